Background: an optimization exercise with open tools, aiming at small area. Do not read the settings as production practice.
Where RTL was checked, it was by simulation tests only, not by an equivalence proof against the original.
Runs are listed by start time; runs that overlapped did not see each other's results, and the first one shown may already differ from the original design.
Not every run is shown, and edits may drop behaviour that the tests do not exercise.
Only the layout flow was run in runs 1 and 12; the RTL was not checked for function there.
The clock port is modelled as an ideal driver; clocking choices that lean on that would not hold on a real chip.
No activity file was given, so power comes from the tool's default toggle rates.

==> design/flow/constraint.sdc <==
create_clock -name core_clock -period 5.0 [get_ports {clk}]
set_input_delay 1.0000 -clock core_clock [delete_from_list [all_inputs] [get_ports {clk}]]
set_output_delay 1.0000 -clock core_clock [all_outputs]
set_load 0.01 [all_outputs]
==> design/flow/design.v <==
`timescale 1ns / 1ps
module axi_stream_insert_header_1 #(
parameter DATA_WD = 32,
parameter DATA_BYTE_WD = DATA_WD / 8,
parameter BYTE_CNT_WD = $clog2(DATA_BYTE_WD)
) (
input clk,
input rst_n,
input valid_in,
input [DATA_WD-1 : 0] data_in,
input [DATA_BYTE_WD-1 : 0] keep_in,
input last_in,
output ready_in,
output valid_out,
output [DATA_WD-1 : 0] data_out,
output [DATA_BYTE_WD-1 : 0] keep_out,
output last_out,
input ready_out,
input valid_insert,
input [DATA_WD-1 : 0] data_insert,
input [DATA_BYTE_WD-1 : 0] keep_insert,
input [BYTE_CNT_WD-1: 0] byte_insert_cnt,
output ready_insert
);
reg last_in_r1;
reg last_in_r2;
wire last_in_pulse_p;
reg [DATA_WD-1 : 0] data_out_r1; 
reg [DATA_WD-1 : 0] data_out_r2;
reg [DATA_BYTE_WD-1 : 0] keep_in_r;
wire axis_ready_in;
wire neg_flag;
always@(posedge clk or negedge rst_n)
if(!rst_n)
begin
    last_in_r1 <= 0;
    last_in_r2 <= 0;
end
else 
begin
    last_in_r1 <= last_in;
    last_in_r2 <= last_in_r1;
end
assign last_in_pulse_p = ~last_in_r1 & last_in_r2;
assign axis_ready_in = last_in_pulse_p? 0 : 1;
assign ready_in = axis_ready_in;
always@(posedge clk or negedge rst_n)
if(!rst_n)
begin
    data_out_r1 <= 0;
end
else if(valid_in && axis_ready_in) 
begin
    keep_in_r <= keep_in;
    data_out_r1 <= data_in;
    data_out_r2 <= data_out_r1;
end
else
begin
    data_out_r1 <= data_out_r1;
    data_out_r2 <= data_out_r2;
end
reg [DATA_WD-1 : 0]header_out_r;
reg insert_flag;
reg [DATA_BYTE_WD-1 : 0] keep_insert_out_r;
always@(posedge clk or negedge rst_n)
if(!rst_n)
begin
    header_out_r <= 0;
    insert_flag <= 0;
end
else if(valid_insert && ready_insert)
begin
    case(keep_insert)
    4'b1111:begin header_out_r<=data_insert;insert_flag<=1; end
    4'b0111:begin header_out_r<={8'b0,data_insert[23:0]};insert_flag<=1;end
    4'b0011:begin header_out_r<={16'b0,data_insert[15:0]};insert_flag<=1;end
    4'b0001:begin header_out_r<={24'b0,data_insert[7:0]};insert_flag<=1;end
    default:begin header_out_r<=header_out_r;insert_flag<=1; end
    endcase
    keep_insert_out_r <= keep_insert;
end
else
begin
	insert_flag<=0;
end
reg [DATA_WD-1 : 0]header_data_out_r;
always@(posedge clk or negedge rst_n)
if(!rst_n)
begin
    header_data_out_r <= 0;
end
else if(insert_flag)
begin
    case(keep_insert)
    4'b1111:begin header_data_out_r<=header_out_r;end
    4'b0111:begin header_data_out_r<={data_insert[23:0],data_out_r1[31:24]};end
    4'b0011:begin header_data_out_r<={data_insert[15:0],data_out_r1[31:16]};end
    4'b0001:begin header_data_out_r<={data_insert[7:0],data_out_r1[31:8]};end
    default:begin header_data_out_r<=header_data_out_r;end
    endcase
end
else 
    begin
        case(keep_insert_out_r)
        4'b1111:begin header_data_out_r<=data_out_r2; end
        4'b0111:begin header_data_out_r<={data_out_r2[23:0],data_out_r1[31:24]};end
        4'b0011:begin header_data_out_r<={data_out_r2[15:0],data_out_r1[31:16]};end
        4'b0001:begin header_data_out_r<={data_out_r2[7:0],data_out_r1[31:8]};end
        default:begin header_data_out_r<=header_data_out_r; end
    endcase
    end
reg s_ready_insert;
assign data_out = ready_out?header_data_out_r:data_out_r2;
always@(posedge clk or negedge rst_n)
begin
    if(!rst_n)
        s_ready_insert<=0;
    else
        s_ready_insert<= insert_flag==1 ? 0:1;
end
assign ready_insert=s_ready_insert;
reg [1:0]insert_flag_r;
always@(posedge clk or negedge rst_n)
begin
    if(!rst_n)
        insert_flag_r<=0;
    else
        insert_flag_r <= {insert_flag_r[0],insert_flag};
end
assign neg_flag = ~insert_flag_r[1]&insert_flag_r[0];
assign valid_out = neg_flag? 0 : 1;
wire last_out_p;
reg [DATA_BYTE_WD-1 : 0] keep_out_r;
always@(posedge clk or negedge rst_n)
begin
    if(!rst_n)
        keep_out_r<=0;
    else if(valid_out)
        keep_out_r <= 4'b1111;
    else if(last_out_p)
    begin
        case(keep_insert)
            4'b1111:begin keep_out_r <= keep_in_r;end
            4'b0111:begin keep_out_r <= keep_in_r<<1;end
            4'b0011:begin keep_out_r <= keep_in_r<<2;end
            4'b0001:begin keep_out_r <= keep_in_r<<3;end
        endcase
    end
    else
        keep_out_r<=0;
end
assign keep_out = keep_out_r;
reg [1:0]last_out_r;
always@(posedge clk or negedge rst_n)
begin
    if(!rst_n)
        last_out_r <= 0;
    else 
    begin
        last_out_r <= {last_out_r[0],last_in_pulse_p};
    end
end
assign last_out_p = ~last_out_r[0]&last_out_r[1];
assign last_out = last_out_p;
endmodule
==> design/flow/config.mk <==
export PLATFORM = sky130hd
export DESIGN_NAME = axi_stream_insert_header_1
export DESIGN_NICKNAME = axi_stream_insert_header_1
export VERILOG_FILES = /design/flow/design.v
export SDC_FILE = /design/flow/constraint.sdc
export NUM_CORES = 4
export LEC_CHECK = 0
export CAP_MARGIN = 20
export CORE_MARGIN = 2
export CORE_UTILIZATION = 40
export SLEW_MARGIN = 20
==> design/flow/run.sh <==
#!/bin/bash
# synth_recipe.tcl (not shown) runs the flow's synth.tcl, then flattens the netlist and writes it again
# the make line also repeats each setting of config.mk as NAME=value (left out here)
make -C /OpenROAD-flow-scripts/flow DESIGN_CONFIG=/design/flow/config.mk WORK_HOME=/design/flow/orfs CLKGATE_MAP_FILE= SYNTH_SCRIPT=/design/flow/synth_recipe.tcl finish
==> reports/results.ini, run 1 <==
[drt]
viasPerCell=5.80
drc_errors=0
dr.pass1.iters=6
wirelength_um=25500
wl_per_cell_um=21.2
vias=6980
drt_iter0_markers=758
ant_nets=0

[cells_and_area]
layout-drive-gt1-share=0.140
num-nets-final=1000
fin_cells=1203
syn2layout_area_growth_pct=23.5
diodes=0
multi_input_comb_area_sq_um=3810
n_fill_cell=1920
seqCellArea_sq_um=3900

[setup_path]
cp_max_fo=40
critPathCaptureType=output port
rr_worst_depth=6
path_cells=clkdlybuf4s50_1 > buf_4 > mux2_2 > clkdlybuf4s50_1
timing.reg2reg.setup_slack_ps=2410
r2r_end=header_data_out_r[24]
timing.rr.start=keep_insert_out_r[3]
critical_path_class=in -> out
critPathMostFrequentCell=clkdlybuf4s50_1
arrival_ps=2840
worstPathRequired_ps=4000
cp_slowest_cell=clkdlybuf4s50_1
start_kind=input pin
cpPeakStageDelay_ps=490

[power]
peakVddDrop_uv=239
clkPwrFrac=0.375
powerDensity_nw_per_um2=354
switching_share=0.278
power.switching_uw=984
p_int_mw=2.56
share_comb_of_total_power=0.184
p_leak_nw=4.03
seq_power_share=0.441

[sta]
setup_ws_ps=1160
worst_pin_slew_ps=982
clock_skew_ps=7.22
finalHoldViolCount=0
finalSetupViolations=0
relSlewSlack=0.345
setup-tns-final_ps=0
fmax_mhz=261
maxSlewViolCount=0
fin_crit_sh=0.768
fin_crit_ps=3840
holdWs_ps=377
rsz0062_at_grt=no

[grt]
grt_pass1_vias=6643
grt_start_max_net_pins=98
grt_pass1_wl_um=39200
antenna_found_initial=0
grt_util_all_layers=0.240
grt_overflow=0

[clocking]
cts-root-buf=clkbuf_16
cts_buffers=17
clockBufferDepth=2
cts_max_level=4
path_clk_slew_ps=60
clk_latency_ps=430
cts_hold_buf=0
postCtsSetupRepairBufs=0
cts_sinks=148
ctsResizeCount=0
tritoncts=yes

[worst_hold_path]
holdPathStages=0
min_to=last_in_r2
hold_class=reg -> reg
hp-start=last_in_r1

[placement]
dp_slack_ps=1170
io_buffers=117
gp_congestion=0.891
place_inst=1171
dp_hpwl_um=16700

[floorplan]
die-area_sq_um=21400
die_y_um=146
die_w_um=146
io_pins=120
start_util=0.405
rows=52
core_sq_um=20000

[outcome]
run_status=no timing/DRC/antenna violations

[synth]
ys_types=59
yosysWarnings=1
synth_area_leaders=dfrtp_1, edfxtp_1, mux2_2, nand2_1, o21ai_0
avgSynthCellArea_sq_um=9.73
syn_nets=914
synthMostInstantiatedCell=nand2_1
synth-seq-cells=148
synth.top_cell.area_share=0.333
synthFlopType=dfrtp_1
synth-edff-count=40
synthCells=834
syn_area_sq_um=8120
async_flop_share=0.730
netlist_top_cells_count=nand2_1, dfrtp_1, o21ai_0, mux2_2, a21oi_1
netlist.top_cell.by_area=dfrtp_1
yosysSeqAreaShare=0.481

[job]
drv_cap=0

## critical path, delay by kind of cell
family,cells,cell delay (ps)
multiplexers,1,450
buffers and inverters,3,1380
## cells in the final DEF (no fill, tap or decap), drive strengths merged, types with 19 or more instances in the layout
cell             n
nand2b          26
clkbuf          22
o21ai           87
clkdlybuf4s50  114
inv             19
nor2            23
edfxtp          40
buf             22
nand2          142
a21oi           54
mux2            73
dfrtp          108
## routing by layer
layer  up-vias  global-route usage  wire length (um)
met4         0               0.107               833
met2       278               0.378             12100
met5         -                   0                 0
li1       3217                   -                 -
met1      3440               0.325             11000
met3        45              0.0422              1590
## cell type report
cell class                      count  area share
Multi-Input combinational cell    598       0.380
Clock buffer                       22      0.0463
Clock inverter                     10      0.0130
Inverter                           19     0.00712
Timing Repair Buffer              136       0.130
Tap cell                          270      0.0337
Sequential cell                   148       0.390
## worst max-delay path by stage
stage	start	to	slack [ps]	cells past startpoint
after floorplan	ready_out	data_out[10]	2280	2
after global placement	ready_out	data_out[15]	1180	4
after detailed placement	ready_out	data_out[15]	1170	4
after CTS	ready_out	data_out[15]	1170	4
after global routing	ready_out	data_out[31]	1080	4
final	ready_out	data_out[15]	1160	4
## power groups by stage
| stage | registers [mW] | clock network (mW) | logic [mW] |
|---|---|---|---|
| after global routing | 1.58 | 1.39 | 0.713 |
| after floorplan | 1.52 | 0 | 0.393 |
| after global placement | 1.58 | 0 | 0.643 |
| after detailed placement | 1.58 | 0 | 0.650 |
| final | 1.56 | 1.33 | 0.650 |
| after CTS | 1.56 | 1.35 | 0.653 |
## metrics by stage
stage	util	instance area [sq um]	power [mW]
2_1_floorplan	-	8120	1.91
3_3_place_gp	0.470	9420	2.22
3_5_place_dp	0.470	9420	2.23
4_1_cts	0.500	10000	3.56
5_1_grt	0.500	10000	3.69
6_report	0.500	10000	3.54
## state kept, by name, indices dropped and copies added (netlist names)
name	flops
s_ready_insert	1
keep_insert_out_r	4
header_data_out_r	32
last_in_r1	1
data_out_r1	32
last_out_r	2
header_out_r	32
data_out_r2	32
insert_flag	1
keep_in_r	4
keep_out_r	4
last_in_r2	1
insert_flag_r	2
## logic make-up after synthesis
logic type             share of synthesized area
multiplexers                               0.122
AO/OA/AOI/OAI                              0.204
flip-flops                                 0.481
AND/OR/NAND/NOR                            0.143
buffers and inverters                     0.0500
==> inputs of run 2 (changes only) <==
==> design/flow/design.v (replaced) <==
`timescale 1ns / 1ps
module axi_stream_insert_header_1 #(
parameter DATA_WD = 32,
parameter DATA_BYTE_WD = DATA_WD / 8,
parameter BYTE_CNT_WD = $clog2(DATA_BYTE_WD)
) (
input clk,
input rst_n,
input valid_in,
input [DATA_WD-1 : 0] data_in,
input [DATA_BYTE_WD-1 : 0] keep_in,
input last_in,
output ready_in,
output valid_out,
output [DATA_WD-1 : 0] data_out,
output [DATA_BYTE_WD-1 : 0] keep_out,
output last_out,
input ready_out,
input valid_insert,
input [DATA_WD-1 : 0] data_insert,
input [DATA_BYTE_WD-1 : 0] keep_insert,
input [BYTE_CNT_WD-1: 0] byte_insert_cnt,
output ready_insert
);
reg l1, l2, lo0, lo1;
wire pulse = ~l1 & l2;
always @(posedge clk or negedge rst_n)
if (!rst_n) begin
    l1 <= 1'b0; l2 <= 1'b0; lo0 <= 1'b0; lo1 <= 1'b0;
end else begin
    l1 <= last_in; l2 <= l1; lo0 <= pulse; lo1 <= lo0;
end
assign ready_in = ~pulse;
assign last_out = lo1;
wire en = valid_in & ~pulse & rst_n;
reg [31:0] r1, r2;
reg [3:0] kin;
reg nz1, nz2;
always @(posedge clk) if (en) begin r1 <= data_in; r2 <= r1; nz2 <= nz1; kin <= keep_in; end
always @(posedge clk or negedge rst_n)
if (!rst_n) nz1 <= 1'b0;
else if (en) nz1 <= 1'b1;
reg s_ready, ins, n1;
wire hs = valid_insert & s_ready;
always @(posedge clk or negedge rst_n)
if (!rst_n) begin
    s_ready <= 1'b0; ins <= 1'b0; n1 <= 1'b0;
end else begin
    ins <= hs; s_ready <= ~ins; n1 <= s_ready;
end
assign ready_insert = s_ready;
assign valid_out = ~n1 | s_ready;
wire k1111 = keep_insert == 4'b1111;
wire k0111 = keep_insert == 4'b0111;
wire k0011 = keep_insert == 4'b0011;
wire k0001 = keep_insert == 4'b0001;
wire kval = k1111 | k0111 | k0011 | k0001;
reg [3:0] ks;
always @(posedge clk) if (hs) ks <= {k0001, k0011, k0111, k1111};
reg [31:0] hdr;
reg [3:0] nzb;
always @(posedge clk) if (hs & kval) hdr <= data_insert;
always @(posedge clk or negedge rst_n)
if (!rst_n) nzb <= 4'b0;
else if (hs & kval) nzb <= {k1111, k1111 | k0111, ~k0001, 1'b1};
wire si0 = ins & k1111, si1 = ins & k0111, si2 = ins & k0011, si3 = ins & k0001;
wire sn0 = ~ins & ks[0], sn1 = ~ins & ks[1], sn2 = ~ins & ks[2], sn3 = ~ins & ks[3];
wire ld = si0 | si1 | si2 | si3 | sn0 | sn1 | sn2 | sn3;
wire a1 = (si1 | sn1) & nz1, a2 = (si2 | sn2) & nz1, a3 = (si3 | sn3) & nz1;
wire b0 = sn0 & nz2, b1 = sn1 & nz2, b2 = sn2 & nz2, b3 = sn3 & nz2;
reg [31:0] hdo;
reg nzh;
wire [7:0] di0 = data_insert[7:0], di1 = data_insert[15:8], di2 = data_insert[23:16];
wire [7:0] q0 = r1[7:0], q1 = r1[15:8], q2 = r1[23:16], q3 = r1[31:24];
wire [7:0] p0 = r2[7:0], p1 = r2[15:8], p2 = r2[23:16], p3 = r2[31:24];
function [7:0] m; input s; input [7:0] v; m = {8{s}} & v; endfunction
wire [7:0] h3 = m(si0 & nzb[3], hdr[31:24]) | m(si1, di2) | m(si2, di1) | m(si3, di0)
              | m(b0, p3) | m(b1, p2) | m(b2, p1) | m(b3, p0) | m(~ld, hdo[31:24]);
wire [7:0] h2 = m(si0 & nzb[2], hdr[23:16]) | m(si1, di1) | m(si2, di0) | m(a3, q3)
              | m(b0, p2) | m(b1, p1) | m(b2, p0) | m(~ld, hdo[23:16]);
wire [7:0] h1 = m(si0 & nzb[1], hdr[15:8]) | m(si1, di0) | m(a2, q3) | m(a3, q2)
              | m(b0, p1) | m(b1, p0) | m(~ld, hdo[15:8]);
wire [7:0] h0 = m(si0 & nzb[0], hdr[7:0]) | m(a1, q3) | m(a2, q2) | m(a3, q1)
              | m(b0, p0) | m(~ld, hdo[7:0]);
always @(posedge clk) hdo <= {h3, h2, h1, h0};
always @(posedge clk or negedge rst_n)
if (!rst_n) nzh <= 1'b0;
else if (ld) nzh <= 1'b1;
wire so = ready_out & nzh, sr = ~ready_out & nz2;
assign data_out = ({32{so}} & hdo) | ({32{sr}} & r2);
reg [3:0] keep_out_r;
wire [3:0] kl = ({4{k1111}} & kin) | ({4{k0111}} & {kin[2:0], 1'b0})
              | ({4{k0011}} & {kin[1:0], 2'b0}) | ({4{k0001}} & {kin[0], 3'b0})
              | {4{~kval}};
always @(posedge clk or negedge rst_n)
if (!rst_n) keep_out_r <= 4'b0;
else keep_out_r <= valid_out ? 4'b1111 : ({4{lo1}} & kl);
assign keep_out = keep_out_r;
endmodule
==> run 2 against run 1 <==
Effect of this change: clock-buffer cell count decreased by 5; first-iteration DRC count decreased by 2.4%; power decreased by 9.8%; non-clock buffer count decreased by 11.
==> reports/results.ini, run 2 <==
[synth]
synth_area_leaders=edfxtp_1, dfxtp_1, dfrtp_1, a22oi_1, a22o_1
syn_nets=594
yosysWarnings=1
synth.top_cell.area_share=0.481
ys_types=48
synthFlopType=edfxtp_1
netlist.top_cell.by_area=edfxtp_1
syn_area_sq_um=6550
synth-edff-count=105
async_flop_share=0.110
avgSynthCellArea_sq_um=12.7
yosysSeqAreaShare=0.644
synthCells=514
synthMostInstantiatedCell=edfxtp_1
synth-seq-cells=154
netlist_top_cells_count=edfxtp_1, nand3_1, a22oi_1, a22o_1, dfxtp_1

[setup_path]
cp_max_fo=32
rr_worst_depth=4
arrival_ps=2830
critPathCaptureType=output port
start_kind=input pin
critical_path_class=in -> out
worstPathRequired_ps=4000

[drt]
drc_errors=0
wl_per_cell_um=22.2
drt_iter0_markers=740
ant_nets=0
wirelength_um=18700
vias=5071
dr.pass1.iters=7
viasPerCell=6.02

[clocking]
clk_latency_ps=440
cts-root-buf=clkbuf_16
cts_sinks=154
cts_buffers=17
cts_hold_buf=0
path_clk_slew_ps=70
cts_max_level=4
ctsResizeCount=0
postCtsSetupRepairBufs=0
clockBufferDepth=2
tritoncts=yes

[cells_and_area]
fin_cells=843
multi_input_comb_area_sq_um=2090
layout_common_cells=clkdlybuf4s50_1, edfxtp_1, nand3_1
final_common_cell=clkdlybuf4s50_1
syn2layout_area_growth_pct=29.0
seqCellArea_sq_um=4220
diodes=0
layout-drive-gt1-share=0.0893
n_fill_cell=1361
num-nets-final=694

[power]
peakVddDrop_uv=254
p_leak_nw=2.92
powerDensity_nw_per_um2=378

[placement]
dp_slack_ps=1180
gp_congestion=0.857
io_buffers=117
place_inst=811
dp_hpwl_um=12500

[floorplan]
io_pins=120
rows=46
die_w_um=132
die-area_sq_um=17400
core_sq_um=15900
die_y_um=132
start_util=0.411

[sta]
setup-tns-final_ps=0
holdWs_ps=351
finalHoldViolCount=0
fmax_mhz=261
worst_pin_slew_ps=1070
rsz0062_at_grt=no
maxSlewViolCount=0
setup_ws_ps=1170
relSlewSlack=0.282
finalSetupViolations=0
fin_crit_ps=3830
clock_skew_ps=10.8
fin_crit_sh=0.767

[grt]
grt_util_all_layers=0.217
grt_start_max_net_pins=59
antenna_found_initial=0
grt_pass1_vias=4796
grt_pass1_wl_um=28600
grt_overflow=0

[job]
drv_cap=0

[worst_hold_path]
holdPathStages=0
hold_class=reg -> reg

[outcome]
run_status=no timing/DRC/antenna violations

-- run 2: changes by cell type after synthesis, sizes merged, moves of 30 or more --
cell    before  now
dfrtp      108   17
mux2        73    0
o21ai       87    9
a22o         3   33
nand3       11   55
a21oi       54   18
edfxtp      40  105
dfxtp        0   32
nand2      142   22
a22oi        2   40
-- run 2: worst max-delay path: stages --
cell and delay, ps:
clkdlybuf4s50_1 490, and2_1 130, buf_4 360, a22o_1 250, clkdlybuf4s50_1 580
-- run 2: through the flow --
stage,utilization,power (mW),cell area [sq um]
floorplan,-,1.71,6550
global placement,0.493,1.91,7860
detailed placement,0.493,1.91,7860
CTS,0.530,3.21,8450
global route,0.530,3.30,8450
finish,0.530,3.20,8450
-- run 2: routing by layer --
metal	global-route usage	routed length [um]	up-vias
li1	-	-	2285
met1	0.323	8510	2494
met2	0.293	8000	274
met3	0.0754	2020	18
met4	0.0688	201	0
met5	0	0	-
-- run 2: cell type report --
cell class                      instances  area share
Inverter                                9     0.00400
Tap cell                              216      0.0320
Clock buffer                           17      0.0503
Sequential cell                       154       0.499
Timing Repair Buffer                  125       0.147
Clock inverter                         15      0.0204
Multi-Input combinational cell        307       0.247
-- run 2: final timing paths --
| check | startpoint | end | slack [ps] |
|---|---|---|---|
| worst max-delay path | ready_out | data_out[10] | 1170 |
| worst min-delay path | lo0 | lo1 | 350 |
| worst max register to register | ins | hdo[9] | 2520 |
| worst min register to register | lo0 | lo1 | 350 |
| max in group asynchronous | rst_n | nzb[2] | 3880 |
| min in group asynchronous | rst_n | l2 | 900 |
-- run 2: report_power, final --
group | switching [mW] | leakage, nW | internal (mW) | total (mW)
Sequential | 0.0654 | 1.42 | 1.45 | 1.51
Clock | 0.588 | 0.295 | 0.717 | 1.30
Combinational | 0.184 | 1.20 | 0.195 | 0.379
-- run 2: cell families after synthesis --
kind of cell | Yosys count | share of synthesized area
AOI/OAI and AO/OA | 165 | 0.201
DFF | 154 | 0.644
and+or+nand+nor | 142 | 0.116
buffers and inverters | 53 | 0.0390
==> inputs of run 3 (changes only) <==
==> design/flow/flow/run.sh (new file) <==
#!/bin/bash
set -euo pipefail
export BUFFER_PORTS_ARGS="-buffer_cell sky130_fd_sc_hd__buf_1"
export CTS_ARGS="-sink_clustering_enable -repair_clock_nets -dont_use_dummy_load -buf_list sky130_fd_sc_hd__clkbuf_8 -sink_clustering_size 20"
bash standard.sh > make.log 2>&1
==> design/flow/standard.sh (new file) <==
#!/bin/bash
# synth_recipe.tcl (not shown) runs the flow's synth.tcl, then flattens the netlist and writes it again
# the make line also repeats each setting of config.mk as NAME=value (left out here)
make -C /OpenROAD-flow-scripts/flow DESIGN_CONFIG=/design/flow/config.mk WORK_HOME=/design/flow/orfs CLKGATE_MAP_FILE= SYNTH_SCRIPT=/design/flow/synth_recipe.tcl "${@:-finish}"
removed: design/flow/run.sh
==> run 3 against run 2 <==
Effect of this change: still clean on timing, DRC and antenna; via count unchanged; first-iteration DRC count down 12%; sequential share of layout area is 7.1 points higher; final area down 13%; synthesized area unchanged; core utilization is 6.6 points lower; sequential power about the same; global-route usage increased by 0.21 points; cell count shrank 1.4%; largest cell class unchanged.
==> reports/results.ini, run 3 <==
[power]
powerDensity_nw_per_um2=337
power.switching_uw=630
share_comb_of_total_power=0.120
p_int_mw=1.86
seq_power_share=0.607
peakVddDrop_uv=197
switching_share=0.253
clkPwrFrac=0.273
p_leak_nw=2.45

[drt]
drc_errors=0
dr.pass1.iters=6
wl_met1_um=8730
wl_per_cell_um=22.8
drt_iter0_markers=654
highest_layer=met4
met3WireLength_um=1750
wirelength_um=18900
vias=5071
dr_wl_met2_um=8270
viasPerCell=6.10
ant_nets=0

[sta]
rsz0062_at_grt=no
fin_crit_sh=0.614
holdWs_ps=373
fin_crit_ps=3070
finalSetupViolations=0
finalHoldViolCount=0
worst_pin_slew_ps=1000
relSlewSlack=0.333
fmax_mhz=326
setup_ws_ps=1930
setup-tns-final_ps=0
maxSlewViolCount=0
clock_skew_ps=26.3

[synth]
synthCells=514
yosysSeqAreaShare=0.644
yosysWarnings=1
avgSynthCellArea_sq_um=12.7
synthFlopType=edfxtp_1
synth-seq-cells=154
syn_nets=594
async_flop_share=0.110
synth_area_leaders=edfxtp_1, dfxtp_1, dfrtp_1, a22oi_1, a22o_1
netlist.top_cell.by_area=edfxtp_1
synth-edff-count=105
syn_area_sq_um=6550
synth.top_cell.area_share=0.481
synthMostInstantiatedCell=edfxtp_1
netlist_top_cells_count=edfxtp_1, nand3_1, a22oi_1, a22o_1, dfxtp_1
ys_types=48

[clocking]
cts-root-buf=clkbuf_8
cts_sinks=154
cts_buffers=17
clk_latency_ps=440
cts_max_level=4
path_clk_slew_ps=80
tritoncts=yes
postCtsSetupRepairBufs=0
cts_hold_buf=0
ctsResizeCount=0
clockBufferDepth=2

[cells_and_area]
layout-drive-gt1-share=0.0715
diodes=0
n_fill_cell=1495
fin_util=0.464
final_common_cell=buf_1
layout_common_cells=buf_1, edfxtp_1, nand3_1
syn2layout_area_growth_pct=12.9
num-nets-final=697

[placement]
gp_congestion=0.860
io_buffers=117
dp_slack_ps=1580
dp_hpwl_um=12700

[grt]
antenna_found_initial=0
grt_overflow=0
grt_util_all_layers=0.219
grt_pass1_wl_um=29000
grt_pass1_vias=4842
grt_start_max_net_pins=38

[setup_path]
worstPathRequired_ps=4000
worst-path-buf-inv=3
start_kind=input pin
critPathCaptureType=output port
cp_slowest_cell=buf_4
cp_max_fo=32
worstSetupStartpoint=ready_out
critical_path_class=in -> out
timing.rr.start=ks[1]
path_cells=buf_1 > and2_1 > buf_4 > a22o_1 > buf_1
arrival_ps=2070
critical-path-top-delay-family=buffers and inverters
critPathMostFrequentCell=buf_1
cpPeakStageDelay_ps=370

[floorplan]
die_y_um=132
io_pins=120
start_util=0.411
rows=46
die_w_um=132
die-area_sq_um=17400
core_sq_um=15900

[outcome]
run_status=no timing/DRC/antenna violations

[worst_hold_path]
hp-start=lo0
hold_class=reg -> reg

[job]
drv_cap=0

## run 3: area by class of cell
class	count	area (sq um)	share of cell area
Multi-Input combinational cell	307	2090	0.283
Inverter	9	33.8	0.00457
Clock buffer	17	234	0.0316
Timing Repair Buffer	128	549	0.0743
Tap cell	216	270	0.0365
Sequential cell	154	4220	0.570
## run 3: worst paths after layout
kind,end,slack [ps],cells past startpoint
max,data_out[17],1930,5
min,lo1,370,0
max reg2reg,hdo[17],2440,4
min reg2reg,lo1,370,0
max in group asynchronous,nzb[0],4270,2
min in group asynchronous,lo0,490,2
## run 3: per-layer routing
metal  track usage  vias to the layer above
li1              -                     2263
met3        0.0565                       17
met5             0                        -
met4        0.0495                        0
met2         0.314                      288
met1         0.332                     2503
## run 3: power groups by stage
stage | registers (mW) | clock network [mW] | logic [mW]
2_1_floorplan | 1.51 | 0 | 0.201
3_5_place_dp | 1.54 | 0 | 0.295
5_1_grt | 1.52 | 0.758 | 0.329
4_1_cts | 1.51 | 0.702 | 0.296
6_report | 1.51 | 0.680 | 0.300
3_3_place_gp | 1.53 | 0 | 0.292
## run 3: cells by family (layout without fill, tap and decap cells)
kind of cell           Yosys count  in the layout  synth area share
buffers and inverters           53            154            0.0390
AND/OR/NAND/NOR                142            142             0.116
flip-flops                     154            154             0.644
AO/OA/AOI/OAI                  165            165             0.201
## run 3: through the flow
step	power (mW)	cells	area (sq um)
floorplan	1.71	514	6550
global placement	1.83	812	7120
detailed placement	1.83	812	7120
CTS	2.51	829	7350
global route	2.61	831	7400
finish	2.49	831	7400
==> inputs of run 4 (changes only) <==
==> design/flow/design.v (replaced) <==
`timescale 1ns / 1ps
module aihs_ao22 (input a1, input a2, input b1, input b2, output y);
assign y = (a1 & a2) | (b1 & b2);
endmodule
module aihs_aoi222 (input a1, input a2, input b1, input b2, input c1, input c2, output y);
assign y = ~((a1 & a2) | (b1 & b2) | (c1 & c2));
endmodule
module aihs_nand2 (input a, input b, output y);
assign y = ~(a & b);
endmodule
module aihs_nand3 (input a, input b, input c, output y);
assign y = ~(a & b & c);
endmodule
module aihs_nand4 (input a, input b, input c, input d, output y);
assign y = ~(a & b & c & d);
endmodule
module axi_stream_insert_header_1 #(
parameter DATA_WD = 32,
parameter DATA_BYTE_WD = DATA_WD / 8,
parameter BYTE_CNT_WD = $clog2(DATA_BYTE_WD)
) (
input clk,
input rst_n,
input valid_in,
input [DATA_WD-1 : 0] data_in,
input [DATA_BYTE_WD-1 : 0] keep_in,
input last_in,
output ready_in,
output valid_out,
output [DATA_WD-1 : 0] data_out,
output [DATA_BYTE_WD-1 : 0] keep_out,
output last_out,
input ready_out,
input valid_insert,
input [DATA_WD-1 : 0] data_insert,
input [DATA_BYTE_WD-1 : 0] keep_insert,
input [BYTE_CNT_WD-1: 0] byte_insert_cnt,
output ready_insert
);
reg l1, l2, lo0, lo1;
wire pulse = ~l1 & l2;
always @(posedge clk or negedge rst_n)
if (!rst_n) begin
    l1 <= 1'b0; l2 <= 1'b0; lo0 <= 1'b0; lo1 <= 1'b0;
end else begin
    l1 <= last_in; l2 <= l1; lo0 <= pulse; lo1 <= lo0;
end
assign ready_in = ~pulse;
assign last_out = lo1;
reg s_ready, ins, n1;
wire hs = valid_insert & s_ready;
always @(posedge clk or negedge rst_n)
if (!rst_n) begin
    s_ready <= 1'b0; ins <= 1'b0; n1 <= 1'b0;
end else begin
    ins <= hs; s_ready <= ~ins; n1 <= s_ready;
end
assign ready_insert = s_ready;
assign valid_out = ~n1 | s_ready;
wire k1111 = keep_insert == 4'b1111;
wire k0111 = keep_insert == 4'b0111;
wire k0011 = keep_insert == 4'b0011;
wire k0001 = keep_insert == 4'b0001;
wire kval = k1111 | k0111 | k0011 | k0001;
wire en = valid_in & ~pulse & rst_n;    
wire eh = hs & kval;                    
wire en_n = ~en;
wire eh_n = ~eh;
wire ek_n = ~hs;
reg [31:0] r1, r2, hdr;
reg [3:0] kin;
reg [3:0] ks;     
reg nz1, nz2;
wire [31:0] r1_d, r2_d, hdr_d;
wire [3:0] kin_d, ks_d;
wire nz2_d;
wire [3:0] ks_new = {k0001, k0011, k0111, k1111};
genvar i;
generate
for (i = 0; i < 32; i = i + 1) begin : g_w
    aihs_ao22 u_r1 (.a1(en), .a2(data_in[i]), .b1(en_n), .b2(r1[i]), .y(r1_d[i]));
    aihs_ao22 u_r2 (.a1(en), .a2(r1[i]), .b1(en_n), .b2(r2[i]), .y(r2_d[i]));
    aihs_ao22 u_hd (.a1(eh), .a2(data_insert[i]), .b1(eh_n), .b2(hdr[i]), .y(hdr_d[i]));
end
for (i = 0; i < 4; i = i + 1) begin : g_k
    aihs_ao22 u_ki (.a1(en), .a2(keep_in[i]), .b1(en_n), .b2(kin[i]), .y(kin_d[i]));
    aihs_ao22 u_ks (.a1(hs), .a2(ks_new[i]), .b1(ek_n), .b2(ks[i]), .y(ks_d[i]));
end
endgenerate
aihs_ao22 u_nz2 (.a1(en), .a2(nz1), .b1(en_n), .b2(nz2), .y(nz2_d));
always @(posedge clk) begin
    r1 <= r1_d; r2 <= r2_d; hdr <= hdr_d; kin <= kin_d; ks <= ks_d; nz2 <= nz2_d;
end
always @(posedge clk or negedge rst_n)
if (!rst_n) nz1 <= 1'b0;
else if (en) nz1 <= 1'b1;
reg [3:0] nzb;
always @(posedge clk or negedge rst_n)
if (!rst_n) nzb <= 4'b0;
else if (eh) nzb <= {k1111, k1111 | k0111, ~k0001, 1'b1};
wire si1 = ins & k0111, si2 = ins & k0011, si3 = ins & k0001;
wire sn0 = ~ins & ks[0], sn1 = ~ins & ks[1], sn2 = ~ins & ks[2], sn3 = ~ins & ks[3];
wire ld = (ins & kval) | sn0 | sn1 | sn2 | sn3;
wire hold = ~ld;
wire [3:0] sh = {4{ins & k1111}} & nzb;
wire a1 = (si1 | sn1) & nz1, a2 = (si2 | sn2) & nz1, a3 = (si3 | sn3) & nz1;
wire b0 = sn0 & nz2, b1 = sn1 & nz2, b2 = sn2 & nz2, b3 = sn3 & nz2;
reg [31:0] hdo;
reg nzh;
wire [31:0] hdo_d;
generate
for (i = 0; i < 8; i = i + 1) begin : g_h
    wire x3a, x3b, x3c;
    aihs_aoi222 u3a (.a1(sh[3]), .a2(hdr[24+i]), .b1(si1), .b2(data_insert[16+i]), .c1(si2), .c2(data_insert[8+i]), .y(x3a));
    aihs_aoi222 u3b (.a1(si3), .a2(data_insert[i]), .b1(b0), .b2(r2[24+i]), .c1(b1), .c2(r2[16+i]), .y(x3b));
    aihs_aoi222 u3c (.a1(b2), .a2(r2[8+i]), .b1(b3), .b2(r2[i]), .c1(hold), .c2(hdo[24+i]), .y(x3c));
    aihs_nand3 u3 (.a(x3a), .b(x3b), .c(x3c), .y(hdo_d[24+i]));
    wire x2a, x2b, x2c, x2d;
    aihs_aoi222 u2a (.a1(sh[2]), .a2(hdr[16+i]), .b1(si1), .b2(data_insert[8+i]), .c1(si2), .c2(data_insert[i]), .y(x2a));
    aihs_aoi222 u2b (.a1(a3), .a2(r1[24+i]), .b1(b0), .b2(r2[16+i]), .c1(b1), .c2(r2[8+i]), .y(x2b));
    aihs_nand2 u2c (.a(b2), .b(r2[i]), .y(x2c));
    aihs_nand2 u2d (.a(hold), .b(hdo[16+i]), .y(x2d));
    aihs_nand4 u2 (.a(x2a), .b(x2b), .c(x2c), .d(x2d), .y(hdo_d[16+i]));
    wire x1a, x1b, x1c;
    aihs_aoi222 u1a (.a1(sh[1]), .a2(hdr[8+i]), .b1(si1), .b2(data_insert[i]), .c1(a2), .c2(r1[24+i]), .y(x1a));
    aihs_aoi222 u1b (.a1(a3), .a2(r1[16+i]), .b1(b0), .b2(r2[8+i]), .c1(b1), .c2(r2[i]), .y(x1b));
    aihs_nand2 u1c (.a(hold), .b(hdo[8+i]), .y(x1c));
    aihs_nand3 u1 (.a(x1a), .b(x1b), .c(x1c), .y(hdo_d[8+i]));
    wire x0a, x0b;
    aihs_aoi222 u0a (.a1(sh[0]), .a2(hdr[i]), .b1(a1), .b2(r1[24+i]), .c1(a2), .c2(r1[16+i]), .y(x0a));
    aihs_aoi222 u0b (.a1(a3), .a2(r1[8+i]), .b1(b0), .b2(r2[i]), .c1(hold), .c2(hdo[i]), .y(x0b));
    aihs_nand2 u0 (.a(x0a), .b(x0b), .y(hdo_d[i]));
end
endgenerate
always @(posedge clk) hdo <= hdo_d;
always @(posedge clk or negedge rst_n)
if (!rst_n) nzh <= 1'b0;
else if (ld) nzh <= 1'b1;
wire so = ready_out & nzh, sr = ~ready_out & nz2;
generate
for (i = 0; i < 32; i = i + 1) begin : g_o
    aihs_ao22 u_o (.a1(so), .a2(hdo[i]), .b1(sr), .b2(r2[i]), .y(data_out[i]));
end
endgenerate
reg [3:0] keep_out_r;
wire [3:0] kl = ({4{k1111}} & kin) | ({4{k0111}} & {kin[2:0], 1'b0})
              | ({4{k0011}} & {kin[1:0], 2'b0}) | ({4{k0001}} & {kin[0], 3'b0})
              | {4{~kval}};
always @(posedge clk or negedge rst_n)
if (!rst_n) keep_out_r <= 4'b0;
else keep_out_r <= valid_out ? 4'b1111 : ({4{lo1}} & kl);
assign keep_out = keep_out_r;
endmodule
==> design/flow/run.sh (new file) <==
#!/bin/bash
# synth_recipe.tcl (not shown) runs the flow's synth.tcl, then flattens the netlist and writes it again
# the make line also repeats each setting of config.mk as NAME=value (left out here)
make -C /OpenROAD-flow-scripts/flow DESIGN_CONFIG=/design/flow/config.mk WORK_HOME=/design/flow/orfs CLKGATE_MAP_FILE= SYNTH_SCRIPT=/design/flow/synth_recipe.tcl finish
--- a/design/flow/config.mk
+++ b/design/flow/config.mk
@@ -11 +11,2 @@
 export SLEW_MARGIN = 20
+export SYNTH_HIERARCHICAL = 1
removed: design/flow/flow/run.sh
removed: design/flow/standard.sh
==> run 4 against run 3 <==
Effect of this change: combinational power grew 130%; critical path type unchanged; clock skew down 16 ps; highest routed layer unchanged; largest cell class unchanged; die area decreased by 11%; flip-flop and latch count did not move.
==> reports/results.ini, run 4 <==
[outcome]
run_status=no timing/DRC/antenna violations

[sta]
fin_crit_sh=0.743
setup_ws_ps=1280
finalHoldViolCount=0
worst_pin_slew_ps=1180
fmax_mhz=269
clock_skew_ps=10.6
relSlewSlack=0.212
maxSlewViolCount=0
finalSetupViolations=0
fin_crit_ps=3720
rsz0062_at_grt=no
setup-tns-final_ps=0

[drt]
drt_iter0_markers=869
drc_errors=0
dr.pass1.iters=8
wirelength_um=18700
ant_nets=0
vias=5527
viasPerCell=6.62
wl_per_cell_um=22.4

[setup_path]
critical-path-top-delay-family=buffers and inverters
cpPeakStageDelay_ps=540
worst-path-buf-inv=3
path_cells=clkdlybuf4s50_1 > and2_1 > buf_4 > a22o_1 > clkdlybuf4s50_1
critical_path_class=in -> out
cp_num_cells=5
rr_worst_depth=6
critPathMostFrequentCell=clkdlybuf4s50_1
start_kind=input pin
r2r_end=hdo[9]
worstPathRequired_ps=4000
critPathCaptureType=output port
cp_max_fo=16
arrival_ps=2720
timing.reg2reg.setup_slack_ps=2740
timing.rr.start=ins
cp_slowest_cell=clkdlybuf4s50_1

[synth]
yosysSeqAreaShare=0.546
synth-seq-cells=154
async_flop_share=0.110
netlist.top_cell.by_area=dfxtp_1
syn_nets=572
yosysWarnings=7
synth.top_cell.area_share=0.473
synth-edff-count=0
netlist_top_cells_count=a22o_1, dfxtp_1, a222oi_1, nand2_1, nand3_1
synthFlopType=dfxtp_1
synth_area_leaders=dfxtp_1, a22o_1, a222oi_1, dfrtp_1, nand2_1
avgSynthCellArea_sq_um=11.8
synthCells=492
ys_types=38
syn_area_sq_um=5800

[cells_and_area]
layout-drive-gt1-share=0.0845
fin_area_sq_um=7870
diodes=0
fin_cells=835
syn2layout_area_growth_pct=35.6
num-nets-final=719
layout_common_cells=a22o_1, dfxtp_1, clkdlybuf4s50_1

[placement]
gp_congestion=0.860
dp_hpwl_um=11300
placed_cell_area_sq_um=7300
io_buffers=117
dp_slack_ps=1290
place_inst=804

[floorplan]
rows=44
die_y_um=124
io_pins=120
start_util=0.404
die_w_um=124
core_sq_um=14400
die-area_sq_um=15500

[clocking]
postCtsSetupRepairBufs=0
clk_latency_ps=430
path_clk_slew_ps=60
ctsResizeCount=0
clockBufferDepth=2
cts_max_level=4
cts_buffers=17
cts_sinks=154
cts-root-buf=clkbuf_16
cts_hold_buf=0
tritoncts=yes

[grt]
grt_start_max_net_pins=71
grt_util_all_layers=0.233
antenna_found_initial=0
grt_overflow=0
grt_pass1_vias=5286
grt_pass1_wl_um=28500

[job]
drv_cap=0

[worst_hold_path]
holdPathStages=0
min_to=lo1
hp-start=lo0
hold_class=reg -> reg

[power]
peakVddDrop_uv=260
powerDensity_nw_per_um2=461
power_mw=3.62
p_leak_nw=3.20

-- run 4: changes by cell type after synthesis, sizes merged, moves of 37 or more --
cell and delta:
dfxtp +105, edfxtp -105, a22o +104, a222oi +64
a22oi -39, nand3 -37
-- run 4: final cells by class --
type                    count  area, sq um
clock inverters             7         63.8
repair buffers            131         1280
clock buffers              24          502
multi-input cells         325         2590
flip-flops and latches    154         3170
inverters                  10         40.0
well taps                 184          230
fillers                  1225         6500
-- run 4: worst max path at each step --
stage	start	end	slack, ps
2_1_floorplan	rst_n	kin[0]	910
3_3_place_gp	ready_out	data_out[15]	1300
3_5_place_dp	ready_out	data_out[14]	1290
4_1_cts	ready_out	data_out[14]	1290
5_1_grt	ready_out	data_out[14]	1220
6_report	ready_out	data_out[14]	1280
-- run 4: per-stage QoR --
step            util  hold WS (ps)
6_report       0.548           355
4_1_cts        0.548           353
5_1_grt        0.548           361
3_3_place_gp   0.508           335
2_1_floorplan      -           331
3_5_place_dp   0.508           345
-- run 4: routing by layer --
layer,vias to the layer above,global-route usage,part of all wire
met5,-,0,0
met4,0,0.118,0.029
met3,47,0.0610,0.080
met2,332,0.356,0.45
met1,2712,0.306,0.44
li1,2436,-,-
-- run 4: cells by family (layout without fill, tap and decap cells) --
group / Yosys count / in the layout / synth area share
mux: 2 / 2 / 0.00453
simple gates: 94 / 94 / 0.0828
buf+inv: 13 / 172 / 0.0110
compound gates: 229 / 229 / 0.356
flops: 154 / 154 / 0.546
-- run 4: Yosys stat by module, one instance, submodules excluded --
module,cells inside,flip-flops and latches,copies in the design
aihs_nand3,1,0,16
aihs_aoi222,1,0,72
aihs_nand4,1,0,8
aihs_ao22,1,0,137
aihs_nand2,1,0,32
axi_stream_insert_header_1,227,154,1
-- run 4: where the power goes --
part,leakage [nW],switching [mW],internal [mW]
registers,1.33,0.205,1.50
logic,1.59,0.279,0.408
clock network,0.282,0.488,0.744
total,3.20,0.973,2.65
==> inputs of run 5 (changes only) <==
==> design/flow/flow/run.sh (new file) <==
#!/bin/bash
# The standard layout (standard.sh), with two changes: the port buffers
# are buf_1 instead of the default pick, and CTS uses clkbuf_8 with no dummy
# loads. All of make's output goes to make.log; ORFS keeps each step's log
# under orfs/logs.
set -euo pipefail
export BUFFER_PORTS_ARGS="-buffer_cell sky130_fd_sc_hd__buf_1"
export CTS_ARGS="-sink_clustering_enable -repair_clock_nets -dont_use_dummy_load -buf_list sky130_fd_sc_hd__clkbuf_8"
bash standard.sh > make.log 2>&1
==> design/flow/standard.sh (new file) <==
#!/bin/bash
# synth_recipe.tcl (not shown) runs the flow's synth.tcl, then flattens the netlist and writes it again
# the make line also repeats each setting of config.mk as NAME=value (left out here)
make -C /OpenROAD-flow-scripts/flow DESIGN_CONFIG=/design/flow/config.mk WORK_HOME=/design/flow/orfs CLKGATE_MAP_FILE= SYNTH_SCRIPT=/design/flow/synth_recipe.tcl "${@:-finish}"
removed: design/flow/run.sh
==> run 5 against run 4 <==
Effect of this change: global-route usage is 0.47 points lower; hold slack better by 24 ps; cell count is 2.2% lower; first-iteration DRC count is 20% lower; core utilization is 7.6 points lower; via count is 2.8% lower; setup slack better by 210 ps; clock skew is 17 ps higher; sequential power hardly changed; synthesized area stayed put.
==> reports/results.ini, run 5 <==
[drt]
wl_per_cell_um=22.0
ant_nets=0
wirelength_um=18000
viasPerCell=6.58
drc_errors=0
drt_iter0_markers=699
dr.pass1.iters=8
vias=5373

[power]
peakVddDrop_uv=173
p_leak_nw=2.71
powerDensity_nw_per_um2=436
power_mw=2.95

[outcome]
run_status=no timing/DRC/antenna violations

[clocking]
path_clk_slew_ps=70
clk_latency_ps=460
postCtsSetupRepairBufs=0
cts_hold_buf=0
cts_max_level=4
cts_sinks=154
clockBufferDepth=2
ctsResizeCount=0
tritoncts=yes
cts-root-buf=clkbuf_8
cts_buffers=17

[sta]
finalSetupViolations=0
setup-tns-final_ps=0
relSlewSlack=0.271
clock_skew_ps=28.1
fin_crit_sh=0.701
finalHoldViolCount=0
fmax_mhz=285
rsz0062_at_grt=no
worst_pin_slew_ps=1090
holdWs_ps=379
maxSlewViolCount=0
fin_crit_ps=3500

[synth]
synth-edff-count=0
synth_area_leaders=dfxtp_1, a22o_1, a222oi_1, dfrtp_1, nand2_1
syn_area_sq_um=5800
async_flop_share=0.110
synth.top_cell.area_share=0.473
netlist_top_cells_count=a22o_1, dfxtp_1, a222oi_1, nand2_1, nand3_1
ys_types=38
avgSynthCellArea_sq_um=11.8
synth-seq-cells=154
yosysWarnings=7
synthCells=492
netlist.top_cell.by_area=dfxtp_1
syn_nets=572
synthFlopType=dfxtp_1
yosysSeqAreaShare=0.546

[grt]
grt_pass1_wl_um=28100
grt_start_max_net_pins=71
grt_overflow=0
antenna_found_initial=0
grt_pass1_vias=5188
grt_util_all_layers=0.229

[setup_path]
critPathCaptureType=output port
cp_slowest_cell=and2_1
arrival_ps=2500
cp_max_fo=17
worst-path-buf-inv=3
critical-path-top-delay-family=simple AND/OR/NAND/NOR gates
cpPeakStageDelay_ps=660
critPathMostFrequentCell=buf_1
worstPathRequired_ps=4000
path_cells=buf_1 > and2_1 > buf_4 > a22o_1 > buf_1
critical_path_class=in -> out
start_kind=input pin

[placement]
gp_congestion=0.860
dp_hpwl_um=11100
io_buffers=117

[floorplan]
io_pins=120
die-area_sq_um=15500
core_sq_um=14400
rows=44
die_y_um=124
start_util=0.404
die_w_um=124

[cells_and_area]
layout_common_cells=a22o_1, dfxtp_1, buf_1
fin_util=0.472
diodes=0
syn2layout_area_growth_pct=16.8
num-nets-final=715
layout-drive-gt1-share=0.0616

[job]
drv_cap=0

[worst_hold_path]
hold_class=reg -> reg

-- run 5: through the flow --
stage | area [sq um] | std cells | setup slack [ps]
global placement | 6540 | 800 | 1430
detailed placement | 6540 | 800 | 1400
global route | 6780 | 817 | 1360
finish | 6780 | 817 | 1500
floorplan | 5800 | 492 | 911
CTS | 6780 | 817 | 1500
-- run 5: layer usage --
layer,routed length (um),global-route usage
met2,8130,0.353
met3,1630,0.0588
met5,0,0
met1,7760,0.300
met4,468,0.106
-- run 5: power breakdown --
group	total, mW	internal (mW)	switching, mW
Sequential	1.70	1.50	0.207
Combinational	0.555	0.284	0.271
Clock	0.693	0.299	0.394
Total	2.95	2.08	0.872
-- run 5: final cells by class --
type | count | area, sq um
Multi-Input combinational cell | 325 | 2590
Tap cell | 184 | 230
Inverter | 10 | 40.0
Clock buffer | 17 | 234
Timing Repair Buffer | 127 | 514
Fill cell | 1338 | 7590
Sequential cell | 154 | 3170
-- run 5: per-module statistics from Yosys (local to each module, per instance) --
module	cells	flip-flops and latches
axi_stream_insert_header_1	227	154
aihs_aoi222	1	0
aihs_ao22	1	0
aihs_nand4	1	0
aihs_nand3	1	0
aihs_nand2	1	0
-- run 5: path summary, 6_finish.rpt --
kind                           start  slack [ps]             to  depth (start not counted)
max                        ready_out        1500   data_out[26]                          5
min                              lo0         380            lo1                          0
max reg2reg                      ins        2500        hdo[19]                          4
min reg2reg                      lo0         380            lo1                          0
max in group asynchronous      rst_n        4290         nzb[2]                          2
min in group asynchronous      rst_n         490  keep_out_r[0]                          2
-- run 5: cell families after synthesis --
logic type	share of synthesized area
mux	0.00453
simple gates	0.0828
compound gates	0.356
buf+inv	0.0110
flops	0.546
-- run 5: worst register-to-register path, delay by kind of cell (launching register included) --
| kind | cells | cell delay (ps) |
|---|---|---|
| compound gates | 2 | 1240 |
| flops | 1 | 500 |
| simple gates | 2 | 710 |
==> inputs of run 6 (changes only) <==
--- a/design/flow/design.v
+++ b/design/flow/design.v
@@ -69,2 +69,12 @@
 wire ek_n = ~hs;
+reg nz1;
+always @(posedge clk or negedge rst_n)
+if (!rst_n) nz1 <= 1'b0;
+else if (en) nz1 <= 1'b1;
+wire en1 = en & nz1;
+wire [3:0] ehb = {4{eh}} & {k1111, k1111 | k0111, ~k0001, 1'b1};
+reg nzh0;
+always @(posedge clk or negedge rst_n)
+if (!rst_n) nzh0 <= 1'b0;
+else if (eh) nzh0 <= 1'b1;
 reg [31:0] r1, r2, hdr;
@@ -72,6 +82,4 @@
 reg [3:0] ks;     
-reg nz1, nz2;
 wire [31:0] r1_d, r2_d, hdr_d;
 wire [3:0] kin_d, ks_d;
-wire nz2_d;
 wire [3:0] ks_new = {k0001, k0011, k0111, k1111};
@@ -81,4 +89,4 @@
     aihs_ao22 u_r1 (.a1(en), .a2(data_in[i]), .b1(en_n), .b2(r1[i]), .y(r1_d[i]));
-    aihs_ao22 u_r2 (.a1(en), .a2(r1[i]), .b1(en_n), .b2(r2[i]), .y(r2_d[i]));
-    aihs_ao22 u_hd (.a1(eh), .a2(data_insert[i]), .b1(eh_n), .b2(hdr[i]), .y(hdr_d[i]));
+    aihs_ao22 u_r2 (.a1(en1), .a2(r1[i]), .b1(en_n), .b2(r2[i]), .y(r2_d[i]));
+    aihs_ao22 u_hd (.a1(ehb[i/8]), .a2(data_insert[i]), .b1(eh_n), .b2(hdr[i]), .y(hdr_d[i]));
 end
@@ -89,20 +97,11 @@
 endgenerate
-aihs_ao22 u_nz2 (.a1(en), .a2(nz1), .b1(en_n), .b2(nz2), .y(nz2_d));
 always @(posedge clk) begin
-    r1 <= r1_d; r2 <= r2_d; hdr <= hdr_d; kin <= kin_d; ks <= ks_d; nz2 <= nz2_d;
+    r1 <= r1_d; r2 <= r2_d; hdr <= hdr_d; kin <= kin_d; ks <= ks_d;
 end
-always @(posedge clk or negedge rst_n)
-if (!rst_n) nz1 <= 1'b0;
-else if (en) nz1 <= 1'b1;
-reg [3:0] nzb;
-always @(posedge clk or negedge rst_n)
-if (!rst_n) nzb <= 4'b0;
-else if (eh) nzb <= {k1111, k1111 | k0111, ~k0001, 1'b1};
 wire si1 = ins & k0111, si2 = ins & k0011, si3 = ins & k0001;
-wire sn0 = ~ins & ks[0], sn1 = ~ins & ks[1], sn2 = ~ins & ks[2], sn3 = ~ins & ks[3];
-wire ld = (ins & kval) | sn0 | sn1 | sn2 | sn3;
+wire b0 = ~ins & ks[0], b1 = ~ins & ks[1], b2 = ~ins & ks[2], b3 = ~ins & ks[3];
+wire ld = (ins & kval) | b0 | b1 | b2 | b3;
 wire hold = ~ld;
-wire [3:0] sh = {4{ins & k1111}} & nzb;
-wire a1 = (si1 | sn1) & nz1, a2 = (si2 | sn2) & nz1, a3 = (si3 | sn3) & nz1;
-wire b0 = sn0 & nz2, b1 = sn1 & nz2, b2 = sn2 & nz2, b3 = sn3 & nz2;
+wire sh = ins & k1111 & nzh0;
+wire a1 = (si1 | b1) & nz1, a2 = (si2 | b2) & nz1, a3 = (si3 | b3) & nz1;
 reg [31:0] hdo;
@@ -113,3 +112,3 @@
     wire x3a, x3b, x3c;
-    aihs_aoi222 u3a (.a1(sh[3]), .a2(hdr[24+i]), .b1(si1), .b2(data_insert[16+i]), .c1(si2), .c2(data_insert[8+i]), .y(x3a));
+    aihs_aoi222 u3a (.a1(sh), .a2(hdr[24+i]), .b1(si1), .b2(data_insert[16+i]), .c1(si2), .c2(data_insert[8+i]), .y(x3a));
     aihs_aoi222 u3b (.a1(si3), .a2(data_insert[i]), .b1(b0), .b2(r2[24+i]), .c1(b1), .c2(r2[16+i]), .y(x3b));
@@ -118,3 +117,3 @@
     wire x2a, x2b, x2c, x2d;
-    aihs_aoi222 u2a (.a1(sh[2]), .a2(hdr[16+i]), .b1(si1), .b2(data_insert[8+i]), .c1(si2), .c2(data_insert[i]), .y(x2a));
+    aihs_aoi222 u2a (.a1(sh), .a2(hdr[16+i]), .b1(si1), .b2(data_insert[8+i]), .c1(si2), .c2(data_insert[i]), .y(x2a));
     aihs_aoi222 u2b (.a1(a3), .a2(r1[24+i]), .b1(b0), .b2(r2[16+i]), .c1(b1), .c2(r2[8+i]), .y(x2b));
@@ -124,3 +123,3 @@
     wire x1a, x1b, x1c;
-    aihs_aoi222 u1a (.a1(sh[1]), .a2(hdr[8+i]), .b1(si1), .b2(data_insert[i]), .c1(a2), .c2(r1[24+i]), .y(x1a));
+    aihs_aoi222 u1a (.a1(sh), .a2(hdr[8+i]), .b1(si1), .b2(data_insert[i]), .c1(a2), .c2(r1[24+i]), .y(x1a));
     aihs_aoi222 u1b (.a1(a3), .a2(r1[16+i]), .b1(b0), .b2(r2[8+i]), .c1(b1), .c2(r2[i]), .y(x1b));
@@ -129,3 +128,3 @@
     wire x0a, x0b;
-    aihs_aoi222 u0a (.a1(sh[0]), .a2(hdr[i]), .b1(a1), .b2(r1[24+i]), .c1(a2), .c2(r1[16+i]), .y(x0a));
+    aihs_aoi222 u0a (.a1(sh), .a2(hdr[i]), .b1(a1), .b2(r1[24+i]), .c1(a2), .c2(r1[16+i]), .y(x0a));
     aihs_aoi222 u0b (.a1(a3), .a2(r1[8+i]), .b1(b0), .b2(r2[i]), .c1(hold), .c2(hdo[i]), .y(x0b));
@@ -138,3 +137,3 @@
 else if (ld) nzh <= 1'b1;
-wire so = ready_out & nzh, sr = ~ready_out & nz2;
+wire so = ready_out & nzh, sr = ~ready_out;
 generate
==> design/flow/flow/run.sh (replaced) <==
#!/bin/bash
# The standard layout (standard.sh) with these changes:
#  - the port buffers are buf_1 instead of the default pick;
#  - CTS builds its tree from clkbuf_4 (root clkbuf_8) with no dummy loads,
#    and post_cts.tcl upsizes leaf buffers whose slew is high.
# make's output goes to make.log; ORFS keeps each step's log under orfs/logs.
set -euo pipefail
export BUFFER_PORTS_ARGS="-buffer_cell sky130_fd_sc_hd__buf_1"
export CTS_ARGS="-sink_clustering_enable -repair_clock_nets -dont_use_dummy_load -root_buf sky130_fd_sc_hd__clkbuf_8 -buf_list sky130_fd_sc_hd__clkbuf_4"
export POST_CTS_TCL="$(pwd)/flow/post_cts.tcl"
bash standard.sh > make.log 2>&1
==> design/flow/flow/post_cts.tcl (new file) <==
estimate_parasitics -placement
set upsized 0
foreach inst [get_cells *] {
  if {[get_property $inst ref_name] == "sky130_fd_sc_hd__clkbuf_4"} {
    set pin [get_pins [get_full_name $inst]/X]
    if {[get_property $pin slew_max] > 0.100} {
      replace_cell [get_full_name $inst] sky130_fd_sc_hd__clkbuf_8
      incr upsized
    }
  }
}
puts "post_cts: upsized $upsized clock buffers"
if {$upsized > 0} {
  detailed_placement
  check_placement -verbose
  estimate_parasitics -placement
}
==> run 6 against run 5 <==
Effect of this change: setup slack improved by 250 ps; clock power down 11%; combinational power up 3%; sequential share of layout area is 0.39 points lower; sequential power fell by 2%; clock-buffer cell count unchanged; largest cell class unchanged; largest power group unchanged.
==> reports/results.ini, run 6 <==
[setup_path]
cp_max_fo=18
worstSetupStartpoint=ready_out
cpPeakStageDelay_ps=450
critical_path_class=in -> out
worst-path-buf-inv=4
start_kind=input pin
critical-path-top-delay-family=buffers and inverters
critPathCaptureType=output port
timing.rr.start=ins
cp_slowest_cell=inv_1
arrival_ps=2260
critPathMostFrequentCell=buf_1
worstPathRequired_ps=4000
path_cells=buf_1 > inv_1 > buf_4 > a22o_1 > buf_1

[power]
p_leak_nw=2.64
peakVddDrop_uv=166
powerDensity_nw_per_um2=430
power_mw=2.85

[cells_and_area]
n_fill_cell=1313
syn2layout_area_growth_pct=17.1
num-nets-final=712
layout-drive-gt1-share=0.0714
layout_common_cells=a22o_1, dfxtp_1, buf_1
multi_input_comb_area_sq_um=2540
seqCellArea_sq_um=3070
diodes=0
fin_util=0.479

[drt]
drc_errors=0
dr.pass1.iters=8
wirelength_um=17200
wl_per_cell_um=21.3
viasPerCell=6.46
drt_iter0_markers=931
ant_nets=0
vias=5230

[clocking]
tritoncts=yes
cts_sinks=150
clk_latency_ps=440
path_clk_slew_ps=70

[sta]
fin_crit_sh=0.652
fmax_mhz=307
rsz0062_at_grt=no
clock_skew_ps=31.5
maxSlewViolCount=0
finalHoldViolCount=0
finalSetupViolations=0
setup-tns-final_ps=0
relSlewSlack=0.297
worst_pin_slew_ps=1050
fin_crit_ps=3260

[synth]
synthFlopType=dfxtp_1
avgSynthCellArea_sq_um=11.7
ys_types=33
synth-adder-area-share=0
synth_top_family_by_area=compound AO/OA/AOI/OAI gates
syn_nets=564
synth-seq-cells=150
syn_area_sq_um=5660
synth_area_leaders=dfxtp_1, a22o_1, a222oi_1, dfrtp_1, nand2_1
async_flop_share=0.0933
synthMuxAreaShare=0
netlist.top_cell.by_area=dfxtp_1
synthCells=484
synth.top_cell.area_share=0.481
netlist_top_cells_count=a22o_1, dfxtp_1, a222oi_1, nand2_1, nand3_1
synthSimpleGateAreaFrac=0.0845
synth_xor_area_frac=0
yosysSeqAreaShare=0.543
yosysWarnings=7
synth_compound_area_frac=0.360
synth-edff-count=0

[grt]
grt_overflow=0
grt_util_all_layers=0.234
grt_start_max_net_pins=41
grt_pass1_wl_um=27000
antenna_found_initial=0
grt_pass1_vias=5037

[floorplan]
die_w_um=123
io_pins=120
die_y_um=123
start_util=0.409
rows=43
die-area_sq_um=15100
core_sq_um=13800

[outcome]
run_status=no timing/DRC/antenna violations

[job]
drv_cap=0

[placement]
io_buffers=117
dp_hpwl_um=11100
gp_congestion=0.852

[worst_hold_path]
hold_class=reg -> reg
hp-start=lo0

==> run 6: cell count changes in the layout (fill, tap and decap cells not counted), moves of 3 or more <==
| cell | delta |
|---|---|
| clkbuf_4 | +6 |
| dfrtp_1 | -3 |
| clkbuf_8 | -6 |
| buf_4 | +5 |
| and2_1 | -4 |
| nor2_1 | +3 |
| and3_1 | -3 |
==> run 6: cells by family after synthesis <==
group	count (synthesis)
and+or+nand+nor	93
buffers and inverters	14
AOI/OAI and AO/OA	227
DFF	150
==> run 6: per-module statistics from Yosys (local to each module, per instance) <==
module                      copies in the design  area [sq um]
aihs_nand3                                    16          5.00
aihs_nand2                                    32          3.75
aihs_nand4                                     8          6.26
axi_stream_insert_header_1                     1          3500
aihs_aoi222                                   72          10.0
aihs_ao22                                    136          8.76
==> run 6: power breakdown <==
part           internal (mW)  total (mW)  switching, mW
logic                  0.289       0.569          0.280
clock network          0.250       0.616          0.365
registers               1.46        1.66          0.202
total                   2.00        2.85          0.847
==> run 6: worst paths after layout <==
path                                end  slack, ps  cells after the start
max                        data_out[30]       1740                      5
max reg2reg                     hdo[14]       2730                      6
max in group asynchronous       s_ready       3850                      1
min in group asynchronous           ins        620                      1
min                                 lo1        350                      0
min reg2reg                         lo1        350                      0
==> run 6: metal layers <==
layer	global-route usage	wire (um)	share of wire
met5	0	0	0
met4	0.0869	296	0.017
met3	0.0572	1450	0.084
met2	0.367	8040	0.47
met1	0.314	7460	0.43
==> run 6: final cells by class <==
class,count,area share
timing repair buffer,132,0.0832
tap,180,0.0340
inverter,11,0.00623
sequential,150,0.464
multi-input combinational,320,0.383
clock buffer,17,0.0296
==> run 6: worst register-to-register path: cells and delay by family (launching register included) <==
family                 cells  cell delay, ps
AOI/OAI and AO/OA          2             990
DFF                        1             470
buffers and inverters      2             480
and+or+nand+nor            2             210
==> run 6: per-stage QoR <==
step | std cells | setup WS, ps | hold slack [ps] | cell area [sq um]
detailed placement | 793 | 1550 | 341 | 6430
global placement | 793 | 1600 | 331 | 6430
floorplan | 484 | 1270 | 331 | 5660
global route | 810 | 1650 | 368 | 6630
finish | 810 | 1740 | 354 | 6630
==> inputs of run 7 (changes only) <==
--- a/design/flow/flow/post_cts.tcl
+++ b/design/flow/flow/post_cts.tcl
@@ -5,3 +5,3 @@
     set pin [get_pins [get_full_name $inst]/X]
-    if {[get_property $pin slew_max] > 0.100} {
+    if {[get_property $pin slew_max] > 0.115} {
       replace_cell [get_full_name $inst] sky130_fd_sc_hd__clkbuf_8
--- a/design/flow/config.mk
+++ b/design/flow/config.mk
@@ -7,6 +7,6 @@
 export LEC_CHECK = 0
-export CAP_MARGIN = 20
+export CAP_MARGIN = 0
 export CORE_MARGIN = 2
 export CORE_UTILIZATION = 40
-export SLEW_MARGIN = 20
+export SLEW_MARGIN = 0
 export SYNTH_HIERARCHICAL = 1
==> run 7 against run 6 <==
Effect of this change: hold slack improved by 8.4 ps; flip-flop and latch count did not move; largest cell class unchanged; still clean on timing, DRC and antenna; clock power fell by 12%; first-iteration DRC count rose by 2.9%; largest power group unchanged; final area fell by 0.77%; global-route usage fell by 0.059 points; die area did not move; synthesized cell count did not move; highest routed layer unchanged; register-to-register slack got worse by 40 ps.
==> reports/results.ini, run 7 <==
[floorplan]
die_y_um=123
die-area_sq_um=15100
core_sq_um=13800
start_util=0.409
rows=43
io_pins=120
die_w_um=123

[synth]
ys_types=33
yosysSeqAreaShare=0.543
synthCells=484
netlist_top_cells_count=a22o_1, dfxtp_1, a222oi_1, nand2_1, nand3_1
avgSynthCellArea_sq_um=11.7
yosysWarnings=7
netlist.top_cell.by_area=dfxtp_1
syn_nets=564
synth-seq-cells=150
syn_area_sq_um=5660
synth_area_leaders=dfxtp_1, a22o_1, a222oi_1, dfrtp_1, nand2_1
async_flop_share=0.0933
synth.top_cell.area_share=0.481
synth-edff-count=0
synthFlopType=dfxtp_1

[setup_path]
worstPathRequired_ps=4000
cpPeakStageDelay_ps=450
start_kind=input pin
arrival_ps=2260
critical-path-top-delay-family=buffers and inverters
critPathCaptureType=output port
path_cells=buf_1 > inv_1 > buf_4 > a22o_1 > buf_1
critical_path_class=in -> out
rr_worst_depth=6
cp_max_fo=18
critPathMostFrequentCell=buf_1
cp_slowest_cell=inv_1
worst-path-buf-inv=4
cp_num_cells=5

[drt]
wl_met1_um=7420
ant_nets=0
drc_errors=0
met3WireLength_um=1450
dr.pass1.iters=10
wirelength_um=17100
drt_iter0_markers=958
dr_wl_met2_um=7960
highest_layer=met4
wl_per_cell_um=21.2
viasPerCell=6.48
vias=5247

[grt]
antenna_found_initial=0
grt_pass1_wl_um=27000
grt_util_all_layers=0.234
grt_start_max_net_pins=41
grt_pass1_vias=5033
grt_overflow=0

[sta]
fin_crit_sh=0.652
clock_skew_ps=34.0
finalSetupViolations=0
setup-tns-final_ps=0
relSlewSlack=0.179
fin_crit_ps=3260
fmax_mhz=307
worst_pin_slew_ps=1230
holdWs_ps=363
finalHoldViolCount=0
maxSlewViolCount=0
rsz0062_at_grt=no

[placement]
io_buffers=117
dp_hpwl_um=11100
gp_congestion=0.852
place_inst=793

[clocking]
path_clk_slew_ps=100
clk_latency_ps=420
tritoncts=yes
cts_sinks=150

[cells_and_area]
seqCellArea_sq_um=3070
n_fill_cell=1319
layout-drive-gt1-share=0.0698
num-nets-final=712
fin_cells=810
layout_common_cells=a22o_1, dfxtp_1, buf_1
multi_input_comb_area_sq_um=2540
syn2layout_area_growth_pct=16.2
diodes=0
fin_util=0.476

[power]
powerDensity_nw_per_um2=421
p_leak_nw=2.62
power_mw=2.77
peakVddDrop_uv=163

[worst_hold_path]
hold_class=reg -> reg
holdPathStages=0

[job]
drv_cap=0

[outcome]
run_status=no timing/DRC/antenna violations

-- run 7: final cells by class --
cell class | count | share of cell area
Inverter | 11 | 0.00628
Clock buffer | 17 | 0.0223
Timing Repair Buffer | 132 | 0.0839
Tap cell | 180 | 0.0342
Multi-Input combinational cell | 320 | 0.386
Sequential cell | 150 | 0.467
-- run 7: layer usage --
layer  vias to the layer above  track usage
li1                       2378            -
met4                         0       0.0862
met3                        23       0.0572
met1                      2572        0.314
met5                         -            0
met2                       274        0.365
-- run 7: per-module statistics from Yosys (local to each module, per instance) --
module	times used	cells
aihs_nand4	8	1
axi_stream_insert_header_1	1	220
aihs_nand3	16	1
aihs_ao22	136	1
aihs_aoi222	72	1
aihs_nand2	32	1
-- run 7: worst paths after layout --
| path | startpoint | end | slack (ps) |
|---|---|---|---|
| hold / removal | lo0 | lo1 | 360 |
| setup / recovery | ready_out | data_out[30] | 1740 |
| setup reg to reg | s_ready | hdr[9] | 2690 |
| max in group asynchronous | rst_n | n1 | 3830 |
| hold reg to reg | lo0 | lo1 | 360 |
| min in group asynchronous | rst_n | keep_out_r[3] | 630 |
-- run 7: cells by family after synthesis --
group | Yosys count | synth area share
compound gates | 227 | 0.360
flops | 150 | 0.543
simple gates | 93 | 0.0845
buf+inv | 14 | 0.0122
-- run 7: worst register-to-register path: stages (launching register included) --
cell and delay, ps:
dfrtp_1 400, nand2_1 160, inv_1 190, nand2b_1 210, buf_4 300, nor2_1 700, a22o_1 260
-- run 7: report_power, final --
group,leakage (nW),switching (mW),internal [mW]
sequential,1.28,0.201,1.46
clock,0.0860,0.357,0.184
combinational,1.25,0.279,0.289
total,2.62,0.837,1.93
-- run 7: per-stage QoR --
| stage | cell area (sq um) | setup WS [ps] |
|---|---|---|
| 6_report | 6580 | 1740 |
| 5_1_grt | 6580 | 1650 |
| 3_5_place_dp | 6430 | 1550 |
| 3_3_place_gp | 6430 | 1600 |
| 2_1_floorplan | 5660 | 1270 |
==> inputs of run 8 (changes only) <==
--- a/design/flow/config.mk
+++ b/design/flow/config.mk
@@ -7,6 +7,6 @@
 export LEC_CHECK = 0
-export CAP_MARGIN = 0
+export CAP_MARGIN = 20
 export CORE_MARGIN = 2
 export CORE_UTILIZATION = 40
-export SLEW_MARGIN = 0
+export SLEW_MARGIN = 20
 export SYNTH_HIERARCHICAL = 1
==> run 8 against run 7 <==
Effect of this change: still clean on timing, DRC and antenna; die area stayed put; register-to-register slack worse by 30 ps; global-route usage stayed put; cell count stayed put.
==> reports/results.ini, run 8 <==
[outcome]
run_status=no timing/DRC/antenna violations

[sta]
clock_skew_ps=33.6
fin_crit_ps=3260
finalHoldViolCount=0
fmax_mhz=306
maxSlewViolCount=0
holdWs_ps=363
worst_pin_slew_ps=1070
relSlewSlack=0.288
setup-tns-final_ps=0
setup_ws_ps=1740
finalSetupViolations=0
rsz0062_at_grt=no
fin_crit_sh=0.653

[cells_and_area]
diodes=0
fin_cells=810
syn2layout_area_growth_pct=16.3
fin_area_sq_um=6580
num-nets-final=712
layout-drive-gt1-share=0.0714
layout_common_cells=a22o_1, dfxtp_1, buf_1

[grt]
grt_util_all_layers=0.234
antenna_found_initial=0
grt_pass1_vias=5033
grt_pass1_wl_um=27000
grt_start_max_net_pins=41
grt_overflow=0

[synth]
synth.top_cell.area_share=0.481
netlist.top_cell.by_area=dfxtp_1
syn_nets=564
synth-seq-cells=150
syn_area_sq_um=5660
ys_types=33
yosysWarnings=7
netlist_top_cells_count=a22o_1, dfxtp_1, a222oi_1, nand2_1, nand3_1
synthCells=484
synth_area_leaders=dfxtp_1, a22o_1, a222oi_1, dfrtp_1, nand2_1
async_flop_share=0.0933
synthFlopType=dfxtp_1
avgSynthCellArea_sq_um=11.7
yosysSeqAreaShare=0.543
synth-edff-count=0

[floorplan]
die_w_um=123
rows=43
io_pins=120
start_util=0.409
die-area_sq_um=15100
die_y_um=123
core_sq_um=13800

[drt]
drt_iter0_markers=958
drc_errors=0
wl_per_cell_um=21.2
dr.pass1.iters=8
ant_nets=0
vias=5248
wirelength_um=17200
viasPerCell=6.48

[clocking]
tritoncts=yes
clk_latency_ps=430
cts_sinks=150
path_clk_slew_ps=100

[placement]
io_buffers=117
dp_slack_ps=1550
gp_congestion=0.852
place_inst=793
dp_hpwl_um=11100
placed_cell_area_sq_um=6430

[power]
seq_power_share=0.599
powerDensity_nw_per_um2=421
share_comb_of_total_power=0.205
clkPwrFrac=0.195
p_leak_nw=2.62
power.switching_uw=838
peakVddDrop_uv=163
p_int_mw=1.93
switching_share=0.302

[setup_path]
worstSetupStartpoint=ready_out
cp_max_fo=18
cp_slowest_cell=inv_1
critPathCaptureType=output port
start_kind=input pin
timing.rr.start=s_ready
cpPeakStageDelay_ps=450
critical_path_class=in -> out
path_cells=buf_1 > inv_1 > buf_4 > a22o_1 > buf_1
worstPathRequired_ps=4000
critPathMostFrequentCell=buf_1
arrival_ps=2260

[worst_hold_path]
hold_class=reg -> reg
hp-start=lo0

[job]
drv_cap=0

-- run 8: cell types whose count changed in the layout (fill, tap and decap cells not counted) --
cell / change
and3_1: -1
and3_2: +1
-- run 8: layout make-up --
| type | count | area (sq um) |
|---|---|---|
| clock buffer | 17 | 146 |
| inverter | 11 | 41.3 |
| sequential | 150 | 3070 |
| fill | 1318 | 7250 |
| multi-input combinational | 320 | 2540 |
| tap | 180 | 225 |
| timing repair buffer | 132 | 552 |
-- run 8: metal layers --
metal,vias to the layer above,global-route usage,part of all wire
met5,-,0,0
met4,0,0.0862,0.018
met2,275,0.365,0.46
met1,2568,0.314,0.43
li1,2380,-,-
met3,25,0.0572,0.085
-- run 8: per-stage QoR --
step | total power [mW] | util
2_1_floorplan | 2.02 | -
3_3_place_gp | 2.23 | 0.465
3_5_place_dp | 2.24 | 0.465
5_1_grt | 2.94 | 0.476
6_report | 2.77 | 0.476
-- run 8: final timing paths --
path	slack (ps)	to	cells past startpoint
worst max register to register	2660	hdr[9]	6
max in group asynchronous	3840	n1	1
worst max-delay path	1740	data_out[30]	5
worst min-delay path	360	lo1	0
min in group asynchronous	630	nzh	1
worst min register to register	360	lo1	0
-- run 8: kinds of logic after synthesis --
logic type      after synthesis  share of synthesized area
buf+inv                      14                     0.0122
simple gates                 93                     0.0845
compound gates              227                      0.360
flops                       150                      0.543
-- run 8: Yosys stat by module (local to each module, per instance) --
module,flops+latches,times used,cells inside,cell area (sq um)
aihs_ao22,0,136,1,8.76
aihs_aoi222,0,72,1,10.0
aihs_nand2,0,32,1,3.75
aihs_nand3,0,16,1,5.00
aihs_nand4,0,8,1,6.26
axi_stream_insert_header_1,150,1,220,3500
-- run 8: power groups by stage --
stage	Clock [mW]	Sequential [mW]	Combinational [mW]
after global placement	0	1.67	0.552
final	0.542	1.66	0.569
after global routing	0.611	1.69	0.631
after floorplan	0	1.62	0.400
after detailed placement	0	1.68	0.567
-- run 8: critical path, delay by kind of cell --
family                 cells  cell delay, ps
buffers and inverters      4            1050
AOI/OAI and AO/OA          1             200
==> inputs of run 9 (changes only) <==
--- a/design/flow/design.v
+++ b/design/flow/design.v
@@ -15,2 +15,38 @@
 assign y = ~(a & b & c & d);
+endmodule
+module aihs_ctl (
+input ins, input [3:0] ks, input [3:0] keep_insert, input nz1, input nzh0,
+input valid_insert, input s_ready, input valid_in, input pulse, input rst_n,
+output k1111, output k0111, output k0011, output k0001, output kval,
+output en, output en_n, output en1, output hs, output ek_n, output eh, output eh_n,
+output [3:0] ehb,
+output si1, output si2, output si3, output b0, output b1, output b2, output b3,
+output ld, output hold, output sh, output a1, output a2, output a3
+);
+assign k1111 = keep_insert == 4'b1111;
+assign k0111 = keep_insert == 4'b0111;
+assign k0011 = keep_insert == 4'b0011;
+assign k0001 = keep_insert == 4'b0001;
+assign kval = k1111 | k0111 | k0011 | k0001;
+assign en = valid_in & ~pulse & rst_n;    
+assign en_n = ~en;
+assign en1 = en & nz1;
+assign hs = valid_insert & s_ready;       
+assign ek_n = ~hs;
+assign eh = hs & kval;                    
+assign eh_n = ~eh;
+assign ehb = {4{eh}} & {k1111, k1111 | k0111, ~k0001, 1'b1};
+assign si1 = ins & k0111;
+assign si2 = ins & k0011;
+assign si3 = ins & k0001;
+assign b0 = ~ins & ks[0];
+assign b1 = ~ins & ks[1];
+assign b2 = ~ins & ks[2];
+assign b3 = ~ins & ks[3];
+assign ld = (ins & kval) | b0 | b1 | b2 | b3;
+assign hold = ~ld;
+assign sh = ins & k1111 & nzh0;
+assign a1 = (si1 | b1) & nz1;
+assign a2 = (si2 | b2) & nz1;
+assign a3 = (si3 | b3) & nz1;
 endmodule
@@ -50,3 +86,2 @@
 reg s_ready, ins, n1;
-wire hs = valid_insert & s_ready;
 always @(posedge clk or negedge rst_n)
@@ -59,13 +94,13 @@
 assign valid_out = ~n1 | s_ready;
-wire k1111 = keep_insert == 4'b1111;
-wire k0111 = keep_insert == 4'b0111;
-wire k0011 = keep_insert == 4'b0011;
-wire k0001 = keep_insert == 4'b0001;
-wire kval = k1111 | k0111 | k0011 | k0001;
-wire en = valid_in & ~pulse & rst_n;    
-wire eh = hs & kval;                    
-wire en_n = ~en;
-wire eh_n = ~eh;
-wire ek_n = ~hs;
-reg nz1;
+wire k1111, k0111, k0011, k0001, kval, en, en_n, en1, hs, ek_n, eh, eh_n;
+wire si1, si2, si3, b0, b1, b2, b3, ld, hold, sh, a1, a2, a3;
+wire [3:0] ehb;
+reg nz1, nzh0;
+reg [3:0] ks;     
+aihs_ctl u_ctl (.ins(ins), .ks(ks), .keep_insert(keep_insert), .nz1(nz1), .nzh0(nzh0),
+    .valid_insert(valid_insert), .s_ready(s_ready), .valid_in(valid_in), .pulse(pulse), .rst_n(rst_n),
+    .k1111(k1111), .k0111(k0111), .k0011(k0011), .k0001(k0001), .kval(kval),
+    .en(en), .en_n(en_n), .en1(en1), .hs(hs), .ek_n(ek_n), .eh(eh), .eh_n(eh_n), .ehb(ehb),
+    .si1(si1), .si2(si2), .si3(si3), .b0(b0), .b1(b1), .b2(b2), .b3(b3),
+    .ld(ld), .hold(hold), .sh(sh), .a1(a1), .a2(a2), .a3(a3));
 always @(posedge clk or negedge rst_n)
@@ -73,5 +108,2 @@
 else if (en) nz1 <= 1'b1;
-wire en1 = en & nz1;
-wire [3:0] ehb = {4{eh}} & {k1111, k1111 | k0111, ~k0001, 1'b1};
-reg nzh0;
 always @(posedge clk or negedge rst_n)
@@ -81,3 +113,2 @@
 reg [3:0] kin;
-reg [3:0] ks;     
 wire [31:0] r1_d, r2_d, hdr_d;
@@ -100,8 +131,2 @@
 end
-wire si1 = ins & k0111, si2 = ins & k0011, si3 = ins & k0001;
-wire b0 = ~ins & ks[0], b1 = ~ins & ks[1], b2 = ~ins & ks[2], b3 = ~ins & ks[3];
-wire ld = (ins & kval) | b0 | b1 | b2 | b3;
-wire hold = ~ld;
-wire sh = ins & k1111 & nzh0;
-wire a1 = (si1 | b1) & nz1, a2 = (si2 | b2) & nz1, a3 = (si3 | b3) & nz1;
 reg [31:0] hdo;
==> run 9 against run 8 <==
Effect of this change: routed wire length rose by 2.7%; register-to-register slack got worse by 240 ps; setup slack improved by 160 ps; maximum frequency rose by 5.2%; clock power rose by 0.7%; global-route usage rose by 0.061 points; critical path type is now in -> reg.
==> reports/results.ini, run 9 <==
[outcome]
run_status=no timing/DRC/antenna violations

[floorplan]
die_w_um=122
rows=43
die_y_um=122
start_util=0.407
die-area_sq_um=15000
io_pins=120
core_sq_um=13800

[cells_and_area]
n_fill_cell=1351
fin_area_sq_um=6510
diodes=0
layout-drive-gt1-share=0.0728
num-nets-final=700
syn2layout_area_growth_pct=16.1
fin_cells=798
seqCellArea_sq_um=3070
multi_input_comb_area_sq_um=2530
layout_common_cells=a22o_1, dfxtp_1, buf_1

[sta]
clock_skew_ps=32.6
setup-tns-final_ps=0
maxSlewViolCount=0
finalHoldViolCount=0
finalSetupViolations=0
fin_crit_sh=0.621
rsz0062_at_grt=no
worst_pin_slew_ps=1040
holdWs_ps=364
relSlewSlack=0.310
fin_crit_ps=3100
fmax_mhz=322

[synth]
synth-seq-cells=150
avgSynthCellArea_sq_um=11.8
synth.top_cell.area_share=0.486
syn_area_sq_um=5610
synthCells=475
synth_area_leaders=dfxtp_1, a22o_1, a222oi_1, dfrtp_1, nand2_1
yosysSeqAreaShare=0.548
netlist_top_cells_count=a22o_1, dfxtp_1, a222oi_1, nand2_1, nand3_1
synth-edff-count=0
syn_nets=555
async_flop_share=0.0933
netlist.top_cell.by_area=dfxtp_1
ys_types=28
yosysWarnings=7
synthFlopType=dfxtp_1

[placement]
gp_congestion=0.850
dp_hpwl_um=11000
place_inst=781
placed_cell_area_sq_um=6350
io_buffers=117

[power]
p_leak_nw=2.58
powerDensity_nw_per_um2=407
power_mw=2.65
peakVddDrop_uv=186

[grt]
grt_overflow=0
grt_start_max_net_pins=39
antenna_found_initial=0
grt_util_all_layers=0.234
grt_pass1_vias=5016
grt_pass1_wl_um=26500

[clocking]
tritoncts=yes
path_clk_slew_ps=80
clk_latency_ps=440
cts_sinks=150

[drt]
dr.pass1.iters=8
vias=5243
drc_errors=0
viasPerCell=6.57
wl_per_cell_um=22.1
wirelength_um=17700
ant_nets=0
drt_iter0_markers=1215

[setup_path]
critical_path_class=in -> reg
cpPeakStageDelay_ps=910
arrival_ps=3450
cp_max_fo=24
path_cells=buf_1 > nor4b_4 > and2_1 > o21a_1 > a222oi_1 > nand4_1
critPathCaptureType=flop
worstPathRequired_ps=5350
cp_slowest_cell=o21a_1
start_kind=input pin

[job]
drv_cap=0

[worst_hold_path]
hold_class=reg -> reg

==> run 9: cell count changes in the layout (fill, tap and decap cells not counted), moves of 3 or more <==
cell	delta
inv_1	-7
buf_4	-5
a21o_1	+4
nand2_1	+3
or2_2	+3
==> run 9: cell type report <==
cell class	instances	share of cell area
Clock buffer	17	0.0225
Multi-Input combinational cell	318	0.388
Tap cell	180	0.0346
Inverter	6	0.00346
Timing Repair Buffer	127	0.0790
Sequential cell	150	0.472
==> run 9: through the flow <==
step | util | setup slack [ps]
finish | 0.472 | 1900
global route | 0.472 | 1680
detailed placement | 0.461 | 1490
global placement | 0.461 | 1560
floorplan | - | 1270
==> run 9: per-layer routing <==
layer | vias up | global-route usage | part of all wire
li1 | 2347 | - | -
met1 | 2540 | 0.317 | 0.42
met2 | 328 | 0.356 | 0.45
met3 | 28 | 0.0637 | 0.11
met4 | 0 | 0.0927 | 0.017
met5 | - | 0 | 0
==> run 9: power breakdown <==
| part | internal [mW] | switching (mW) | total [mW] |
|---|---|---|---|
| clock network | 0.184 | 0.362 | 0.546 |
| logic | 0.247 | 0.246 | 0.492 |
| registers | 1.42 | 0.186 | 1.61 |
| total | 1.85 | 0.794 | 2.65 |
==> run 9: cell families (layout without fill, tap and decap cells) <==
| kind of cell | after synthesis | in the layout | share of synthesized area |
|---|---|---|---|
| AOI/OAI and AO/OA | 221 | 221 | 0.359 |
| DFF | 150 | 150 | 0.548 |
| buffers and inverters | 7 | 150 | 0.00536 |
| and+or+nand+nor | 97 | 97 | 0.0879 |
==> run 9: critical path, delay by kind of cell <==
family / cells / cell delay, ps
and+or+nand+nor: 3 / 1080
buffers and inverters: 1 / 160
AOI/OAI and AO/OA: 2 / 1190
==> run 9: per-module statistics from Yosys, one instance, submodules excluded <==
module | copies in the design | area, sq um | cells | flip-flops and latches
aihs_nand4 | 8 | 6.26 | 1 | 0
aihs_aoi222 | 72 | 10.0 | 1 | 0
aihs_nand3 | 16 | 5.00 | 1 | 0
aihs_nand2 | 32 | 3.75 | 1 | 0
aihs_ctl | 1 | 239 | 38 | 0
axi_stream_insert_header_1 | 1 | 3210 | 173 | 150
aihs_ao22 | 136 | 8.76 | 1 | 0
==> run 9: path summary, 6_finish.rpt <==
path | end | from | slack (ps) | depth (start not counted)
max | hdo[23] | keep_insert[3] | 1900 | 6
min | lo1 | lo0 | 360 | 0
max reg2reg | hdo[23] | ins | 2420 | 4
min reg2reg | lo1 | lo0 | 360 | 0
max in group asynchronous | keep_out_r[3] | rst_n | 3840 | 1
min in group asynchronous | nz1 | rst_n | 640 | 1
==> inputs of run 10 (changes only) <==
--- a/design/flow/flow/post_cts.tcl
+++ b/design/flow/flow/post_cts.tcl
@@ -5,3 +5,3 @@
     set pin [get_pins [get_full_name $inst]/X]
-    if {[get_property $pin slew_max] > 0.115} {
+    if {[get_property $pin slew_max] > 0.110} {
       replace_cell [get_full_name $inst] sky130_fd_sc_hd__clkbuf_8
==> run 10 against run 9 <==
Effect of this change: critical path depth stayed put; clock skew down 3.1 ps; hold slack barely moved; power is 0.43% higher; critical path type unchanged; largest cell class unchanged.
==> reports/results.ini, run 10 <==
[sta]
fin_crit_ps=3120
setup_ws_ps=1880
maxSlewViolCount=0
relSlewSlack=0.300
clock_skew_ps=29.4
setup-tns-final_ps=0
worst_pin_slew_ps=1050
fmax_mhz=321
finalSetupViolations=0
finalHoldViolCount=0
rsz0062_at_grt=no
fin_crit_sh=0.623

[grt]
antenna_found_initial=0
grt_pass1_wl_um=26600
grt_pass1_vias=5016
grt_start_max_net_pins=39
grt_overflow=0
grt_util_all_layers=0.235

[floorplan]
core_sq_um=13800
start_util=0.407
die_w_um=122
die_y_um=122
rows=43
io_pins=120
die-area_sq_um=15000

[synth]
syn_nets=555
synth.top_cell.area_share=0.486
syn_area_sq_um=5610
avgSynthCellArea_sq_um=11.8
synthCells=475
synthMuxAreaShare=0
synth_area_leaders=dfxtp_1, a22o_1, a222oi_1, dfrtp_1, nand2_1
synthSimpleGateAreaFrac=0.0879
yosysWarnings=7
synth-seq-cells=150
synthFlopType=dfxtp_1
netlist_top_cells_count=a22o_1, dfxtp_1, a222oi_1, nand2_1, nand3_1
yosysSeqAreaShare=0.548
synth_top_family_by_area=compound AO/OA/AOI/OAI gates
synth-adder-area-share=0
synth_compound_area_frac=0.359
async_flop_share=0.0933
synth-edff-count=0
ys_types=28
netlist.top_cell.by_area=dfxtp_1
synth_xor_area_frac=0

[cells_and_area]
multi_input_comb_area_sq_um=2530
layout-drive-gt1-share=0.0728
diodes=0
fin_util=0.473
layout_common_cells=a22o_1, dfxtp_1, buf_1
n_fill_cell=1350
syn2layout_area_growth_pct=16.2
seqCellArea_sq_um=3070
num-nets-final=700
fin_area_sq_um=6510

[job]
drv_cap=0

[power]
peakVddDrop_uv=186
powerDensity_nw_per_um2=408
p_leak_nw=2.59
power_mw=2.66

[setup_path]
rr_worst_depth=4
cpPeakStageDelay_ps=920
start_kind=input pin
r2r_end=hdo[12]
cp_slowest_cell=o21a_1
path_cells=buf_1 > nor4b_4 > and2_1 > o21a_1 > a222oi_1 > nand3_1
critical_path_class=in -> reg
timing.reg2reg.setup_slack_ps=2410
worstPathRequired_ps=5340
arrival_ps=3460
worst-path-buf-inv=1
worstSetupStartpoint=keep_insert[3]
crit_path_end=hdo[12]
timing.rr.start=ins
cp_max_fo=24
critPathCaptureType=flop
critical-path-top-delay-family=compound AO/OA/AOI/OAI gates
cp_num_cells=6

[drt]
drc_errors=0
viasPerCell=6.61
vias=5271
ant_nets=0
drt_iter0_markers=1237
wirelength_um=17700
dr.pass1.iters=10
wl_per_cell_um=22.2

[clocking]
cts_sinks=150
clk_latency_ps=430
tritoncts=yes
path_clk_slew_ps=80

[worst_hold_path]
holdPathStages=0
hold_class=reg -> reg

[placement]
dp_hpwl_um=11000
gp_congestion=0.850
io_buffers=117
dp_slack_ps=1490
placed_cell_area_sq_um=6350

[outcome]
run_status=no timing/DRC/antenna violations

## run 10: cell types whose count changed in the layout (fill, tap and decap cells not counted)
cell      change
clkbuf_4      -1
clkbuf_8      +1
## run 10: through the flow
stage               instances  hold WS (ps)
global placement          781           334
global route              798           383
detailed placement        781           351
finish                    798           365
floorplan                 475           331
## run 10: how the worst min path moves through the flow
stage | start | to | slack [ps]
after detailed placement | lo0 | lo1 | 350
final | lo0 | lo1 | 360
after global placement | lo0 | lo1 | 330
after floorplan | lo0 | lo1 | 330
after global routing | lo0 | lo1 | 380
## run 10: where the power goes
| group | leakage [nW] | internal (mW) | switching (mW) |
|---|---|---|---|
| Clock | 0.0886 | 0.192 | 0.364 |
| Sequential | 1.28 | 1.42 | 0.187 |
| Combinational | 1.22 | 0.246 | 0.246 |
## run 10: cell families (layout without fill, tap and decap cells)
group | Yosys count | in the layout
compound gates | 221 | 221
flops | 150 | 150
simple gates | 97 | 97
buf+inv | 7 | 150
## run 10: Yosys stat by module (local to each module, per instance)
module / copies in the design / flops+latches / cell area, sq um
axi_stream_insert_header_1: 1 / 150 / 3210
aihs_ctl: 1 / 0 / 239
aihs_nand3: 16 / 0 / 5.00
aihs_nand2: 32 / 0 / 3.75
aihs_ao22: 136 / 0 / 8.76
aihs_aoi222: 72 / 0 / 10.0
aihs_nand4: 8 / 0 / 6.26
## run 10: routing by layer
metal,wire length [um],GRT usage,vias to the layer above
met5,0,0,-
met4,328,0.0927,0
met3,1830,0.0637,36
met2,7970,0.356,320
met1,7610,0.317,2568
li1,-,-,2347
## run 10: layout make-up
cell class                 count  share of cell area
clock buffer                  17              0.0234
inverter                       6             0.00346
multi-input combinational    318               0.388
sequential                   150               0.472
tap                          180              0.0346
timing repair buffer         127              0.0789
==> inputs of run 11 (changes only) <==
--- a/design/flow/config.mk
+++ b/design/flow/config.mk
@@ -9,3 +9,4 @@
 export CORE_MARGIN = 2
-export CORE_UTILIZATION = 40
+export CORE_UTILIZATION = 65
+export PLACE_DENSITY = 0.8
 export SLEW_MARGIN = 20
==> run 11 against run 10 <==
Effect of this change: clock-buffer cell count unchanged; clock power about the same; largest cell class unchanged; critical path depth unchanged; still clean; flip-flop and latch count unchanged; first-iteration DRC count down 34%; register-to-register slack worse by 110 ps; routed wire length down 7.1%; sequential share of layout area up 0.75 points.
==> reports/results.ini, run 11 <==
[synth]
synth-seq-cells=150
avgSynthCellArea_sq_um=11.8
netlist_top_cells_count=a22o_1, dfxtp_1, a222oi_1, nand2_1, nand3_1
async_flop_share=0.0933
yosysSeqAreaShare=0.548
synthFlopType=dfxtp_1
syn_nets=555
yosysWarnings=7
synth-edff-count=0
synth.top_cell.area_share=0.486
synthCells=475
syn_area_sq_um=5610
ys_types=28
netlist.top_cell.by_area=dfxtp_1
synth_area_leaders=dfxtp_1, a22o_1, a222oi_1, dfrtp_1, nand2_1

[sta]
holdWs_ps=353
finalSetupViolations=0
fin_crit_ps=3200
finalHoldViolCount=0
setup-tns-final_ps=0
fin_crit_sh=0.641
clock_skew_ps=32.5
relSlewSlack=0.268
rsz0062_at_grt=no
worst_pin_slew_ps=1100
maxSlewViolCount=0
fmax_mhz=312

[setup_path]
critPathCaptureType=flop
cp_slowest_cell=o21a_1
timing.reg2reg.setup_slack_ps=2300
r2r_end=hdo[21]
critical-path-top-delay-family=compound AO/OA/AOI/OAI gates
rr_worst_depth=4
path_cells=buf_1 > nor4b_4 > and2_1 > o21a_1 > a222oi_1 > nand4_1
timing.rr.start=ins
worstPathRequired_ps=5340
critical_path_class=in -> reg
start_kind=input pin
arrival_ps=3540
cp_max_fo=24
worst-path-buf-inv=1
cpPeakStageDelay_ps=960

[grt]
gr-usage-met2=0.541
grt_pass1_vias=5304
grt_util_all_layers=0.344
grt_use_met3=0.0997
grt_pass1_wl_um=26200
use_met1=0.443
grt_start_max_net_pins=70
busiest_layer=met2
antenna_found_initial=0
grt_overflow=0

[worst_hold_path]
hp-start=lo0
holdPathStages=0
min_to=lo1
hold_class=reg -> reg

[drt]
vias=5394
ant_nets=0
dr.pass1.iters=11
wl_per_cell_um=22.8
wirelength_um=16500
drt_iter0_markers=814
drc_errors=0
viasPerCell=7.47

[floorplan]
die_y_um=96.9
io_pins=120
start_util=0.676
die_w_um=96.9
die-area_sq_um=9380
rows=33
core_sq_um=8300

[cells_and_area]
num-nets-final=699
syn2layout_area_growth_pct=14.3
layout-drive-gt1-share=0.0697
diodes=0
layout_common_cells=a22o_1, dfxtp_1, buf_1

[clocking]
path_clk_slew_ps=80
clk_latency_ps=430
cts_sinks=150
tritoncts=yes

[power]
p_leak_nw=2.58
powerDensity_nw_per_um2=416
peakVddDrop_uv=301

[job]
drv_cap=0

[placement]
gp_congestion=0.924
dp_hpwl_um=9960
io_buffers=117

[outcome]
run_status=no timing/DRC/antenna violations

==> run 11: cell types whose count changed in the layout (fill, tap and decap cells not counted) <==
cell      before  now
nand2_2        1    0
nand2_1       40   41
nor2_2         0    1
buf_4         10    9
nor2_4         1    0
clkbuf_8       4    5
clkbuf_4      13   12
==> run 11: how the worst max path moves through the flow <==
stage | endpoint | depth (start not counted) | start | slack [ps]
floorplan | r2[0] | 5 | rst_n | 1270
global placement | r2[25] | 8 | rst_n | 1600
detailed placement | r2[6] | 8 | rst_n | 1450
global route | r2[29] | 8 | rst_n | 1690
finish | hdo[21] | 6 | keep_insert[1] | 1800
==> run 11: modules after synthesis (local to each module, per instance) <==
module                      copies in the design  cells
aihs_nand2                                    32      1
axi_stream_insert_header_1                     1    173
aihs_nand4                                     8      1
aihs_aoi222                                   72      1
aihs_ao22                                    136      1
aihs_ctl                                       1     38
aihs_nand3                                    16      1
==> run 11: layout make-up <==
| class | instances | area, sq um |
|---|---|---|
| Clock buffer | 17 | 159 |
| Fill cell | 576 | 1890 |
| Inverter | 6 | 22.5 |
| Multi-Input combinational cell | 318 | 2520 |
| Sequential cell | 150 | 3070 |
| Tap cell | 105 | 131 |
| Timing Repair Buffer | 126 | 507 |
==> run 11: worst register-to-register path, cell delays in order (launching register included) <==
cell and delay [ps]:
dfrtp_1 620, and2_1 620, o21a_1 960, a222oi_1 300, nand4_1 130
==> run 11: cell families (layout without fill, tap and decap cells) <==
kind of cell	Yosys count	in the layout	share of synthesized area
flip-flops	150	150	0.548
AND/OR/NAND/NOR	97	97	0.0879
AO/OA/AOI/OAI	221	221	0.359
buffers and inverters	7	149	0.00536
==> run 11: layer usage <==
layer	up-vias	routed length [um]
met4	0	425
li1	2338	-
met2	435	7710
met3	59	2120
met5	-	0
met1	2562	6230
==> run 11: through the flow <==
| stage | setup WS, ps | utilization | instances | power (mW) | cell area, sq um |
|---|---|---|---|---|---|
| global placement | 1600 | 0.752 | 705 | 2.08 | 6240 |
| floorplan | 1270 | - | 475 | 1.91 | 5610 |
| detailed placement | 1450 | 0.752 | 705 | 2.11 | 6240 |
| finish | 1800 | 0.773 | 722 | 2.67 | 6410 |
| global route | 1690 | 0.773 | 722 | 2.78 | 6410 |
==> run 11: report_power, final <==
group	leakage [nW]	switching, mW	internal, mW	total [mW]
combinational	1.21	0.245	0.246	0.491
clock	0.0912	0.359	0.201	0.559
sequential	1.28	0.192	1.42	1.62
total	2.58	0.795	1.87	2.67
==> inputs of run 12 (changes only) <==
--- a/design/flow/design.v
+++ b/design/flow/design.v
@@ -17,3 +17,3 @@
 module aihs_ctl (
-input ins, input [3:0] ks, input [3:0] keep_insert, input nz1, input nzh0,
+input ins, input [3:0] ksn, input [3:0] keep_insert, input nz1, input nzh0,
 input valid_insert, input s_ready, input valid_in, input pulse, input rst_n,
@@ -41,6 +41,6 @@
 assign si3 = ins & k0001;
-assign b0 = ~ins & ks[0];
-assign b1 = ~ins & ks[1];
-assign b2 = ~ins & ks[2];
-assign b3 = ~ins & ks[3];
+assign b0 = ~(ins | ksn[0]);
+assign b1 = ~(ins | ksn[1]);
+assign b2 = ~(ins | ksn[2]);
+assign b3 = ~(ins | ksn[3]);
 assign ld = (ins & kval) | b0 | b1 | b2 | b3;
@@ -98,4 +98,4 @@
 reg nz1, nzh0;
-reg [3:0] ks;     
-aihs_ctl u_ctl (.ins(ins), .ks(ks), .keep_insert(keep_insert), .nz1(nz1), .nzh0(nzh0),
+reg [3:0] ksn;    
+aihs_ctl u_ctl (.ins(ins), .ksn(ksn), .keep_insert(keep_insert), .nz1(nz1), .nzh0(nzh0),
     .valid_insert(valid_insert), .s_ready(s_ready), .valid_in(valid_in), .pulse(pulse), .rst_n(rst_n),
@@ -114,4 +114,4 @@
 wire [31:0] r1_d, r2_d, hdr_d;
-wire [3:0] kin_d, ks_d;
-wire [3:0] ks_new = {k0001, k0011, k0111, k1111};
+wire [3:0] kin_d, ksn_d;
+wire [3:0] ksn_new = ~{k0001, k0011, k0111, k1111};
 genvar i;
@@ -125,3 +125,3 @@
     aihs_ao22 u_ki (.a1(en), .a2(keep_in[i]), .b1(en_n), .b2(kin[i]), .y(kin_d[i]));
-    aihs_ao22 u_ks (.a1(hs), .a2(ks_new[i]), .b1(ek_n), .b2(ks[i]), .y(ks_d[i]));
+    aihs_ao22 u_ks (.a1(hs), .a2(ksn_new[i]), .b1(ek_n), .b2(ksn[i]), .y(ksn_d[i]));
 end
@@ -129,3 +129,3 @@
 always @(posedge clk) begin
-    r1 <= r1_d; r2 <= r2_d; hdr <= hdr_d; kin <= kin_d; ks <= ks_d;
+    r1 <= r1_d; r2 <= r2_d; hdr <= hdr_d; kin <= kin_d; ksn <= ksn_d;
 end
--- a/design/flow/flow/run.sh
+++ b/design/flow/flow/run.sh
@@ -4,3 +4,3 @@
 #  - CTS builds its tree from clkbuf_4 (root clkbuf_8) with no dummy loads,
-#    and post_cts.tcl upsizes leaf buffers whose slew is high.
+#    and post_cts.tcl resizes leaf buffers by their slew.
 # make's output goes to make.log; ORFS keeps each step's log under orfs/logs.
==> design/flow/flow/post_cts.tcl (replaced) <==
estimate_parasitics -placement
set up 0
set down 0
foreach inst [get_cells *] {
  if {[get_property $inst ref_name] != "sky130_fd_sc_hd__clkbuf_4"} { continue }
  set name [get_full_name $inst]
  set pin [get_pins $name/X]
  set s [get_property $pin slew_max]
  if {$s > 0.110} {
    replace_cell $name sky130_fd_sc_hd__clkbuf_8
    incr up
  } elseif {$s < 0.075} {
    replace_cell $name sky130_fd_sc_hd__clkbuf_2
    estimate_parasitics -placement
    if {[get_property [get_pins $name/X] slew_max] > 0.100} {
      replace_cell $name sky130_fd_sc_hd__clkbuf_4
      estimate_parasitics -placement
    } else {
      incr down
    }
  }
}
puts "post_cts: upsized $up, downsized $down clock buffers"
if {$up + $down > 0} {
  detailed_placement
  check_placement -verbose
  estimate_parasitics -placement
}
--- a/design/flow/config.mk
+++ b/design/flow/config.mk
@@ -9,4 +9,3 @@
 export CORE_MARGIN = 2
-export CORE_UTILIZATION = 65
-export PLACE_DENSITY = 0.8
+export CORE_UTILIZATION = 40
 export SLEW_MARGIN = 20
==> run 12 against run 11 <==
Effect of this change: setup slack better by 180 ps; critical path depth stayed put; register-to-register slack better by 130 ps; sequential power is 2% higher.
==> reports/results.ini, run 12 <==
[cells_and_area]
syn2layout_area_growth_pct=16.6
layout_common_cells=a22o_1, dfxtp_1, buf_1
num-nets-final=708
fin_cells=806
diodes=0
layout-drive-gt1-share=0.0687

[setup_path]
critical_path_class=in -> reg
timing.rr.start=l1
cpPeakStageDelay_ps=900
arrival_ps=3370
worstSetupStartpoint=keep_insert[3]
path_cells=buf_1 > nor4b_4 > and2_1 > o21a_1 > a222oi_1 > nand2_1
critPathCaptureType=flop
worstPathRequired_ps=5350
cp_max_fo=24
cp_slowest_cell=o21a_1
start_kind=input pin

[floorplan]
rows=43
core_sq_um=13800
die_y_um=122
io_pins=120
die-area_sq_um=15000
start_util=0.407
die_w_um=122

[synth]
synth-seq-cells=150
async_flop_share=0.0933
synth.top_cell.area_share=0.486
syn_nets=560
avgSynthCellArea_sq_um=11.7
synthCells=480
synthFlopType=dfxtp_1
yosysWarnings=7
netlist.top_cell.by_area=dfxtp_1
netlist_top_cells_count=a22o_1, dfxtp_1, a222oi_1, nand2_1, nand3_1
synth-edff-count=0
yosysSeqAreaShare=0.548
synth_area_leaders=dfxtp_1, a22o_1, a222oi_1, dfrtp_1, nand2_1
ys_types=22
syn_area_sq_um=5610

[grt]
grt_start_max_net_pins=70
grt_use_met3=0.0586
gr-usage-met2=0.383
use_met1=0.309
grt_overflow=0
grt_util_all_layers=0.238
grt_pass1_wl_um=27200
grt_pass1_vias=5085
antenna_found_initial=0
busiest_layer=met2

[drt]
ant_nets=0
wirelength_um=17700
drt_iter0_markers=1072
viasPerCell=6.48
vias=5223
dr.pass1.iters=13
drc_errors=0
wl_per_cell_um=22.0

[sta]
rsz0062_at_grt=no
worst_pin_slew_ps=1020
finalSetupViolations=0
fin_crit_sh=0.604
fmax_mhz=331
relSlewSlack=0.320
clock_skew_ps=33.1
maxSlewViolCount=0
setup-tns-final_ps=0
holdWs_ps=366
finalHoldViolCount=0
fin_crit_ps=3020

[clocking]
path_clk_slew_ps=90
tritoncts=yes
cts_sinks=150
clk_latency_ps=440

[placement]
io_buffers=117
place_inst=789
dp_hpwl_um=11100
gp_congestion=0.840

[worst_hold_path]
hp-start=lo0
hold_class=reg -> reg

[job]
drv_cap=0

[power]
powerDensity_nw_per_um2=433
p_leak_nw=2.61
peakVddDrop_uv=163

[outcome]
run_status=no timing/DRC/antenna violations

==> run 12: cell families after synthesis <==
| logic type | share of synthesized area |
|---|---|
| flops | 0.548 |
| buf+inv | 0.00893 |
| simple gates | 0.0841 |
| compound gates | 0.359 |
==> run 12: power by group <==
group	switching, mW	internal [mW]
logic	0.307	0.297
registers	0.204	1.45
clock network	0.365	0.200
==> run 12: final timing paths <==
kind,endpoint,slack (ps),cells past startpoint
min,lo1,370,0
max reg2reg,r2[26],2430,8
min in group asynchronous,nzh0,500,2
max,hdo[2],1980,6
min reg2reg,lo1,370,0
max in group asynchronous,keep_out_r[3],4300,2
==> run 12: cell type report <==
cell class / instances / area, sq um
fillers: 1336 / 7240
flip-flops and latches: 150 / 3070
multi-input cells: 318 / 2500
repair buffers: 131 / 544
well taps: 180 / 225
clock buffers: 17 / 159
inverters: 10 / 37.5
==> run 12: per-module statistics from Yosys, one instance, submodules excluded <==
module | cell area, sq um | flip-flops and latches | times used | cells inside
axi_stream_insert_header_1 | 3220 | 150 | 1 | 177
aihs_nand4 | 6.26 | 0 | 8 | 1
aihs_ctl | 223 | 0 | 1 | 39
aihs_aoi222 | 10.0 | 0 | 72 | 1
aihs_nand2 | 3.75 | 0 | 32 | 1
aihs_ao22 | 8.76 | 0 | 136 | 1
aihs_nand3 | 5.00 | 0 | 16 | 1
==> run 12: worst max-delay path: cells and delay by family <==
kind,cells,cell delay (ps)
AO/OA/AOI/OAI,2,1170
AND/OR/NAND/NOR,3,1040
buffers and inverters,1,150
==> run 12: per-stage QoR <==
stage	area (sq um)	worst slack (ps)	util	total power [mW]
floorplan	5610	1650	-	2.03
global placement	6370	1600	0.463	2.25
detailed placement	6370	1550	0.463	2.27
global route	6540	1830	0.474	2.97
finish	6540	1980	0.474	2.83
==> run 12: metal layers <==
layer  up-vias  routed length [um]
li1       2371                   -
met1      2568                7540
met2       264                8400
met3        20                1550
met4         0                 237
met5         -                   0
==> inputs of run 13 (changes only) <==
--- a/design/flow/design.v
+++ b/design/flow/design.v
@@ -13,4 +13,4 @@
 endmodule
-module aihs_nand4 (input a, input b, input c, input d, output y);
-assign y = ~(a & b & c & d);
+module aihs_nand2aoi22 (input x1, input x2, input a1, input a2, input b1, input b2, output y);
+assign y = ~(x1 & x2 & ~((a1 & a2) | (b1 & b2)));
 endmodule
@@ -141,8 +141,6 @@
     aihs_nand3 u3 (.a(x3a), .b(x3b), .c(x3c), .y(hdo_d[24+i]));
-    wire x2a, x2b, x2c, x2d;
+    wire x2a, x2b;
     aihs_aoi222 u2a (.a1(sh), .a2(hdr[16+i]), .b1(si1), .b2(data_insert[8+i]), .c1(si2), .c2(data_insert[i]), .y(x2a));
     aihs_aoi222 u2b (.a1(a3), .a2(r1[24+i]), .b1(b0), .b2(r2[16+i]), .c1(b1), .c2(r2[8+i]), .y(x2b));
-    aihs_nand2 u2c (.a(b2), .b(r2[i]), .y(x2c));
-    aihs_nand2 u2d (.a(hold), .b(hdo[16+i]), .y(x2d));
-    aihs_nand4 u2 (.a(x2a), .b(x2b), .c(x2c), .d(x2d), .y(hdo_d[16+i]));
+    aihs_nand2aoi22 u2 (.x1(x2a), .x2(x2b), .a1(b2), .a2(r2[i]), .b1(hold), .b2(hdo[16+i]), .y(hdo_d[16+i]));
     wire x1a, x1b, x1c;
--- a/design/flow/flow/run.sh
+++ b/design/flow/flow/run.sh
@@ -4,3 +4,3 @@
 #  - CTS builds its tree from clkbuf_4 (root clkbuf_8) with no dummy loads,
-#    and post_cts.tcl resizes leaf buffers by their slew.
+#    and post_cts.tcl upsizes leaf buffers whose slew is high.
 # make's output goes to make.log; ORFS keeps each step's log under orfs/logs.
==> design/flow/flow/post_cts.tcl (replaced) <==
estimate_parasitics -placement
set upsized 0
foreach inst [get_cells *] {
  if {[get_property $inst ref_name] == "sky130_fd_sc_hd__clkbuf_4"} {
    set pin [get_pins [get_full_name $inst]/X]
    if {[get_property $pin slew_max] > 0.110} {
      replace_cell [get_full_name $inst] sky130_fd_sc_hd__clkbuf_8
      incr upsized
    }
  }
}
puts "post_cts: upsized $upsized clock buffers"
if {$upsized > 0} {
  detailed_placement
  check_placement -verbose
  estimate_parasitics -placement
}
==> run 13 against run 12 <==
Effect of this change: still clean on timing, DRC and antenna; cell count down 1.1%; core utilization about the same; critical path depth unchanged; sequential power about the same; final area about the same; register-to-register slack worse by 160 ps; power down 0.42%; critical endpoint is now hdo[15]; largest cell class unchanged; largest power group unchanged; highest routed layer unchanged.
==> reports/results.ini, run 13 <==
[setup_path]
cpPeakStageDelay_ps=980
cp_max_fo=24
worstPathRequired_ps=5340
cp_slowest_cell=o21a_1
critical_path_class=in -> reg
start_kind=input pin
arrival_ps=3550
critPathCaptureType=flop
path_cells=buf_1 > nor4b_4 > and2_1 > o21a_1 > a222oi_1 > nand3_1

[synth]
synth-seq-cells=150
synthFlopType=dfxtp_1
async_flop_share=0.0933
syn_nets=552
avgSynthCellArea_sq_um=11.9
synth.top_cell.area_share=0.487
netlist.top_cell.by_area=dfxtp_1
syn_area_sq_um=5600
synth-edff-count=0
synthCells=472
ys_types=22
synth_area_leaders=dfxtp_1, a22o_1, a222oi_1, dfrtp_1, nand3_1
yosysSeqAreaShare=0.549
netlist_top_cells_count=a22o_1, dfxtp_1, a222oi_1, nand3_1, nand2_1
yosysWarnings=7

[drt]
ant_nets=0
drc_errors=0
viasPerCell=6.57
drt_iter0_markers=1074
dr.pass1.iters=10
wirelength_um=17600
vias=5236
wl_per_cell_um=22.1

[sta]
fmax_mhz=312
worst_pin_slew_ps=1110
fin_crit_sh=0.641
clock_skew_ps=27.5
finalSetupViolations=0
finalHoldViolCount=0
fin_crit_ps=3210
maxSlewViolCount=0
rsz0062_at_grt=no
setup-tns-final_ps=0
relSlewSlack=0.259

[floorplan]
die-area_sq_um=15000
io_pins=120
die_w_um=122
rows=43
core_sq_um=13800
start_util=0.406
die_y_um=122

[power]
switching_share=0.310
powerDensity_nw_per_um2=431
p_int_mw=1.94
share_comb_of_total_power=0.218
seq_power_share=0.588
peakVddDrop_uv=176
clkPwrFrac=0.194
power.switching_uw=873
p_leak_nw=2.60

[cells_and_area]
syn2layout_area_growth_pct=16.7
layout-drive-gt1-share=0.0697
n_fill_cell=1391
diodes=0
layout_common_cells=a22o_1, dfxtp_1, buf_1
num-nets-final=699
fin_util=0.474

[grt]
antenna_found_initial=0
grt_pass1_wl_um=26800
gr-usage-met2=0.369
grt_util_all_layers=0.235
grt_use_met3=0.0590
grt_overflow=0
grt_pass1_vias=5092
grt_start_max_net_pins=69
use_met1=0.308
busiest_layer=met2

[clocking]
clk_latency_ps=430
cts_sinks=150
path_clk_slew_ps=90
tritoncts=yes

[placement]
io_buffers=117
gp_congestion=0.879
dp_hpwl_um=11200

[outcome]
run_status=no timing/DRC/antenna violations

[worst_hold_path]
hold_class=reg -> reg

[job]
drv_cap=0

==> run 13: cell types whose count changed after synthesis, sizes merged <==
| cell | previous run | this run |
|---|---|---|
| nand4 | 9 | 1 |
| nand3 | 19 | 27 |
| nand2 | 40 | 24 |
| a22oi | 2 | 10 |
==> run 13: power by group through the flow <==
| stage | Sequential [mW] | Combinational, mW | Clock, mW |
|---|---|---|---|
| 2_1_floorplan | 1.61 | 0.418 | 0 |
| 3_3_place_gp | 1.67 | 0.585 | 0 |
| 3_5_place_dp | 1.67 | 0.609 | 0 |
| 5_1_grt | 1.68 | 0.674 | 0.608 |
| 6_report | 1.65 | 0.614 | 0.547 |
==> run 13: worst paths after layout <==
path | start | endpoint | slack (ps) | depth (start not counted)
min | lo0 | lo1 | 360 | 0
min in group asynchronous | rst_n | keep_out_r[3] | 490 | 2
max reg2reg | ins | hdo[15] | 2270 | 4
max | keep_insert[0] | hdo[15] | 1790 | 6
min reg2reg | lo0 | lo1 | 360 | 0
max in group asynchronous | rst_n | lo0 | 4330 | 2
==> run 13: critical path, delay by kind of cell <==
kind                   cells  cell delay [ps]
AO/OA/AOI/OAI              2             1290
buffers and inverters      1              190
AND/OR/NAND/NOR            3             1060
==> run 13: final cells by class <==
type,count,area [sq um],share of cell area
Multi-Input combinational cell,310,2490,0.381
Tap cell,180,225,0.0345
Inverter,10,37.5,0.00575
Timing Repair Buffer,130,564,0.0864
Sequential cell,150,3070,0.470
Clock buffer,17,146,0.0224
==> run 13: cell families (layout without fill, tap and decap cells) <==
kind of cell,count (synthesis),in the layout,synth area share
compound gates,229,229,0.370
buf+inv,12,157,0.00894
flops,150,150,0.549
simple gates,81,81,0.0718
==> run 13: stage by stage <==
stage	worst slack, ps	hold WS [ps]	total power, mW	area [sq um]	instances
finish	1790	360	2.82	6530	797
global route	1790	376	2.97	6530	797
detailed placement	1470	344	2.28	6380	780
global placement	1520	333	2.25	6340	778
floorplan	1650	331	2.03	5600	472
==> run 13: routing by layer <==
metal  routed length [um]  up-vias
li1                     -     2354
met1                 7770     2570
met2                 8030      273
met3                 1450       39
met4                  335        0
met5                    0        -
==> run 13: modules after synthesis (local to each module, per instance) <==
| module | flip-flops and latches | cells inside | copies in the design |
|---|---|---|---|
| aihs_ao22 | 0 | 1 | 136 |
| aihs_ctl | 0 | 39 | 1 |
| aihs_nand3 | 0 | 1 | 16 |
| aihs_nand2aoi22 | 0 | 2 | 8 |
| aihs_nand2 | 0 | 1 | 16 |
| aihs_aoi222 | 0 | 1 | 72 |
| axi_stream_insert_header_1 | 150 | 177 | 1 |
==> inputs of run 14 (changes only) <==
--- a/design/flow/config.mk
+++ b/design/flow/config.mk
@@ -10,2 +10,3 @@
 export CORE_UTILIZATION = 40
+export GPL_TIMING_DRIVEN = 0
 export SLEW_MARGIN = 20
==> run 14 against run 13 <==
Effect of this change: via count down 0.88%; register-to-register slack got worse by 300 ps; flip-flop and latch count is the same; largest cell class unchanged; power rose by 0.56%; sequential power barely moved; maximum frequency decreased by 9.7%; first-iteration DRC count shrank 4.9%.
==> reports/results.ini, run 14 <==
[outcome]
run_status=no timing/DRC/antenna violations

[sta]
fin_crit_ps=3550
fmax_mhz=282
worst_pin_slew_ps=1250
finalHoldViolCount=0
rsz0062_at_grt=no
holdWs_ps=362
clock_skew_ps=34.7
fin_crit_sh=0.710
relSlewSlack=0.161
setup-tns-final_ps=0
setup_ws_ps=1450
finalSetupViolations=0
maxSlewViolCount=0

[synth]
synth-edff-count=0
synthCells=472
synth-seq-cells=150
netlist_top_cells_count=a22o_1, dfxtp_1, a222oi_1, nand3_1, nand2_1
syn_nets=552
synthSimpleGateAreaFrac=0.0718
syn_area_sq_um=5600
synth_area_leaders=dfxtp_1, a22o_1, a222oi_1, dfrtp_1, nand3_1
synthMuxAreaShare=0
synthFlopType=dfxtp_1
synth.top_cell.area_share=0.487
synth_compound_area_frac=0.370
async_flop_share=0.0933
yosysSeqAreaShare=0.549
yosysWarnings=7
synth_top_family_by_area=compound AO/OA/AOI/OAI gates
synth_xor_area_frac=0
netlist.top_cell.by_area=dfxtp_1
avgSynthCellArea_sq_um=11.9
synth-adder-area-share=0
ys_types=22

[cells_and_area]
layout_common_cells=a22o_1, dfxtp_1, buf_1
n_fill_cell=1341
diodes=0
fin_cells=791
fin_area_sq_um=6540
num-nets-final=693
seqCellArea_sq_um=3070
fin_util=0.475
syn2layout_area_growth_pct=16.9
layout-drive-gt1-share=0.0704
multi_input_comb_area_sq_um=2510

[clocking]
path_clk_slew_ps=100
tritoncts=yes
clk_latency_ps=440
cts_sinks=150

[grt]
grt_start_max_net_pins=70
grt_util_all_layers=0.238
grt_pass1_vias=5061
grt_overflow=0
grt_pass1_wl_um=26900
antenna_found_initial=0

[setup_path]
worstPathRequired_ps=5350
worstSetupStartpoint=rst_n
cp_max_fo=69
crit_path_end=r2[27]
arrival_ps=3900
critical_path_class=in -> reg
rr_worst_depth=7
r2r_end=r2[27]
timing.rr.start=l1
start_kind=input pin
critPathCaptureType=flop
timing.reg2reg.setup_slack_ps=1970

[floorplan]
die_w_um=122
die_y_um=122
rows=43
start_util=0.406
core_sq_um=13800
die-area_sq_um=15000
io_pins=120

[worst_hold_path]
hold_class=reg -> reg

[drt]
wirelength_um=17800
ant_nets=0
drt_iter0_markers=1021
vias=5190
wl_per_cell_um=22.4
drc_errors=0
viasPerCell=6.56
dr.pass1.iters=10

[placement]
gp_congestion=0.870
dp_hpwl_um=11100
placed_cell_area_sq_um=6380
place_inst=774
io_buffers=117
dp_slack_ps=952

[power]
p_leak_nw=2.58
power_mw=2.83
powerDensity_nw_per_um2=433
peakVddDrop_uv=172

[job]
drv_cap=0

-- run 14: cell counts after synthesis --
No cell type changed its count.
-- run 14: worst min-delay path by stage --
stage	start	endpoint	depth (start not counted)
2_1_floorplan	lo0	lo1	0
3_3_place_gp	lo0	lo1	0
3_5_place_dp	lo0	lo1	0
5_1_grt	lo0	lo1	0
6_report	lo0	lo1	0
-- run 14: cell families (layout without fill, tap and decap cells) --
kind of cell    count (synthesis)  in the layout
compound gates                229            229
flops                         150            150
buf+inv                        12            151
simple gates                   81             81
-- run 14: critical path: stages --
cell	delay [ps]
buf_1	600
nand2_1	110
or2_4	520
inv_2	700
and2_2	570
buf_16	220
a22o_1	160
-- run 14: power by group --
part	total, mW	leakage (nW)	switching, mW	internal, mW
Clock	0.562	0.0912	0.362	0.200
Combinational	0.615	1.21	0.313	0.302
Sequential	1.65	1.29	0.202	1.45
-- run 14: layout make-up --
type	count	share of cell area
tap	180	0.0344
clock buffer	17	0.0243
sequential	150	0.470
inverter	10	0.00574
multi-input combinational	310	0.384
buffer	2	0.00191
timing repair buffer	122	0.0800
-- run 14: layer usage --
| metal | global-route usage | wire (um) |
|---|---|---|
| met5 | 0 | 0 |
| met1 | 0.307 | 7580 |
| met4 | 0.113 | 472 |
| met2 | 0.369 | 7950 |
| met3 | 0.0646 | 1750 |
-- run 14: modules after synthesis, one instance, submodules excluded --
module	flip-flops and latches	cell area, sq um	cells
aihs_ao22	0	8.76	1
axi_stream_insert_header_1	150	3220	177
aihs_aoi222	0	10.0	1
aihs_nand3	0	5.00	1
aihs_nand2aoi22	0	12.5	2
aihs_nand2	0	3.75	1
aihs_ctl	0	223	39
==> inputs of run 15 (changes only) <==
--- a/design/flow/design.v
+++ b/design/flow/design.v
@@ -17,3 +17,3 @@
 module aihs_ctl (
-input ins, input [3:0] ksn, input [3:0] keep_insert, input nz1, input nzh0,
+input ins, input [3:0] ks, input [3:0] keep_insert, input nz1, input nzh0,
 input valid_insert, input s_ready, input valid_in, input pulse, input rst_n,
@@ -41,6 +41,6 @@
 assign si3 = ins & k0001;
-assign b0 = ~(ins | ksn[0]);
-assign b1 = ~(ins | ksn[1]);
-assign b2 = ~(ins | ksn[2]);
-assign b3 = ~(ins | ksn[3]);
+assign b0 = ~ins & ks[0];
+assign b1 = ~ins & ks[1];
+assign b2 = ~ins & ks[2];
+assign b3 = ~ins & ks[3];
 assign ld = (ins & kval) | b0 | b1 | b2 | b3;
@@ -98,4 +98,4 @@
 reg nz1, nzh0;
-reg [3:0] ksn;    
-aihs_ctl u_ctl (.ins(ins), .ksn(ksn), .keep_insert(keep_insert), .nz1(nz1), .nzh0(nzh0),
+reg [3:0] ks;     
+aihs_ctl u_ctl (.ins(ins), .ks(ks), .keep_insert(keep_insert), .nz1(nz1), .nzh0(nzh0),
     .valid_insert(valid_insert), .s_ready(s_ready), .valid_in(valid_in), .pulse(pulse), .rst_n(rst_n),
@@ -114,4 +114,4 @@
 wire [31:0] r1_d, r2_d, hdr_d;
-wire [3:0] kin_d, ksn_d;
-wire [3:0] ksn_new = ~{k0001, k0011, k0111, k1111};
+wire [3:0] kin_d, ks_d;
+wire [3:0] ks_new = {k0001, k0011, k0111, k1111};
 genvar i;
@@ -125,3 +125,3 @@
     aihs_ao22 u_ki (.a1(en), .a2(keep_in[i]), .b1(en_n), .b2(kin[i]), .y(kin_d[i]));
-    aihs_ao22 u_ks (.a1(hs), .a2(ksn_new[i]), .b1(ek_n), .b2(ksn[i]), .y(ksn_d[i]));
+    aihs_ao22 u_ks (.a1(hs), .a2(ks_new[i]), .b1(ek_n), .b2(ks[i]), .y(ks_d[i]));
 end
@@ -129,3 +129,3 @@
 always @(posedge clk) begin
-    r1 <= r1_d; r2 <= r2_d; hdr <= hdr_d; kin <= kin_d; ksn <= ksn_d;
+    r1 <= r1_d; r2 <= r2_d; hdr <= hdr_d; kin <= kin_d; ks <= ks_d;
 end
--- a/design/flow/config.mk
+++ b/design/flow/config.mk
@@ -10,3 +10,2 @@
 export CORE_UTILIZATION = 40
-export GPL_TIMING_DRIVEN = 0
 export SLEW_MARGIN = 20
==> run 15 against run 14 <==
Effect of this change: largest power group unchanged; first-iteration DRC count grew 1.8%; synthesized cell count shrank 1.1%; largest cell class unchanged; flip-flop and latch count is the same.
==> reports/results.ini, run 15 <==
[outcome]
run_status=no timing/DRC/antenna violations

[worst_hold_path]
holdPathStages=0
hold_class=reg -> reg

[drt]
ant_nets=0
wirelength_um=17500
drt_iter0_markers=1039
wl_per_cell_um=22.0
viasPerCell=6.52
drc_errors=0
vias=5170
dr.pass1.iters=8

[cells_and_area]
seqCellArea_sq_um=3070
n_fill_cell=1340
diodes=0
layout-drive-gt1-share=0.0767
num-nets-final=695
layout_common_cells=a22o_1, dfxtp_1, buf_1
multi_input_comb_area_sq_um=2500
syn2layout_area_growth_pct=16.9
fin_cells=793

[placement]
gp_congestion=0.840
place_inst=776
dp_hpwl_um=10800
io_buffers=117

[power]
share_comb_of_total_power=0.183
clkPwrFrac=0.220
switching_share=0.298
p_leak_nw=2.61
p_int_mw=1.89
power_mw=2.70
seq_power_share=0.597
peakVddDrop_uv=173
powerDensity_nw_per_um2=412
power.switching_uw=803

[floorplan]
die_w_um=122
die-area_sq_um=15000
rows=43
core_sq_um=13800
io_pins=120
start_util=0.406
die_y_um=122

[grt]
antenna_found_initial=0
grt_util_all_layers=0.235
grt_pass1_wl_um=26600
grt_start_max_net_pins=70
grt_overflow=0
grt_pass1_vias=4919

[synth]
avgSynthCellArea_sq_um=12.0
synthFlopType=dfxtp_1
ys_types=27
synthCells=467
yosysWarnings=7
async_flop_share=0.0933
synth-seq-cells=150
yosysSeqAreaShare=0.549
synth_area_leaders=dfxtp_1, a22o_1, a222oi_1, dfrtp_1, nand3_1
netlist_top_cells_count=a22o_1, dfxtp_1, a222oi_1, nand3_1, nand2_1
syn_area_sq_um=5600
synth-edff-count=0
netlist.top_cell.by_area=dfxtp_1
synth.top_cell.area_share=0.486
syn_nets=547

[setup_path]
worstPathRequired_ps=4000
start_kind=input pin
rr_worst_depth=4
arrival_ps=2470
cp_max_fo=18
critical_path_class=in -> out
critPathCaptureType=output port
timing.reg2reg.setup_slack_ps=2420

[clocking]
tritoncts=yes
path_clk_slew_ps=70
cts_sinks=150
clk_latency_ps=450

[sta]
relSlewSlack=0.298
holdWs_ps=365
finalSetupViolations=0
maxSlewViolCount=0
clock_skew_ps=39.8
fmax_mhz=288
rsz0062_at_grt=no
setup-tns-final_ps=0
fin_crit_ps=3470
worst_pin_slew_ps=1050
fin_crit_sh=0.695
finalHoldViolCount=0

[job]
drv_cap=0

## run 15: power by group through the flow
| stage | Sequential (mW) | Combinational (mW) | Clock [mW] |
|---|---|---|---|
| after floorplan | 1.57 | 0.340 | 0 |
| after detailed placement | 1.63 | 0.492 | 0 |
| final | 1.61 | 0.493 | 0.592 |
| after global placement | 1.62 | 0.479 | 0 |
| after global routing | 1.64 | 0.543 | 0.653 |
## run 15: critical path, stage by stage
cell and delay (ps):
buf_1 100, and2_1 560, buf_4 390, a22o_1 240
buf_1 170
## run 15: kinds of logic (layout without fill, tap and decap cells)
| kind of cell | count (synthesis) | count (layout) | synth area share |
|---|---|---|---|
| AO/OA/AOI/OAI | 229 | 229 | 0.370 |
| flip-flops | 150 | 150 | 0.549 |
| AND/OR/NAND/NOR | 81 | 81 | 0.0756 |
| buffers and inverters | 7 | 153 | 0.00537 |
## run 15: area by class of cell
| class | instances | share of cell area |
|---|---|---|
| inverters | 6 | 0.00344 |
| clock buffers | 17 | 0.0262 |
| repair buffers | 130 | 0.0832 |
| flip-flops and latches | 150 | 0.470 |
| well taps | 180 | 0.0344 |
| multi-input cells | 310 | 0.383 |
## run 15: modules after synthesis, one instance, submodules excluded, excerpt
module,cell area (sq um),times used,flops+latches,cells
aihs_ao22,8.76,136,0,1
aihs_aoi222,10.0,72,0,1
axi_stream_insert_header_1,3210,1,150,173
aihs_nand3,5.00,16,0,1
aihs_ctl,239,1,0,38
aihs_nand2aoi22,12.5,8,0,2
## run 15: path summary, 6_finish.rpt
kind | to | startpoint
min in group asynchronous | ins | rst_n
worst min-delay path | lo1 | lo0
worst max-delay path | data_out[15] | ready_out
max in group asynchronous | nz1 | rst_n
worst min register to register | lo1 | lo0
worst max register to register | hdo[23] | ins
## run 15: stage by stage
step	utilization	worst slack, ps	area (sq um)
6_report	0.475	1530	6540
5_1_grt	0.475	1460	6540
3_5_place_dp	0.462	1540	6370
3_3_place_gp	0.461	1610	6350
2_1_floorplan	-	1270	5600
## run 15: metal layers
metal / wire [um] / vias up / global-route usage
met2: 7820 / 307 / 0.356
met5: 0 / - / 0
met3: 1750 / 42 / 0.0609
met1: 7430 / 2488 / 0.312
met4: 473 / 0 / 0.110
li1: - / 2333 / -

re-timing with driven ports:
The results above use ideal ports. As a check the final layouts listed here were re-extracted and re-timed, cells and wires unchanged. Step 1 (the two cells are an assumption about what drives the block):
set clk [get_ports {clk}]
set_driving_cell -lib_cell sky130_fd_sc_hd__clkbuf_16 $clk
set_driving_cell -lib_cell sky130_fd_sc_hd__buf_2 [delete_from_list [all_inputs] $clk]
Step 2 moves the port delays by t, midway between the first and last clock arrival at a register: inputs arrive t later, outputs are due t later. That takes back most of the time a late clock gives input paths. a / b / c = ideal ports / drivers / drivers and shift; a / b = the first two.
run	shift t [ns]	setup WS [ns]	worst setup path after step 2
run 1	0.477	1.161 / 1.133 / 1.133	input to output
run 2	0.472	1.166 / 1.131 / 1.131	input to output
run 3	0.468	1.929 / 1.900 / 1.708	input to register
run 4	0.465	1.285 / 1.263 / 1.263	input to output
run 5	0.481	1.495 / 1.439 / 1.260	input to register
run 6	0.460	1.742 / 1.718 / 1.528	input to register
run 7	0.445	1.739 / 1.715 / 1.498	input to register
run 8	0.448	1.736 / 1.712 / 1.488	input to register
run 9	0.452	1.897 / 1.910 / 1.459	input to register
run 10	0.450	1.885 / 1.900 / 1.450	input to register
run 11	0.443	1.796 / 1.800 / 1.357	input to register
run 12	0.455	1.980 / 1.978 / 1.529	input to register
run 13	0.450	1.794 / 1.798 / 1.348	input to register
run 14	0.460	1.450 / 1.460 / 1.001	input to register
run 15	0.461	1.526 / 1.487 / 1.433	input to register
After both steps every run listed still meets setup and hold. For run 12, which loses most, drivers alone change the setup slack by -0.002 ns; drivers and shift together by -0.451 ns.
